Background: an optimization exercise with open tools, aiming at small area and a short achievable clock period. Do not read the settings as production practice.
At most, simulation tests tie the RTL to the original design; equivalence was not proved.
The runs stand in the order in which they began. Some may have run side by side, so a run need not build on the results above it, and the first need not be the original design.
Not every run is shown, and edits may drop behaviour that the tests do not exercise.
No functional check of the RTL was part of runs 1 and 2.
No activity file was given, so power comes from the tool's default toggle rates.

$ cat design.v
`timescale 1ns / 1ps
module procsn32(
    input clock,
    input [31:0] inst,
    output [31:0] result
    );
    wire [4:0] rs1_num, rs2_num, rd_num;
    reg [4:0] rd_num_r, rd_num_rr;
    wire [3:0] ctrl;
    wire [11:0] imm;
    wire [31:0]  rs1, rs2;
    wire [31:0] inst_r,outP;
    inst_dec ID (inst, rs1_num, rs2_num, rd_num, inst_r, clock);
    control CTRL (inst_r, ctrl, imm, clock);
    always@(posedge clock) begin
    rd_num_r <= rd_num;
    rd_num_rr <= rd_num_r;
    end 
    ALU ALU (rs1, rs2, imm, ctrl, outP, clock);
    regBank regB(clock, rs1_num, rs2_num, rd_num_rr, outP, rs1, rs2);
    assign result = outP;
endmodule
module regBank(input clock, input [4:0] rs1_num, rs2_num, dataW_num, 
               input [31:0] dataW, output reg [31:0] data1, data2);
reg [31:0] regBank [0:31];   
always@(posedge clock) begin
data1 <= regBank[rs1_num];
data2 <= regBank[rs2_num];
regBank[dataW_num] <= dataW;
end
endmodule
module inst_dec(input [31:0] inst, 
    output [4:0] rs1_num, rs2_num, rd_num,
    output reg [31:0] inst_r, input clock);
always@(posedge clock) inst_r <= inst;
assign rs1_num = inst_r[19:15];    
assign rs2_num = inst_r[24:20];    
assign rd_num = inst_r[11:7];   
endmodule
module control(input [31:0] inst, output reg [3:0] ctrl,
               output reg [11:0] imm, input clock);
parameter   ADD = 10'b0000001, SUB = 10'b0010001, SLL = 10'b0000011,
            SRL = 10'b0010011, SRA = 10'b0100011, SLT = 10'b0000111,
            SLTU= 10'b0010111, XOR = 10'b0001111, OR  = 10'b0011111,
            AND = 10'b0101111, ADDI = 10'b0000101;        
    always@(posedge clock) begin                 
    imm <= inst[31:20];
    case({inst[14:12],inst[3:0]})  
            ADD : ctrl <= 4'h1;
            SUB : ctrl <= 4'h2;
            SLL : ctrl <= 4'h3; 
            SRL : ctrl <= 4'h4;
            SRA : ctrl <= 4'h5;
            SLT : ctrl <= 4'h6;
            SLTU: ctrl <= 4'h7;
            XOR : ctrl <= 4'h8;
            OR  : ctrl <= 4'h9;
            AND : ctrl <= 4'ha;
            ADDI: ctrl <= 4'hb;
            default : ctrl <= 4'h0;
    endcase
    end
endmodule
module ALU(input [31:0] rs1, input [31:0] rs2, input [11:0] imm,
             input [3:0] ctrl, output reg [31:0] outP, input clock);
always@(posedge clock) begin 
case(ctrl)  
4'h1 : outP <= rs1 + rs2 ;
4'h2 : outP <= rs1 - rs2 ;
4'h3 : outP <= rs1 << rs2[4:0] ; 
4'h4 : outP <= rs1 >> rs2[4:0] ;
4'h5 : outP <= $signed(rs1) >>> rs2[4:0] ;
4'h6 : outP <= ($signed(rs1) < $signed(rs2)) 
              ? 32'h00000001 : 32'h00000000 ;
4'h7 : outP <= (rs1 < rs2) 
              ? 32'h00000001 : 32'h00000000 ;
4'h8 : outP <= rs1 ^ rs2 ;
4'h9 : outP <= rs1 | rs2 ;
4'ha : outP <= rs1 & rs2 ;
4'hb : outP <= rs1 + {{20{imm[11]}}, imm} ;
default : outP <= 32'h00000000 ;
endcase
end
endmodule
$ cat run.sh
#!/bin/bash
# synth_recipe.tcl (not shown) runs the flow's synth.tcl, then flattens the netlist and writes it again
# the make line also repeats each setting of config.mk as NAME=value (left out here)
make -C /OpenROAD-flow-scripts/flow DESIGN_CONFIG=/design/flow/config.mk WORK_HOME=/design/flow/orfs CLKGATE_MAP_FILE= SYNTH_SCRIPT=/design/flow/synth_recipe.tcl finish
$ cat constraint.sdc
create_clock -name core_clock -period 4.6 [get_ports {clock}]
set_input_delay 0.9200 -clock core_clock [delete_from_list [all_inputs] [get_ports {clock}]]
set_output_delay 0.9200 -clock core_clock [all_outputs]
set_load 0.01 [all_outputs]
$ cat config.mk
export PLATFORM = sky130hd
export DESIGN_NAME = procsn32
export DESIGN_NICKNAME = procsn32
export VERILOG_FILES = /design/flow/design.v
export SDC_FILE = /design/flow/constraint.sdc
export NUM_CORES = 4
export LEC_CHECK = 0
export CAP_MARGIN = 20
export CORE_MARGIN = 2
export CORE_UTILIZATION = 40
export SLEW_MARGIN = 20
==> results of run 1 <==
## cell usage in the layout (no fill, tap or decap), drive strengths merged, types with 6 or more instances in the layout
| master | Yosys | layout |
|---|---|---|
| mux4 | 700 | 700 |
| a211oi | 32 | 32 |
| a221o | 6 | 6 |
| nand4 | 9 | 9 |
| or3 | 13 | 13 |
| nor4 | 7 | 7 |
| mux2i | 38 | 38 |
| nor2 | 207 | 207 |
| dfxtp | 151 | 151 |
| inv | 92 | 98 |
| clkbuf | 149 | 178 |
| clkdlybuf4s50 | 0 | 61 |
| a21oi | 127 | 127 |
| nor2b | 13 | 13 |
| o31ai | 8 | 8 |
| nand2 | 128 | 128 |
| nand3 | 16 | 16 |
| a221oi | 14 | 14 |
| o211ai | 14 | 14 |
| edfxtp | 1024 | 1024 |
| xnor2 | 34 | 34 |
| o21ai | 94 | 94 |
| clkinv | 1 | 45 |
| nand2b | 15 | 15 |
| xor2 | 15 | 15 |
| ha | 129 | 129 |
| o21bai | 12 | 12 |
| nor3 | 33 | 33 |
| o221ai | 20 | 20 |
| a31oi | 19 | 19 |
| a21o | 25 | 25 |
| o22ai | 11 | 11 |
| mux2 | 79 | 79 |
| nand3b | 8 | 8 |
| a211o | 11 | 11 |
| buf | 96 | 176 |
| bufinv | 0 | 7 |
| clkinvlp | 0 | 6 |
## state kept, by name, indices dropped and copies added (netlist names)
name	flops
regB.regBank	1024
ALU.outP	32
regB.data1	32
regB.data2	32
ID.inst_r	29
CTRL.imm	12
rd_num_r	5
rd_num_rr	5
CTRL.ctrl	4
## worst max-delay path: stages, from the launching register on
cell	delay [ns]
sky130_fd_sc_hd__dfxtp_1	0.40
sky130_fd_sc_hd__nor2b_1	0.29
sky130_fd_sc_hd__nand3_4	0.31
sky130_fd_sc_hd__mux2_2	0.37
sky130_fd_sc_hd__ha_1	0.34
sky130_fd_sc_hd__o21ai_0	0.14
sky130_fd_sc_hd__o21bai_2	0.35
sky130_fd_sc_hd__a2111oi_0	0.18
sky130_fd_sc_hd__buf_4	0.17
sky130_fd_sc_hd__o31a_1	0.32
sky130_fd_sc_hd__o21ai_1	0.24
sky130_fd_sc_hd__a21oi_1	0.18
sky130_fd_sc_hd__or4_1	0.54
sky130_fd_sc_hd__a21oi_1	0.19
sky130_fd_sc_hd__a211o_1	0.12
## what timing repair did
action,4_1_cts,5_1_grt
gates resized for setup,1,2
buffers inserted,0,0
setup endpoints to repair,1,3
## area by class of cell
type / count / area [um2]
timing repair buffer: 237 / 2280
tap: 1930 / 2410
fill: 12400 / 79800
clock buffer: 178 / 3660
multi-input combinational: 1904 / 24400
sequential: 1175 / 33800
inverter: 93 / 349
clock inverter: 63 / 594
## path summary, 6_finish.rpt
path	cells past startpoint	endpoint	start
worst max-delay path	14	ALU.outP[27]$_DFF_P_	CTRL.ctrl[3]$_DFF_P_
worst min-delay path	0	rd_num_rr[2]$_DFF_P_	rd_num_r[2]$_DFF_P_
worst max register to register	14	ALU.outP[27]$_DFF_P_	CTRL.ctrl[3]$_DFF_P_
worst min register to register	0	rd_num_rr[2]$_DFF_P_	rd_num_r[2]$_DFF_P_
## logic make-up (layout without fill, tap and decap cells)
kind of cell	Yosys count	in the layout
AO/OA/AOI/OAI	432	432
XOR/XNOR	49	49
adder cells (fa/ha/maj)	131	131
buffers and inverters	338	571
flip-flops	1175	1175
multiplexers	817	817
AND/OR/NAND/NOR	475	475
## per-layer routing
metal / routed length [um] / vias to the layer above / global-route usage
li1: - / 14500 / -
met1: 74300 / 18800 / 0.338
met2: 86300 / 1810 / 0.384
met3: 16300 / 298 / 0.0469
met4: 5260 / 0 / 0.0702
met5: 0 / - / 0
## power groups by stage
stage	logic (mW)	registers [mW]	clock network, mW
after floorplan	3.14	12.7	0
after global placement	4.71	12.8	0
after detailed placement	4.71	12.8	0
after CTS	4.74	12.6	10.6
after global routing	5.13	12.6	11.0
final	4.79	12.6	10.4
## stage by stage
step	area [um2]	power [mW]
finish	67500	27.8
detailed placement	63200	17.5
global placement	63100	17.5
floorplan	59200	15.8
CTS	67400	27.9
global route	67500	28.7
==> run summary, run 1 <==
- Each instance of the synthesized netlist takes up on average 17.3 um2.
- In this run, post-CTS hold repair placed 0 buffers.
- The share of the core filled with cells in the final layout is 0.458.
- For this run, the detailed router's first-pass iteration total came to 6.
- The latest clock arrival within the worst-skew pair is 0.78 ns.
- Setup slack on the worst reg-to-reg path comes out at 0.39 ns.
- The congestion estimate from routability-driven global placement came to 0.956.
- The combined global-route utilization of all metal layers is 0.241.
- At the placement stage, the worst setup path has a slack of -0.0746 ns.
- The simple-gate portion of the synthesized area is 0.0357.
- After synthesis, the share of flip-flops with an asynchronous set or reset is 0.
- The leakage power summed over all cells is 22.7 nW.
- Setup repair after global routing left no endpoint under its margin.
- The tool flagged a number of max-cap violations equal to 0.
- Subtracting the final worst setup slack from the clock period gives 4.21 ns.
- The xor and xnor area share after synthesis is 0.00725.
- The flow ran to the end and the layout has no timing, DRC or antenna violations.
- Counting the buffers created by CTS gives 131.
- CTS built an H-tree with a depth of 4.
- The number of global-route vias before repair is 35500.
- The number of antenna violations at the first check in global routing was 10.
- The first global-routing pass estimated 260000 um of wire.
- The root buffer cell is sky130_fd_sc_hd__clkbuf_16.
- Setup violations remaining at the end of the flow were counted as 0.
- The number of buffers on the longest clock path is 3.
- At the end of the flow, the number of nets in the layout was 3706.
- The post-synthesis sequential element count is 1175.
- The number of synthesized flops with an enable pin is 1024.
- The area of the mapped netlist is 59200 um2.
- Along the worst path, the maximum fanout reaches 12.
- The floorplan step defined a die boundary enclosing 151000 um2.
- Measured against the total synthesized area, the mux share comes to 0.288.
- The share of total power dissipated in sequential elements is 0.452.
- The routed length per placed instance is 32.7 um.
- The share of the synthesized area in the top cell type is 0.519.
- The share of final-layout standard cells stronger than drive strength 1 is 0.333.
- The fraction of power consumed by the clock network is 0.375.
- The critical path launch point type is a register.
- For this configuration, the core starts out at a cell density of 0.402.
- The dominant combinational cell family by area after synthesis is multiplexers.
- The synthesis-to-layout area growth is 14.0%.
- The post-synthesis share of cell area spent on full adders, half adders and majority gates is 0.0279.
- The final instance count without filler cells is 5580.
- Measured along the y axis, the die boundary spans 389 um.
- The yosys synthesis warning count is 5.
- The worst clock skew is 0.0339 ns.
- The net switching power is 7.63 mW.
- The worst setup path is captured at a register.
- Counting tap cells, the placed design contains a total of 5337 instances.
- By startpoint and endpoint, the worst setup path is classified as reg2reg.
- TritonCTS built the clock tree.
- The placeable core region is 147000 um2.
- The floorplan die width is 389 um.
- At the worst endpoint, the arrival time is 4.92 ns.
- The max-slew headroom at the worst pin is 0.213.
- The number of pins with negative max-slew slack in the final report is 0.
- At the pin with the least slew margin, the transition time is 1.18 ns.
- The post-CTS clock slew at the launch and capture registers of the worst setup and hold paths is 0.06 ns.
- Derived from the worst setup path, the maximum achievable clock frequency is 238 MHz.
- Input and output buffers added on the ports amount to 61.
- The number of hold violations in the final report came to 0.
- In this run, distinct cell masters in the synthesized netlist total 78.
- The class of the tightest hold or removal check is reg2reg.
- Across all hold checks on the routed design, the worst slack comes to 0.330 ns.
- The complex-gate fraction of the synthesized area is 0.0485.
- Clock tree synthesis found a total of 1175 sinks.
- Detailed routing inserted a total of 35400 vias.
- Cell internal power was estimated by the tool at 20.1 mW.
- The DRC violation total after the first TritonRoute iteration is 4676.
- sky130_fd_sc_hd__edfxtp_1 takes more of the synthesized area than any other cell.
- The number of rows created at floorplan is 141.
- The total global routing overflow is 0.
- Of the total power, the share spent switching nets is 0.275.
- The power density of the placed cells is 412 nW/um2.
- The smallest setup slack after layout is 0.394 ns.
- The residual antenna-violating net count after detailed routing is 0.
- The combinational share of power is 0.172.
- The routed via count divided by cell count is 6.34.
- For this run, design rule violations remaining after detail routing come to 0.
- The post-detailed-placement half-perimeter wirelength is 115000 um.
- The data required time of the critical path is 5.31 ns.
- The instance count of the mapped netlist is 3417.
- The aggregate negative setup slack is 0 ns.
- Dividing the final minimum period by the clock period gives 0.914.
- The wire length reported by the detailed router is 182000 um.
- Entering global routing, the biggest net connects 81 pins.
- The number of ports placed on the die boundary is 65.
- The worst vdd rail ir drop is 0.000409 V.
- In the synthesized netlist the dominant register cell turns out to be sky130_fd_sc_hd__edfxtp_1.
- The repair_antennas step left the layout with diodes totalling 0.
- For this run, the register share of the synthesized area comes to 0.570.
- By count the netlist is led by 1024 x sky130_fd_sc_hd__edfxtp_1, 700 x sky130_fd_sc_hd__mux4_2, 207 x sky130_fd_sc_hd__nor2_1, 151 x sky130_fd_sc_hd__dfxtp_1, 149 x sky130_fd_sc_hd__clkbuf_1.
- After synthesis, the cell types taking the most area are sky130_fd_sc_hd__edfxtp_1 52%, sky130_fd_sc_hd__mux4_2 27%, sky130_fd_sc_hd__dfxtp_1 5.1%, sky130_fd_sc_hd__ha_1 2.7%, sky130_fd_sc_hd__mux2_2 1.5%.
- The cell with the most instances after synthesis is sky130_fd_sc_hd__edfxtp_1.
- The total nets after synthesis is 3581.
==> run 2: changes to the inputs <==
==> design.v (replaced) <==
module procsn32(
    input clock,
    input [31:0] inst,
    output [31:0] result
    );
    wire [2:0] f3 = inst[14:12];
    wire [3:0] op = inst[3:0];
    wire d_add  = (f3 == 3'd0) & (op == 4'b0001);
    wire d_sub  = (f3 == 3'd1) & (op == 4'b0001);
    wire d_sll  = (f3 == 3'd0) & (op == 4'b0011);
    wire d_srl  = (f3 == 3'd1) & (op == 4'b0011);
    wire d_sra  = (f3 == 3'd2) & (op == 4'b0011);
    wire d_slt  = (f3 == 3'd0) & (op == 4'b0111);
    wire d_sltu = (f3 == 3'd1) & (op == 4'b0111);
    wire d_xor  = (f3 == 3'd0) & (op == 4'b1111);
    wire d_or   = (f3 == 3'd1) & (op == 4'b1111);
    wire d_and  = (f3 == 3'd2) & (op == 4'b1111);
    wire d_addi = (f3 == 3'd0) & (op == 4'b0101);
    reg [31:0] s1_sel1, s1_sel2;    
    reg [4:0]  s1_rd;
    reg [11:0] s1_imm;              
    reg        s1_inv, s1_rev;
    reg        s1_sum, s1_shr, s1_shl, s1_sra, s1_slt, s1_signed;
    reg        s1_xor, s1_or, s1_and;
    always @(posedge clock) begin
        s1_sel1   <= 32'd1 << inst[19:15];
        s1_sel2   <= d_addi ? 32'd0 : 32'd1 << inst[24:20];
        s1_rd     <= inst[11:7];
        s1_imm    <= d_addi ? inst[31:20] : 12'd0;
        s1_inv    <= d_sub | d_slt | d_sltu;
        s1_rev    <= d_sll;
        s1_sum    <= d_add | d_sub | d_addi;
        s1_shr    <= d_srl | d_sra;
        s1_shl    <= d_sll;
        s1_sra    <= d_sra;
        s1_slt    <= d_slt | d_sltu;
        s1_signed <= d_slt;
        s1_xor    <= d_xor;
        s1_or     <= d_or;
        s1_and    <= d_and;
    end
    reg  [31:0] outP;
    reg  [4:0]  s2_rd;
    reg  [31:0] s3_we;              
    reg  [31:0] rf [0:31];
    integer i;
    always @(posedge clock)
        for (i = 0; i < 32; i = i + 1)
            if (s3_we[i]) rf[i] <= outP;
    wire [31:0] sel1 = s1_sel1;
    wire [31:0] sel2 = s1_sel2;
    reg [31:0] rd1, rd2;
    always @(*) begin
        rd1 = 32'd0;
        rd2 = 32'd0;
        for (i = 0; i < 32; i = i + 1) begin
            rd1 = rd1 | ({32{sel1[i]}} & rf[i]);
            rd2 = rd2 | ({32{sel2[i]}} & rf[i]);
        end
    end
    reg [31:0] rd1_rev;
    always @(*)
        for (i = 0; i < 32; i = i + 1)
            rd1_rev[i] = rd1[31-i];
    wire [31:0] opa = s1_rev ? rd1_rev : rd1;
    wire [31:0] opb = (rd2 | {{20{s1_imm[11]}}, s1_imm}) ^ {32{s1_inv}};
    reg [31:0] s2_a, s2_b;
    reg        s2_cin, s2_sum, s2_shr, s2_shl, s2_fill, s2_slt, s2_signed;
    reg        s2_xor, s2_or, s2_and;
    always @(posedge clock) begin
        s2_a      <= opa;
        s2_b      <= opb;
        s2_rd     <= s1_rd;
        s2_cin    <= s1_inv;
        s2_sum    <= s1_sum;
        s2_shr    <= s1_shr;
        s2_shl    <= s1_shl;
        s2_fill   <= s1_sra & rd1[31];
        s2_slt    <= s1_slt;
        s2_signed <= s1_signed;
        s2_xor    <= s1_xor;
        s2_or     <= s1_or;
        s2_and    <= s1_and;
    end
    wire [33:0] sum_w = {1'b0, s2_a, 1'b1} + {1'b0, s2_b, s2_cin};
    wire [31:0] sum   = sum_w[32:1];
    wire        cout  = sum_w[33];
    wire        lt    = ~cout ^ (s2_signed & ~(s2_a[31] ^ s2_b[31]));
    wire [4:0]  sh  = s2_b[4:0];
    wire [63:0] shx = {{32{s2_fill}}, s2_a} >> sh;
    wire [31:0] shr = shx[31:0];
    reg  [31:0] shl;
    always @(*)
        for (i = 0; i < 32; i = i + 1)
            shl[i] = shr[31-i];
    wire [31:0] alu =
          ({32{s2_sum}} & sum)
        | ({32{s2_shr}} & shr)
        | ({32{s2_shl}} & shl)
        | ({32{s2_xor}} & (s2_a ^ s2_b))
        | ({32{s2_or}}  & (s2_a | s2_b))
        | ({32{s2_and}} & (s2_a & s2_b))
        | {31'd0, s2_slt & lt};
    always @(posedge clock) begin
        outP  <= alu;
        s3_we <= 32'd1 << s2_rd;
    end
    assign result = outP;
endmodule
--- a/config.mk
+++ b/config.mk
@@ -6,6 +6,9 @@
 export NUM_CORES = 4
 export LEC_CHECK = 0
+export ABC_CLOCK_PERIOD_IN_PS = 2400
 export CAP_MARGIN = 20
 export CORE_MARGIN = 2
-export CORE_UTILIZATION = 40
+export CORE_UTILIZATION = 45
+export SETUP_SLACK_MARGIN = 2.0
 export SLEW_MARGIN = 20
+export TNS_END_PERCENT = 20
==> run 2 against run 1 <==
  * Count of clock-buffer cells in the layout down 1
  * Hold slack got worse by 0.0061 ns
  * Worst setup slack better by 1.2 ns
  * Combinational power is 37% lower
  * Largest cell class unchanged
==> run summary, run 2 <==
- The total placed cells including tap cells is 5278 (-1.1%).
- The share of final-layout standard cells stronger than drive strength 1 is 0.179 (-0.155).
- STA classifies the critical path endpoint as a register.
- The pin count of the biggest net entering global routing is 35 (-57%).
- The slack of the worst reg-to-reg path is 1.60 ns (+1.20 ns).
- The worst-path maximum fanout came to 19 (+7).
- The combined global-route utilization of all metal layers is 0.405 (+0.164).
- The post-CTS clock slew at the launch and capture registers of the worst setup and hold paths came to 0.06 ns (about the same).
- The worst hold path terminates at s2_slt$_DFF_P_.
- The post-synthesis share of cell area spent on full adders, half adders and majority gates is 0.0155 (-0.0124).
- The final period demand of the worst path was 3.00 ns (-1.20 ns).
- The latest clock arrival within the worst-skew pair is 0.77 ns (about the same).
- The residual antenna-violating net count after detailed routing is 0 (unchanged).
- The sequential cell area fraction in the yosys report is 0.669 (+0.0986).
- The post-synthesis sequential element count is 1258 (+7.1%).
- The number of distinct library cells after synthesis was 79 (+1.3%).
- TritonCTS built the clock tree.
- The overall via count from detail_route is 43800 (+24%).
- The root buffer cell is sky130_fd_sc_hd__clkbuf_16.
- The startpoint of the lowest-slack hold path is s1_slt$_DFF_P_.
- The actual transition at the worst max-transition pin is 1.32 ns (+0.145 ns).
- The number of buffers on the longest clock path came to 3 (unchanged).
- The depth of the worst register-to-register path is 6 (-8).
- The share of async-settable or async-resettable flops after synthesis is 0 (unchanged).
- The wire length reported by the detailed router is 252000 um (+38%).
- The cell with the most instances after synthesis is sky130_fd_sc_hd__edfxtp_1.
- The final setup violation count was 0 (unchanged).
- The DRC violation total after the first TritonRoute iteration is 10000 (+110%).
- The critical path in this run is classified as reg2reg.
- The total global routing overflow was 0 (unchanged).
- The max-slew headroom at the worst pin is 0.118 (-0.0947).
- The flip-flop count of the largest register after layout was 1024 (unchanged).
- The data arrival at the endpoint of the critical path is 3.64 ns (-1.28 ns).
- The post-route clock period utilization was 0.653 (-0.261).
- The number of clock sinks came to 1258 (+7.1%).
- The final instance count without filler cells was 5578 (-0.036%).
- After synthesis, the cell types taking the most area are sky130_fd_sc_hd__edfxtp_1 58%, sky130_fd_sc_hd__dfxtp_1 8.8%, sky130_fd_sc_hd__a22oi_1 7.4%, sky130_fd_sc_hd__a221oi_1 3.8%, sky130_fd_sc_hd__a22o_1 3.7%.
- The aggregate negative setup slack is 0 ns (unchanged).
- The count of buffering cells on the critical path with inverters included is 1 (unchanged).
- The xor and xnor area share after synthesis is 0.00794 (+0.000688).
- The number of maximum-capacitance violations is 0 (unchanged).
- The y dimension of the die is 347 um (-11%).
- The placeable core region is 117000 um2 (-21%).
- The signal on the critical path passes through buf_4, a22o_1, a221oi_1, nand3_1, or4_1, mux2_2.
- The number of pins with negative max-slew slack in the final report is 0 (unchanged).
- The effective utilization at floorplan is 0.455 (+0.0527).
- The total nets after synthesis is 3893 (+8.7%).
- The achievable frequency came to 333 MHz (+40%).
- The critical path's largest stage delay is 0.81 ns (+0.27 ns).
- The share of the synthesized area in the top cell type is 0.581 (+0.0612).
- The power density of the placed cells is 437 nW/um2 (+6.2%).
- The weighted congestion at the end of routability-driven global placement was 0.956 (about the same).
- The wire length of the first global-routing pass is 334000 um (+29%).
- The instance count of the mapped netlist is 3795 (+11%).
- The data required time of the critical path came to 5.23 ns (-0.08 ns).
- The endpoint identified for the worst register-to-register timing path is s2_a[19]$_DFF_P_.
- The floorplan die width is 347 um (-11%).
- The cell class contributing the biggest share of worst-path delay is simple AND/OR/NAND/NOR gates.
- The worst vdd rail ir drop was 0.000377 V (-7.8%).
- Setup repair after global routing could not meet its margin everywhere.
- The number of rows created at floorplan is 125 (-11%).
- The run finished with no timing, DRC or antenna violations.
- The number of nets at the end of the flow is 4036 (+8.9%).
- The number of hold violations in the final report came to 0 (unchanged).
- The mean instance size in the synthesized netlist is 14.0 um2 (-19%).
- The post-detailed-placement half-perimeter wirelength is 144000 um (+25%).
- The area growth from synthesis to layout is 16.0%.
- The most common cell after layout, fill and taps aside is sky130_fd_sc_hd__edfxtp_1.
- The path class of the tightest hold or removal check is reg2reg.
- The dominant combinational cell family by area after synthesis is compound AO/OA/AOI/OAI gates.
- The number of antenna violations at the first check in global routing is 18 (+8).
- The leakage power summed over all cells is 21.1 nW (-6.8%).
- The number of CTS-inserted buffers is 132 (+0.76%).
- The remaining design rule violation count came to 0 (unchanged).
- The worst clock skew was 0.0423 ns (+0.00845 ns).
- The area of the mapped netlist is 53000 um2 (-11%).
- The yosys synthesis warning count is 2 (-3).
- The full die area is 120000 um2 (-20%).
- The routed length per placed instance is 45.2 um (+38%).
- The commonest cells after synthesis are 1024 x sky130_fd_sc_hd__edfxtp_1, 521 x sky130_fd_sc_hd__a22oi_1, 234 x sky130_fd_sc_hd__clkbuf_1, 234 x sky130_fd_sc_hd__dfxtp_1, 232 x sky130_fd_sc_hd__a221oi_1.
- The simple-gate portion of the synthesized area is 0.0647 (+0.0291).
- The complex-gate fraction of the synthesized area was 0.192 (+0.144).
- The number of cells traversed by the worst hold path is 0 (unchanged).
- The beginning of the worst register-to-register path is s1_sel1[4]$_SDFF_PP0_.
- The count of input and output buffers was 61 (unchanged).
- The routed via count divided by cell count is 7.85 (+24%).
- The cell accounting for the most synthesized area is sky130_fd_sc_hd__edfxtp_1.
- The number of ports placed on the die boundary is 65 (unchanged).
- The number of global-route vias before repair is 40200 (+13%).
- On the critical path, the stage with the largest delay is an instance of sky130_fd_sc_hd__or4_1.
- The number of synthesized flops with an enable pin is 1024 (unchanged).
- The critical path launch point type is a register.
- Ranked by flip-flop count, first place goes to rf.
- The multiplexer share of the synthesized area is 0.0249 (-0.263).
- The number of H-tree branching levels is 4 (unchanged).
- The most used flip-flop cell after synthesis is sky130_fd_sc_hd__edfxtp_1.
- The first-pass iteration count of the detailed router is 9 (+3).
- The top cell types in the final layout, fill and taps aside, are 1024 x sky130_fd_sc_hd__edfxtp_1, 520 x sky130_fd_sc_hd__a22oi_1, 232 x sky130_fd_sc_hd__a221oi_1.
==> run 2: logic make-up after synthesis <==
group                    Yosys count
buffers and inverters            355
AND/OR/NAND/NOR                  672
AO/OA/AOI/OAI                   1309
adder cells (fa/ha/maj)           65
flip-flops                      1258
XOR/XNOR                          48
multiplexers                      88
==> run 2: metrics by stage <==
step / setup slack [ns] / util / hold WS (ns) / instance area (um2) / total power [mW]
2_1_floorplan: 1.92 / - / 0.310 / 53100 / 14.7
3_3_place_gp: 1.25 / 0.480 / 0.310 / 56000 / 15.8
3_5_place_dp: 1.22 / 0.480 / 0.312 / 56000 / 15.8
4_1_cts: 1.73 / 0.524 / 0.323 / 61100 / 26.6
5_1_grt: 1.69 / 0.527 / 0.334 / 61400 / 27.4
6_report: 1.60 / 0.527 / 0.324 / 61500 / 26.9
==> run 2: what timing repair did <==
item                                   4_1_cts  5_1_grt
gates resized for setup                    164       57
endpoints found under the hold margin        0        0
cloned                                       2        0
pin swaps                                   26       15
buffers inserted                            31       16
hold buffers                                 0        0
setup endpoints to repair                   91       89
==> run 2: metal layers <==
layer	vias to the layer above	GRT usage	part of all wire
met5	-	0.00640	0.00071
met2	5254	0.551	0.39
met1	21100	0.507	0.33
met3	1370	0.206	0.19
li1	16000	-	-
met4	20	0.254	0.082
==> run 2: how the worst max path moves through the flow <==
stage,startpoint,end,slack [ns],depth (start not counted)
3_5_place_dp,s2_a[16]$_DFF_P_,outP[30]$_DFF_P_,1.22,10
3_3_place_gp,s2_a[16]$_DFF_P_,outP[30]$_DFF_P_,1.25,10
6_report,s1_sel1[4]$_SDFF_PP0_,s2_a[19]$_DFF_P_,1.60,6
5_1_grt,s2_b[0]$_DFF_P_,outP[19]$_DFF_P_,1.69,9
2_1_floorplan,s2_b[2]$_DFF_P_,outP[23]$_DFF_P_,1.92,12
4_1_cts,outP[7]$_DFF_P_,result[7],1.73,2
==> run 2: layout make-up <==
cell class	instances	area, um2
Tap cell	1524	1910
Fill cell	9551	55100
Sequential cell	1258	35700
Timing Repair Buffer	281	2600
Clock buffer	177	3710
Timing Repair inverter	2	13.8
Antenna cell	10	25.0
Multi-Input combinational cell	2182	16600
Clock inverter	63	583
Inverter	81	337
==> run 2: worst register-to-register path: cells and delay by family, from the launching register on <==
| family | cells | cell delay, ns |
|---|---|---|
| compound gates | 2 | 0.58 |
| flops | 1 | 0.52 |
| mux | 1 | 0.41 |
| buf+inv | 1 | 0.46 |
| simple gates | 2 | 0.93 |
==> run 2: power by group <==
group	switching (mW)	internal, mW	leakage [nW]	total (mW)
sequential	0.401	12.7	12.1	13.1
combinational	1.93	1.10	6.94	3.03
clock	4.66	6.11	2.12	10.8
total	6.99	19.9	21.1	26.9
==> run 3: changes to the inputs <==
--- a/design.v
+++ b/design.v
@@ -20,5 +20,5 @@
     reg [4:0]  s1_rd;
     reg [11:0] s1_imm;              
-    reg        s1_inv, s1_rev;
+    reg        s1_inv;
     reg        s1_sum, s1_shr, s1_shl, s1_sra, s1_slt, s1_signed;
     reg        s1_xor, s1_or, s1_and;
@@ -29,5 +29,4 @@
         s1_imm    <= d_addi ? inst[31:20] : 12'd0;
         s1_inv    <= d_sub | d_slt | d_sltu;
-        s1_rev    <= d_sll;
         s1_sum    <= d_add | d_sub | d_addi;
         s1_shr    <= d_srl | d_sra;
@@ -40,5 +39,6 @@
         s1_and    <= d_and;
     end
-    reg  [31:0] outP;
+    reg  [31:0] outP;               
+    reg  [31:0] wb_n;               
     reg  [4:0]  s2_rd;
     reg  [31:0] s3_we;              
@@ -47,5 +47,5 @@
     always @(posedge clock)
         for (i = 0; i < 32; i = i + 1)
-            if (s3_we[i]) rf[i] <= outP;
+            if (s3_we[i]) rf[i] <= ~wb_n;
     wire [31:0] sel1 = s1_sel1;
     wire [31:0] sel2 = s1_sel2;
@@ -59,11 +59,8 @@
         end
     end
-    reg [31:0] rd1_rev;
-    always @(*)
-        for (i = 0; i < 32; i = i + 1)
-            rd1_rev[i] = rd1[31-i];
-    wire [31:0] opa = s1_rev ? rd1_rev : rd1;
+    wire [31:0] opa = rd1;
     wire [31:0] opb = (rd2 | {{20{s1_imm[11]}}, s1_imm}) ^ {32{s1_inv}};
     reg [31:0] s2_a, s2_b;
+    reg [4:0]  s2_sh;               
     reg        s2_cin, s2_sum, s2_shr, s2_shl, s2_fill, s2_slt, s2_signed;
     reg        s2_xor, s2_or, s2_and;
@@ -71,4 +68,5 @@
         s2_a      <= opa;
         s2_b      <= opb;
+        s2_sh     <= (s1_shr | s1_shl) ? rd2[4:0] : 5'd0;
         s2_rd     <= s1_rd;
         s2_cin    <= s1_inv;
@@ -87,6 +85,10 @@
     wire        cout  = sum_w[33];
     wire        lt    = ~cout ^ (s2_signed & ~(s2_a[31] ^ s2_b[31]));
-    wire [4:0]  sh  = s2_b[4:0];
-    wire [63:0] shx = {{32{s2_fill}}, s2_a} >> sh;
+    reg  [31:0] a_rev;
+    always @(*)
+        for (i = 0; i < 32; i = i + 1)
+            a_rev[i] = s2_a[31-i];
+    wire [31:0] sha = s2_shl ? a_rev : s2_a;
+    wire [63:0] shx = {{32{s2_fill}}, sha} >> s2_sh;
     wire [31:0] shr = shx[31:0];
     reg  [31:0] shl;
@@ -104,4 +106,5 @@
     always @(posedge clock) begin
         outP  <= alu;
+        wb_n  <= ~alu;
         s3_we <= 32'd1 << s2_rd;
     end
==> flow/run.sh (new file) <==
#!/bin/bash
# Layout flow: the standard ORFS flow, with the port buffers made of
# ordinary buffers (sized by repair like any other buffer) instead of the
# delay cells buffer_ports picks by default.
set -euo pipefail
export BUFFER_PORTS_ARGS="-buffer_cell sky130_fd_sc_hd__buf_4"
bash standard.sh finish > standard.log 2>&1
==> standard.sh (new file) <==
#!/bin/bash
# synth_recipe.tcl (not shown) runs the flow's synth.tcl, then flattens the netlist and writes it again
# the make line also repeats each setting of config.mk as NAME=value (left out here)
make -C /OpenROAD-flow-scripts/flow DESIGN_CONFIG=/design/flow/config.mk WORK_HOME=/design/flow/orfs CLKGATE_MAP_FILE= SYNTH_SCRIPT=/design/flow/synth_recipe.tcl "${@:-finish}"
--- a/config.mk
+++ b/config.mk
@@ -6,8 +6,8 @@
 export NUM_CORES = 4
 export LEC_CHECK = 0
-export ABC_CLOCK_PERIOD_IN_PS = 2400
+export ABC_AREA = 1
 export CAP_MARGIN = 20
 export CORE_MARGIN = 2
-export CORE_UTILIZATION = 45
+export CORE_UTILIZATION = 40
 export SETUP_SLACK_MARGIN = 2.0
 export SLEW_MARGIN = 20
removed: run.sh
==> run 3 against run 2 <==
  * Via count grew 14%
  * Synthesized cell count rose by 48%
  * Sequential share of layout area decreased by 2.2 points
  * Die area grew 21%
  * Wire length grew 7.3%
  * Final cell count up 38%
  * Count of clock-buffer cells in the layout rose by 17
  * Clock power increased by 5%
  * Critical endpoint is now s2_b[11]$_DFF_P_
==> run summary, run 3 <==
- The flow ran to the end and the layout has no timing, DRC or antenna violations.
- The register with the most flip-flops is rf.
- The floorplan die width came to 382 um (+10%).
- The number of CTS-inserted buffers was 141 (+6.8%).
- The aggregate negative setup slack came to 0 ns (unchanged).
- The synthesis-to-layout area growth is 14.1%.
- The number of hold violations in the final report is 0 (unchanged).
- The leakage power summed over all cells is 25.4 nW (+20%).
- The share of the synthesized area in the top cell type is 0.539 (-0.0416).
- The actual transition at the worst max-transition pin is 1.33 ns (+0.00278 ns).
- The total nets after synthesis was 5715 (+47%).
- The yosys synthesis warning count is 2 (unchanged).
- The DRC violation total after the first TritonRoute iteration is 9604 (-4.4%).
- The routed via count divided by cell count was 6.44 (-18%).
- The wire length reported by the detailed router is 271000 um (+7.3%).
- The total global routing overflow was 0 (unchanged).
- The final period demand of the worst path is 2.80 ns (-0.200 ns).
- The effective utilization at floorplan is 0.403 (-0.0516).
- The number of distinct library cells after synthesis came to 47 (-41%).
- The cell with the most instances after synthesis is sky130_fd_sc_hd__nand2_1.
- The number of clock sinks came to 1295 (+2.9%).
- The number of nets at the end of the flow is 5818 (+44%).
- The mean instance size in the synthesized netlist is 10.2 um2 (-27%).
- In the layout the commonest cells are 1818 x sky130_fd_sc_hd__nand2_1, 1024 x sky130_fd_sc_hd__edfxtp_1, 494 x sky130_fd_sc_hd__nand3_1.
- The share of async-settable or async-resettable flops after synthesis is 0 (unchanged).
- Sorting the synthesized cells by how often they occur yields 1824 x sky130_fd_sc_hd__nand2_1, 1024 x sky130_fd_sc_hd__edfxtp_1, 497 x sky130_fd_sc_hd__nand3_1, 376 x sky130_fd_sc_hd__inv_1, 299 x sky130_fd_sc_hd__nand4_1.
- The critical path's largest stage delay is 0.61 ns (-0.20 ns).
- The worst vdd rail ir drop was 0.000472 V (+25%).
- The category of the most critical setup path is reg2reg.
- The number of rows created at floorplan is 138 (+10%).
- Leaving out fill and tap cells, the most frequent cell in the layout is sky130_fd_sc_hd__nand2_1.
- The number of maximum-capacitance violations is 0 (unchanged).
- The critical path launch point type is a register.
- The type of element capturing the critical path is a register.
- The cell class contributing the biggest share of worst-path delay is simple AND/OR/NAND/NOR gates.
- The sequential cell area is 36300 um2 (+1.9%).
- The number of ports placed on the die boundary is 65 (unchanged).
- The number of global-route vias before repair came to 45800 (+14%).
- The data required time of the critical path is 5.25 ns (+0.02 ns).
- The worst clock skew is 0.0355 ns (-0.00686 ns).
- The worst-path maximum fanout was 14 (-5).
- The tightest min-delay check is of the in2reg type.
- The residual antenna-violating net count after detailed routing is 0 (unchanged).
- The post-detailed-placement half-perimeter wirelength came to 169000 um (+18%).
- The post-route clock period utilization is 0.609 (-0.0435).
- The share of the core filled with cells in the final layout is 0.460 (-0.0677).
- The flip-flop count of the largest register after layout is 1024 (unchanged).
- Sorting the synthesized cells by area gives the leading types as sky130_fd_sc_hd__edfxtp_1 54%, sky130_fd_sc_hd__nand2_1 12%, sky130_fd_sc_hd__dfxtp_1 9.5%, sky130_fd_sc_hd__nand3_1 4.4%, sky130_fd_sc_hd__nand4_1 3.3%.
- The instance count of the mapped netlist is 5617 (+48%).
- The wire length of the first global-routing pass was 364000 um (+8.9%).
- The remaining design rule violation count is 0 (unchanged).
- The weighted congestion at the end of routability-driven global placement came to 1.01 (+5.4%).
- The overall via count from detail_route is 49800 (+14%).
- The final setup violation count was 0 (unchanged).
- The power density of the placed cells is 410 nW/um2 (-6.2%).
- The routed length per placed instance came to 35.0 um (-23%).
- The library cell appearing most often on the critical path is sky130_fd_sc_hd__nand4_1.
- The placeable core region is 142000 um2 (+22%).
- The final design instance area without fill was 65100 um2 (+5.9%).
- The smallest setup slack after layout is 1.80 ns (+0.200 ns).
- The combined global-route utilization of all metal layers is 0.362 (-0.0430).
- The post-synthesis sequential element count is 1295 (+2.9%).
- Setup repair after global routing could not meet its margin everywhere.
- The full die area is 146000 um2 (+21%).
- The setup slack after placement came to 1.69 ns (+0.472 ns).
- The number of synthesized flops with an enable pin is 1024 (unchanged).
- The post-route total power is 26.7 mW (-0.68%).
- The pin count of the biggest net entering global routing is 37 (+5.7%).
- The max-slew headroom at the worst pin is 0.116 (-0.00185).
- The clock tree from TritonCTS is done.
- The data arrival at the endpoint of the critical path is 3.46 ns (-0.18 ns).
- The first-pass iteration count of the detailed router was 9 (unchanged).
- The number of buffers on the longest clock path came to 3 (unchanged).
- The critical path goes through buf_4, nand2_1, nand4_1, nor4_1, nand4_1, xor2_1.
- Among all stages on the critical path, the largest delay is contributed by sky130_fd_sc_hd__dfxtp_2.
- The number of H-tree branching levels is 4 (unchanged).
- The count of buffering cells on the critical path with inverters included came to 1 (unchanged).
- The number of antenna violations at the first check in global routing is 12 (-6).
- The latest clock arrival within the worst-skew pair is 0.80 ns (+0.03 ns).
- The total placed instance area is 60300 um2 (+7.8%).
- The tree is rooted in a sky130_fd_sc_hd__clkbuf_16.
- The most used flip-flop cell after synthesis is sky130_fd_sc_hd__edfxtp_1.
- The count of input and output buffers was 61 (unchanged).
- The total of fill cells in the finished design is 13200 (+39%).
- The achievable frequency is 357 MHz (+7.1%).
- The number of pins with negative max-slew slack in the final report is 0 (unchanged).
- The area of the mapped netlist is 57100 um2 (+7.7%).
- The sequential cell area fraction in the yosys report was 0.634 (-0.0349).
- The post-CTS clock slew at the launch and capture registers of the worst setup and hold paths is 0.06 ns (about the same).
- The cell accounting for the most synthesized area is sky130_fd_sc_hd__edfxtp_1.
- The multi-input logic area is 18400 um2 (+11%).
- The y dimension of the die came to 382 um (+10%).
- The share of final-layout standard cells stronger than drive strength 1 came to 0.106 (-0.0725).
==> run 3: cell types whose count changed after synthesis, moves of 34 or more <==
| cell | before | now |
|---|---|---|
| sky130_fd_sc_hd__a22oi_1 | 521 | 0 |
| sky130_fd_sc_hd__a211oi_1 | 3 | 37 |
| sky130_fd_sc_hd__inv_1 | 78 | 376 |
| sky130_fd_sc_hd__dfxtp_1 | 234 | 271 |
| sky130_fd_sc_hd__mux2_2 | 38 | 0 |
| sky130_fd_sc_hd__a221oi_1 | 232 | 148 |
| sky130_fd_sc_hd__nor2_1 | 134 | 247 |
| sky130_fd_sc_hd__a22o_1 | 224 | 179 |
| sky130_fd_sc_hd__nand2_1 | 142 | 1824 |
| sky130_fd_sc_hd__nand3_1 | 111 | 497 |
| sky130_fd_sc_hd__xnor2_1 | 42 | 1 |
| sky130_fd_sc_hd__nand4_1 | 134 | 299 |
| sky130_fd_sc_hd__nor4_1 | 3 | 46 |
==> run 3: per-layer routing <==
layer / wire length [um] / global-route usage / vias to the layer above
li1: - / - / 20100
met1: 90200 / 0.443 / 23700
met2: 110000 / 0.523 / 4635
met3: 43600 / 0.132 / 1335
met4: 26300 / 0.266 / 12
met5: 84 / 0 / -
==> run 3: cell type report <==
class | count | share of cell area
sequential | 1295 | 0.558
multi-input combinational | 3657 | 0.283
clock buffer | 194 | 0.0614
tap | 1890 | 0.0363
timing repair buffer | 235 | 0.0299
inverter | 389 | 0.0226
clock inverter | 60 | 0.00796
antenna | 4 | 0.000154
timing repair inverter | 1 | 0.000115
==> run 3: worst register-to-register path, cell delays in order (launching register included) <==
cell                      delay, ns
sky130_fd_sc_hd__dfxtp_2       0.61
sky130_fd_sc_hd__buf_4         0.39
sky130_fd_sc_hd__nand2_1       0.10
sky130_fd_sc_hd__nand4_1       0.11
sky130_fd_sc_hd__nor4_1        0.60
sky130_fd_sc_hd__nand4_1       0.56
sky130_fd_sc_hd__xor2_1        0.30
==> run 3: cells by family after synthesis <==
group / Yosys count / synth area share
flip-flops: 1295 / 0.634
adder cells (fa/ha/maj): 65 / 0.0144
AO/OA/AOI/OAI: 576 / 0.0765
XOR/XNOR: 28 / 0.00430
AND/OR/NAND/NOR: 2988 / 0.226
buffers and inverters: 665 / 0.0449
==> run 3: worst paths after layout <==
kind / cells past startpoint / slack, ns / start / to
min reg2reg: 0 / 0.33 / s1_xor$_DFF_P_ / s2_xor$_DFF_P_
max: 6 / 1.80 / s1_sel2[20]$_SDFF_PP0_ / s2_b[11]$_DFF_P_
max reg2reg: 6 / 1.80 / s1_sel2[20]$_SDFF_PP0_ / s2_b[11]$_DFF_P_
min: 1 / 0.24 / inst[8] / s1_rd[1]$_DFF_P_
==> run 3: stage by stage <==
step / std cells / hold WS (ns)
after floorplan: 5617 / 0.310
after global placement: 7458 / 0.313
after detailed placement: 7459 / 0.312
after CTS: 7714 / 0.203
after global routing: 7721 / 0.207
final: 7725 / 0.239
==> run 3: repair_timing <==
item,in CTS,in global routing
buffers inserted,0,6
gates resized for setup,31,36
setup endpoints to repair,51,58
hold buffers,0,0
cloned,1,0
pin swaps,0,1
==> run 3: power by group <==
part	internal, mW	switching [mW]	total, mW	leakage (nW)
Sequential	12.9	0.410	13.3	12.4
Clock	6.47	4.84	11.3	2.20
Combinational	0.569	1.53	2.10	10.8
Total	19.9	6.78	26.7	25.4
==> run 4: changes to the inputs <==
--- a/design.v
+++ b/design.v
@@ -39,6 +39,5 @@
         s1_and    <= d_and;
     end
-    reg  [31:0] outP;               
-    reg  [31:0] wb_n;               
+    reg  [31:0] outP;
     reg  [4:0]  s2_rd;
     reg  [31:0] s3_we;              
@@ -47,5 +46,5 @@
     always @(posedge clock)
         for (i = 0; i < 32; i = i + 1)
-            if (s3_we[i]) rf[i] <= ~wb_n;
+            if (s3_we[i]) rf[i] <= outP;
     wire [31:0] sel1 = s1_sel1;
     wire [31:0] sel2 = s1_sel2;
@@ -106,5 +105,4 @@
     always @(posedge clock) begin
         outP  <= alu;
-        wb_n  <= ~alu;
         s3_we <= 32'd1 << s2_rd;
     end
--- a/config.mk
+++ b/config.mk
@@ -9,5 +9,5 @@
 export CAP_MARGIN = 20
 export CORE_MARGIN = 2
-export CORE_UTILIZATION = 40
+export CORE_UTILIZATION = 45
 export SETUP_SLACK_MARGIN = 2.0
 export SLEW_MARGIN = 20
==> run 4 against run 3 <==
  * Final cell count decreased by 5.0%
  * First-iteration DRC count decreased by 2.8%
  * Largest power group unchanged
  * Largest cell class unchanged
  * Die area decreased by 13%
==> run summary, run 4 <==
- The max-slew headroom at the worst pin came to 0.101 (-0.0148).
- The post-route total power came to 25.9 mW (-2.8%).
- The worst clock skew is 0.0248 ns (-0.0107 ns).
- The worst vdd rail ir drop came to 0.000365 V (-23%).
- The number of nets at the end of the flow is 5684 (-2.3%).
- The multi-input logic area is 18300 um2 (-0.94%).
- The area of the mapped netlist came to 55900 um2 (-2.0%).
- The total global routing overflow is 0 (unchanged).
- The portion of total power attributed to sequential cells is 0.500 (+0.003).
- The actual transition at the worst max-transition pin is 1.35 ns (+0.0222 ns).
- By instance count, the leading cell after synthesis is sky130_fd_sc_hd__nand2_1.
- The DRC violation total after the first TritonRoute iteration is 9338 (-2.8%).
- The yosys synthesis warning count was 2 (unchanged).
- The post-detailed-placement half-perimeter wirelength came to 157000 um (-7.0%).
- The power density of the placed cells came to 410 nW/um2 (+0.16%).
- The cell-internal power is 19.2 mW (-3.3%).
- The overall via count from detail_route came to 49000 (-1.5%).
- The effective utilization at floorplan is 0.453 (+0.0498).
- The total of fill cells in the finished design is 11100 (-16%).
- The flip-flop count of the largest register after layout is 1024 (unchanged).
- The aggregate negative setup slack came to 0 ns (unchanged).
- The category of the most critical setup path is reg2reg.
- The critical path's largest stage delay was 1.21 ns (+0.60 ns).
- The routed length per placed instance is 35.2 um (+0.35%).
- The mean instance size in the synthesized netlist is 10.2 um2 (about the same).
- The number of global-route vias before repair came to 45400 (-0.83%).
- The net switching share of the total power is 0.259 (+0.00448).
- The largest total area in the synthesized netlist belongs to sky130_fd_sc_hd__edfxtp_1.
- The number of antenna violations at the first check in global routing is 5 (-7).
- The instance count of the mapped netlist is 5504 (-2.0%).
- The achievable frequency is 364 MHz (+2.1%).
- The placeable core region is 123000 um2 (-13%).
- The wire length reported by the detailed router is 258000 um (-4.6%).
- The post-synthesis sequential element count was 1263 (-2.5%).
- The critical path launch point type is a register.
- The share of the core filled with cells in the final layout is 0.512 (+0.0521).
- The pin count of the biggest net entering global routing was 65 (+76%).
- The wire length of the first global-routing pass is 350000 um (-3.8%).
- The register with the most flip-flops is rf.
- The number of distinct library cells after synthesis is 41 (-13%).
- The synthesis-to-layout area growth is 13.1%.
- The latest clock arrival within the worst-skew pair is 0.77 ns (-0.03 ns).
- The number of hold violations in the final report was 0 (unchanged).
- The number of maximum-capacitance violations is 0 (unchanged).
- The number of pins with negative max-slew slack in the final report came to 0 (unchanged).
- The count of input and output buffers came to 61 (unchanged).
- The library cells used most frequently in the layout, excluding fill and tap cells, are 1919 x sky130_fd_sc_hd__nand2_1, 1024 x sky130_fd_sc_hd__edfxtp_1, 527 x sky130_fd_sc_hd__nand3_1.
- The depth of the worst register-to-register path is 6 (unchanged).
- The worst setup path is captured at a register.
- The share of async-settable or async-resettable flops after synthesis is 0 (unchanged).
- TritonCTS built the clock tree.
- The most common cell after layout, fill and taps aside is sky130_fd_sc_hd__nand2_1.
- Setup repair after global routing could not meet its margin everywhere.
- The first-pass iteration count of the detailed router came to 8 (-1).
- The number of synthesized flops with an enable pin was 1024 (unchanged).
- The worst-path maximum fanout is 21 (+7).
- In this run the critical register-to-register path is launched from s1_sel2[7]$_SDFF_PP0_.
- The post-route clock period utilization is 0.597 (-0.0125).
- The y dimension of the die is 356 um (-6.6%).
- The final setup violation count is 0 (unchanged).
- Among the stages of the critical path, the cell type that occurs most often is sky130_fd_sc_hd__nand3_1.
- The final period demand of the worst path was 2.75 ns (-0.0576 ns).
- The min-delay analysis places its worst path in the category in2reg.
- The data arrival at the endpoint of the critical path was 3.34 ns (-0.12 ns).
- The signal on the critical path passes through buf_4, nand2_1, nand3_1, nor4_1, nand3_1, xor2_1.
- The endpoint identified for the worst register-to-register timing path is s2_b[20]$_DFF_P_.
- The post-CTS setup buffer count is 0 (unchanged).
- The fraction of power consumed by the clock network is 0.421 (-0.003).
- The full die area came to 127000 um2 (-13%).
- The startpoint of the lowest-slack hold path is inst[9].
- The number of buffers on the longest clock path is 3 (unchanged).
- The most instantiated flip-flop cell in the synthesis netlist is sky130_fd_sc_hd__edfxtp_1.
- The sequential cell area came to 35700 um2 (-1.8%).
- On the critical path, the stage with the largest delay is an instance of sky130_fd_sc_hd__dfxtp_2.
- The number of clock sinks came to 1263 (-2.5%).
- The sequential cell area fraction in the yosys report is 0.636 (+0.00157).
- The residual antenna-violating net count after detailed routing is 0 (unchanged).
- The number of CTS-inserted buffers is 132 (-6.4%).
- The number of H-tree branching levels is 4 (unchanged).
- The floorplan die width is 356 um (-6.6%).
- The weighted congestion at the end of routability-driven global placement was 1.00 (-0.48%).
- The root buffer cell is sky130_fd_sc_hd__clkbuf_16.
- The combined global-route utilization of all metal layers is 0.399 (+0.0368).
- The number of ports placed on the die boundary is 65 (unchanged).
- The routed via count divided by cell count came to 6.68 (+3.7%).
- The share of the synthesized area in the top cell type was 0.550 (+0.0111).
- The flow ran to the end and the layout has no timing, DRC or antenna violations.
- The number of cells traversed by the worst hold path came to 1 (unchanged).
- The number of rows created at floorplan was 129 (-6.5%).
- The data required time of the critical path was 5.19 ns (-0.06 ns).
- The slack of the worst reg-to-reg path came to 1.85 ns (+0.06 ns).
- The total nets after synthesis is 5602 (-2.0%).
- Counting instances in the post-synthesis netlist gives the leading cell types as 1922 x sky130_fd_sc_hd__nand2_1, 1024 x sky130_fd_sc_hd__edfxtp_1, 527 x sky130_fd_sc_hd__nand3_1, 330 x sky130_fd_sc_hd__nand4_1, 274 x sky130_fd_sc_hd__inv_1.
- The post-CTS clock slew at the launch and capture registers of the worst setup and hold paths is 0.06 ns (about the same).
- The remaining design rule violation count is 0 (unchanged).
- After synthesis, the cell types taking the most area are sky130_fd_sc_hd__edfxtp_1 55%, sky130_fd_sc_hd__nand2_1 13%, sky130_fd_sc_hd__dfxtp_1 8.6%, sky130_fd_sc_hd__nand3_1 4.7%, sky130_fd_sc_hd__nand4_1 3.7%.
- The total of hold buffers inserted after clock tree synthesis was 0 (unchanged).
- The worst hold path terminates at s1_rd[2]$_DFF_P_.
- The share of final-layout standard cells stronger than drive strength 1 is 0.0999 (-0.00643).
- The combinational share of power came to 0.079 (about the same).
- The net switching power is 6.71 mW (-1.0%).
- The leakage power summed over all cells came to 24.2 nW (-4.6%).
run 4: changes by cell type after synthesis, moves of 23 or more:
cell and change:
sky130_fd_sc_hd__inv_1 -102, sky130_fd_sc_hd__nand4_1 +31, sky130_fd_sc_hd__nand3_1 +30, sky130_fd_sc_hd__nor2_1 -23, sky130_fd_sc_hd__a21oi_1 -34, sky130_fd_sc_hd__nand2_1 +98, sky130_fd_sc_hd__a22o_1 -23, sky130_fd_sc_hd__dfxtp_1 -32
run 4: area by class of cell:
cell class | count | area share
timing repair buffer | 222 | 0.0276
clock inverter | 66 | 0.0112
tap | 1637 | 0.0324
timing repair inverter | 1 | 0.000119
multi-input combinational | 3687 | 0.289
inverter | 279 | 0.0167
antenna | 8 | 0.000317
sequential | 1263 | 0.565
clock buffer | 178 | 0.0579
run 4: repair_timing:
| item | in CTS | in global routing |
|---|---|---|
| gates resized for setup | 12 | 34 |
| setup endpoints to repair | 22 | 53 |
| cloned | 0 | 1 |
run 4: stage by stage:
stage / worst slack, ns / hold WS [ns] / area [um2] / std cells
2_1_floorplan: 2.58 / 0.310 / 55900 / 5504
3_3_place_gp: 1.94 / 0.314 / 58700 / 7088
3_5_place_dp: 1.93 / 0.314 / 58700 / 7088
4_1_cts: 1.86 / 0.229 / 63100 / 7332
5_1_grt: 1.88 / 0.246 / 63200 / 7333
6_report: 1.85 / 0.268 / 63200 / 7341
run 4: worst max-delay path by stage:
stage | startpoint | end | slack [ns] | cells after the start
6_report | s1_sel2[7]$_SDFF_PP0_ | s2_b[20]$_DFF_P_ | 1.85 | 6
5_1_grt | s2_a[4]$_DFF_P_ | outP[10]$_DFF_P_ | 1.88 | 11
4_1_cts | outP[22]$_DFF_P_ | result[22] | 1.86 | 2
3_5_place_dp | inst[14] | s1_sel2[24]$_SDFF_PP0_ | 1.93 | 8
3_3_place_gp | inst[14] | s1_sel2[11]$_SDFF_PP0_ | 1.94 | 8
2_1_floorplan | inst[14] | s1_sel2[10]$_SDFF_PP0_ | 2.58 | 7
run 4: power by group through the flow:
stage          clock (mW)  sequential (mW)  combinational, mW
2_1_floorplan           0             13.0               1.09
3_3_place_gp            0             13.2               1.92
3_5_place_dp            0             13.2               1.93
4_1_cts              10.9             12.9               1.94
5_1_grt              11.3             13.0               2.17
6_report             10.9             13.0               2.04
run 4: kinds of logic (layout without fill, tap and decap cells):
family          after synthesis  in the layout  synth area share
compound gates              478            478            0.0665
other cells                   0              8                 0
xor+xnor                     27             27           0.00423
buf+inv                     554            746            0.0384
fa+ha+maj                    65             65            0.0147
simple gates               3117           3117             0.241
flops                      1263           1263             0.636
run 4: worst max-delay path: cells and delay by family, from the launching register on:
kind / cells / cell delay (ns)
buf+inv: 1 / 0.37
xor+xnor: 1 / 0.55
flops: 1 / 1.21
simple gates: 4 / 0.40
run 4: layer usage:
layer	up-vias	routed length, um	track usage
li1	19700	-	-
met1	23600	88000	0.501
met2	4490	108000	0.582
met3	1212	40400	0.135
met4	2	22000	0.271
met5	-	20	0.00222
==> run 5: changes to the inputs <==
==> design.v (replaced) <==
module procsn32(
    input clock,
    input [31:0] inst,
    output [31:0] result
    );
    integer i, l;
    wire [2:0] f3 = inst[14:12];
    wire [3:0] op = inst[3:0];
    wire d_add  = (f3 == 3'd0) & (op == 4'b0001);
    wire d_sub  = (f3 == 3'd1) & (op == 4'b0001);
    wire d_sll  = (f3 == 3'd0) & (op == 4'b0011);
    wire d_srl  = (f3 == 3'd1) & (op == 4'b0011);
    wire d_sra  = (f3 == 3'd2) & (op == 4'b0011);
    wire d_slt  = (f3 == 3'd0) & (op == 4'b0111);
    wire d_sltu = (f3 == 3'd1) & (op == 4'b0111);
    wire d_xor  = (f3 == 3'd0) & (op == 4'b1111);
    wire d_or   = (f3 == 3'd1) & (op == 4'b1111);
    wire d_and  = (f3 == 3'd2) & (op == 4'b1111);
    wire d_addi = (f3 == 3'd0) & (op == 4'b0101);
    wire [31:0] dec1 = 32'd1 << inst[19:15];
    wire [31:0] dec2 = d_addi ? 32'd0 : 32'd1 << inst[24:20];
    reg [31:0] s1_sel1, s1_sel2;        
    reg [4:0]  s1_rd;
    reg [11:0] s1_imm;                  
    reg        s1_inv, s1_shift;
    reg        s1_sum, s1_shr, s1_shl, s1_sra, s1_slt, s1_signed;
    reg        s1_xor, s1_or, s1_and;
    always @(posedge clock) begin
        s1_sel1   <= dec1;
        s1_sel2   <= dec2;
        s1_rd     <= inst[11:7];
        s1_imm    <= d_addi ? inst[31:20] : 12'd0;
        s1_inv    <= d_sub | d_slt | d_sltu;
        s1_shift  <= d_sll | d_srl | d_sra;
        s1_sum    <= d_add | d_sub | d_addi;
        s1_shr    <= d_srl | d_sra;
        s1_shl    <= d_sll;
        s1_sra    <= d_sra;
        s1_slt    <= d_slt | d_sltu;
        s1_signed <= d_slt;
        s1_xor    <= d_xor;
        s1_or     <= d_or;
        s1_and    <= d_and;
    end
    reg  [31:0] outP;               
    reg  [31:0] wb_n;               
    reg  [4:0]  s2_rd;
    reg  [31:0] s3_we;              
    reg  [31:0] rf [0:31];
    always @(posedge clock)
        for (i = 0; i < 32; i = i + 1)
            if (s3_we[i]) rf[i] <= ~wb_n;
    reg [31:0] rd1, rd2;
    always @(*) begin
        rd1 = 32'd0;
        rd2 = 32'd0;
        for (i = 0; i < 32; i = i + 1) begin
            rd1 = rd1 | ({32{s1_sel1[i]}} & rf[i]);
            rd2 = rd2 | ({32{s1_sel2[i]}} & rf[i]);
        end
    end
    wire [31:0] opa = rd1;
    wire [31:0] opb = (rd2 | {{20{s1_imm[11]}}, s1_imm}) ^ {32{s1_inv}};
    reg [31:0] s2_a, s2_p, s2_g;    
    reg [4:0]  s2_sh;               
    reg        s2_cin, s2_sum, s2_shr, s2_shl, s2_fill, s2_slt, s2_signed;
    reg        s2_norev;            
    reg        s2_xor, s2_or, s2_and;
    always @(posedge clock) begin
        s2_a      <= opa;
        s2_p      <= opa | opb;
        s2_g      <= opa & opb;
        s2_sh     <= s1_shift ? rd2[4:0] : 5'd0;
        s2_rd     <= s1_rd;
        s2_cin    <= s1_inv;
        s2_sum    <= s1_sum;
        s2_shr    <= s1_shr;
        s2_shl    <= s1_shl;
        s2_norev  <= ~s1_shl;
        s2_fill   <= s1_sra & rd1[31];
        s2_slt    <= s1_slt;
        s2_signed <= s1_signed;
        s2_xor    <= s1_xor;
        s2_or     <= s1_or;
        s2_and    <= s1_and;
    end
    reg [31:0] gk [0:5];
    reg [31:0] pk [0:5];
    always @(*) begin
        gk[0] = {s2_g[31:1], s2_g[0] | (s2_p[0] & s2_cin)};
        pk[0] = {s2_p[31:1], 1'b0};
        for (l = 0; l < 5; l = l + 1)
            for (i = 0; i < 32; i = i + 1)
                if (i >= (1 << l)) begin
                    gk[l+1][i] = gk[l][i] | (pk[l][i] & gk[l][i - (1 << l)]);
                    pk[l+1][i] = pk[l][i] & pk[l][i - (1 << l)];
                end else begin
                    gk[l+1][i] = gk[l][i];
                    pk[l+1][i] = pk[l][i];
                end
    end
    wire [31:0] carry = {gk[5][30:0], s2_cin};    
    wire        cout  = gk[5][31];
    wire [31:0] x     = s2_p & ~s2_g;               
    wire [31:0] sum   = x ^ carry;
    wire        lt    = ~cout ^ (s2_signed & ~x[31]);
    reg  [31:0] a_rev;
    always @(*)
        for (i = 0; i < 32; i = i + 1)
            a_rev[i] = s2_a[31-i];
    wire [31:0] sha = s2_norev ? s2_a : a_rev;
    wire [63:0] shx = {{32{s2_fill}}, sha} >> s2_sh;
    wire [31:0] shr = shx[31:0];
    reg  [31:0] shl;
    always @(*)
        for (i = 0; i < 32; i = i + 1)
            shl[i] = shr[31-i];
    wire [31:0] other =
          ({32{s2_shr}} & shr)
        | ({32{s2_shl}} & shl)
        | ({32{s2_xor}} & x)
        | ({32{s2_or}}  & s2_p)
        | ({32{s2_and}} & s2_g);
    wire [31:0] alu = other
        | ({32{s2_sum}} & sum)
        | {31'd0, s2_slt & lt};
    always @(posedge clock) begin
        outP  <= alu;
        wb_n  <= ~alu;
        s3_we <= 32'd1 << s2_rd;
    end
    assign result = outP;
endmodule
--- a/config.mk
+++ b/config.mk
@@ -9,6 +9,9 @@
 export CAP_MARGIN = 20
 export CORE_MARGIN = 2
-export CORE_UTILIZATION = 45
-export SETUP_SLACK_MARGIN = 2.0
+export CORE_UTILIZATION = 55
+export CTS_CLUSTER_DIAMETER = 60
+export CTS_CLUSTER_SIZE = 24
+export PLACE_DENSITY = 0.7
+export SETUP_SLACK_MARGIN = 2.5
 export SLEW_MARGIN = 20
-export TNS_END_PERCENT = 20
+export TNS_END_PERCENT = 100
==> run 5 against run 4 <==
  * Worst setup slack gained 0.55 ns
  * Design area increased by 3.5%
  * Combinational power increased by 4%
  * Fmax rose by 25%
  * Die area is 16% lower
  * Sequential cell count increased by 66
  * Clock power decreased by 11%
  * Hold slack better by 0.020 ns
  * Clock skew is 0.0036 ns higher
  * Largest power group unchanged
  * Critical path type unchanged
  * Still clean on timing, DRC and antenna
  * Via count is 6.3% higher
  * Largest cell class unchanged
==> run summary, run 5 <==
- The smallest setup slack after layout is 2.40 ns (+0.551 ns).
- The total length of routed met2 wires is 103000 um (-4.2%).
- The placeable core region is 103000 um2 (-16%).
- The net switching share of the total power is 0.277 (+0.0183).
- The share of final-layout standard cells stronger than drive strength 1 is 0.140 (+0.0402).
- The number of rows created at floorplan was 118 (-8.5%).
- The number of cells traversed by the worst hold path is 1 (unchanged).
- The instance count of the mapped netlist is 5589 (+1.5%).
- The fraction of power consumed by the clock network came to 0.382 (-0.039).
- In this run the most critical hold path is launched from inst[8].
- CTS placed an instance of sky130_fd_sc_hd__clkbuf_16 at the clock tree root.
- The floorplan die width is 327 um (-8.4%).
- The y dimension of the die is 327 um (-8.4%).
- The total placed instance area was 59500 um2 (+1.3%).
- The end of the worst register-to-register path is s2_g[6]$_DFF_P_.
- The sequential cell area fraction in the yosys report is 0.644 (+0.00789).
- The DRC violation total after the first TritonRoute iteration was 11000 (+17%).
- The routed via count divided by cell count is 7.27 (+8.8%).
- Setup repair after global routing could not meet its margin everywhere.
- The min-delay analysis places its worst path in the category in2reg.
- The latest clock arrival within the worst-skew pair is 0.75 ns (-0.02 ns).
- The number of H-tree branching levels is 3 (-1).
- The final instance count without filler cells came to 7172 (-2.3%).
- The cell accounting for the most synthesized area is sky130_fd_sc_hd__edfxtp_1.
- In this run the critical register-to-register path is launched from s1_sel2[15]$_SDFF_PP0_.
- The number of synthesized flops with an enable pin is 1024 (unchanged).
- The number of CTS-inserted buffers is 98 (-26%).
- The number of pins with negative max-slew slack in the final report is 0 (unchanged).
- The data arrival at the endpoint of the critical path is 2.86 ns (-0.48 ns).
- The register with the most flip-flops is rf.
- The share of the synthesized area in the top cell type is 0.537 (-0.0131).
- The number of maximum-capacitance violations is 0 (unchanged).
- The final-layout worst hold slack was 0.288 ns (+0.0202 ns).
- In the post-synthesis netlist, the biggest area contributors are sky130_fd_sc_hd__edfxtp_1 54%, sky130_fd_sc_hd__nand2_1 12%, sky130_fd_sc_hd__dfxtp_1 11%, sky130_fd_sc_hd__nand4_1 4.2%, sky130_fd_sc_hd__a22o_1 3.8%.
- The worst vdd rail ir drop is 0.000316 V (-13%).
- For this run, the leading register cell type out of synthesis is sky130_fd_sc_hd__edfxtp_1.
- The depth of the worst register-to-register path is 8 (+2).
- The leakage power summed over all cells is 25.2 nW (+4.3%).
- The routed length per placed instance was 36.9 um (+5.0%).
- The yosys synthesis warning count is 4 (+2).
- The achievable frequency is 456 MHz (+25%).
- The full die area is 107000 um2 (-16%).
- The top routing layer in use is met5.
- The actual transition at the worst max-transition pin is 1.26 ns (-0.0906 ns).
- The critical path launch point type is a register.
- The final period demand of the worst path is 2.20 ns (-0.551 ns).
- The mean instance size in the synthesized netlist is 10.2 um2 (+0.89%).
- The flow ran to the end and the layout has no timing, DRC or antenna violations.
- The number of distinct library cells after synthesis is 49 (+20%).
- The number of buffers on the longest clock path came to 3 (unchanged).
- The number of global-route vias before repair is 46800 (+3.1%).
- The final setup violation count is 0 (unchanged).
- TritonCTS built the clock tree.
- The count of input and output buffers came to 61 (unchanged).
- The post-route total power was 25.4 mW (-2.2%).
- The critical path is of the reg2reg type.
- The worst clock skew is 0.0284 ns (+0.00360 ns).
- Leaving out fill and tap cells, the most frequent cell in the layout is sky130_fd_sc_hd__nand2_1.
- The met3 routed wirelength came to 52900 um (+31%).
- The wire length reported by the detailed router is 265000 um (+2.6%).
- The post-synthesis sequential element count came to 1329 (+5.2%).
- The post-CTS clock slew at the launch and capture registers of the worst setup and hold paths is 0.08 ns (+0.02 ns).
- The share of async-settable or async-resettable flops after synthesis is 0 (unchanged).
- The pin count of the biggest net entering global routing is 34 (-48%).
- The effective utilization at floorplan was 0.554 (+0.101).
- The residual antenna-violating net count after detailed routing is 0 (unchanged).
- By count the netlist is led by 1794 x sky130_fd_sc_hd__nand2_1, 1024 x sky130_fd_sc_hd__edfxtp_1, 425 x sky130_fd_sc_hd__nand3_1, 386 x sky130_fd_sc_hd__nand4_1, 324 x sky130_fd_sc_hd__inv_1.
- The setup slack after placement is 1.81 ns (-0.119 ns).
- The number of ports placed on the die boundary is 65 (unchanged).
- In the layout the commonest cells are 1745 x sky130_fd_sc_hd__nand2_1, 1024 x sky130_fd_sc_hd__edfxtp_1, 396 x sky130_fd_sc_hd__nand3_1.
- The number of antenna violations at the first check in global routing is 11 (+6).
- The total of fill cells in the finished design was 8147 (-27%).
- Yosys instantiated no cell more often than sky130_fd_sc_hd__nand2_1.
- The combinational share of power is 0.084 (+0.005).
- The number of hold violations in the final report came to 0 (unchanged).
- The max-slew headroom at the worst pin came to 0.162 (+0.0604).
- The combined global-route utilization of all metal layers is 0.479 (+0.0805).
- The area of the mapped netlist is 57300 um2 (+2.4%).
- The total global routing overflow is 0 (unchanged).
- The share of the core filled with cells in the final layout is 0.633 (+0.121).
- The worst hold path terminates at s1_rd[1]$_DFF_P_.
- The synthesis-to-layout area growth is 14.3%.
- STA classifies the critical path endpoint as a register.
- The routed length on met1 is 78400 um (-11%).
- The worst-path maximum fanout is 20 (-4.8%).
- The total nets after synthesis is 5622 (+0.36%).
- The weighted congestion at the end of routability-driven global placement was 1.08 (+7.6%).
- The net switching power is 7.03 mW (+4.7%).
- The wire length of the first global-routing pass came to 353000 um (+0.82%).
- The aggregate negative setup slack is 0 ns (unchanged).
- The data required time of the critical path is 5.27 ns (+0.08 ns).
- The flip-flop count of the largest register after layout was 1024 (unchanged).
- The first-pass iteration count of the detailed router is 8 (unchanged).
- The overall via count from detail_route is 52100 (+6.3%).
- The cell-internal power is 18.4 mW (-4.6%).
- The post-detailed-placement half-perimeter wirelength was 155000 um (-1.7%).
- The final design instance area without fill is 65400 um2 (+3.5%).
- The slack of the worst reg-to-reg path came to 2.40 ns (+0.55 ns).
- The portion of total power attributed to sequential cells was 0.535 (+0.035).
- The remaining design rule violation count was 0 (unchanged).
- The power density of the placed cells is 388 nW/um2 (-5.5%).
- The number of nets at the end of the flow was 5730 (+0.81%).
- The total placed cells including tap cells is 6885 (-2.9%).
- The post-route clock period utilization is 0.477 (-0.120).
- The number of clock sinks is 1329 (+5.2%).
==> run 5: how the worst max path moves through the flow <==
stage	from	slack [ns]	end	depth (start not counted)
after global routing	s2_norev$_DFF_P_	2.46	wb_n[24]$_DFF_P_	13
after CTS	s2_p[7]$_DFF_P_	2.46	outP[28]$_DFF_P_	8
final	s1_sel2[15]$_SDFF_PP0_	2.40	s2_g[6]$_DFF_P_	8
after detailed placement	inst[14]	1.81	s1_sel2[30]$_SDFF_PP0_	8
after floorplan	inst[14]	2.65	s1_sel2[10]$_SDFF_PP0_	7
after global placement	s2_sh[1]$_SDFF_PN0_	1.87	wb_n[17]$_DFF_P_	11
==> run 5: what timing repair did <==
| action | 4_1_cts | 5_1_grt |
|---|---|---|
| resized for setup | 163 | 204 |
| hold buffers | 0 | 0 |
| cloned | 5 | 2 |
| setup buffers | 35 | 50 |
| pin swaps | 17 | 29 |
| endpoints found under the setup margin | 167 | 180 |
==> run 5: worst max-delay path, cell delays in order (launching register included) <==
cell,delay [ns]
sky130_fd_sc_hd__dfxtp_4,0.51
sky130_fd_sc_hd__buf_8,0.30
sky130_fd_sc_hd__nand2_1,0.12
sky130_fd_sc_hd__nand3_1,0.12
sky130_fd_sc_hd__nor4_2,0.40
sky130_fd_sc_hd__nand3_1,0.12
sky130_fd_sc_hd__nand2_1,0.07
sky130_fd_sc_hd__nand2_1,0.28
sky130_fd_sc_hd__nor2_1,0.17
==> run 5: final cells by class <==
| type | count | area (um2) | area share |
|---|---|---|---|
| diodes | 12 | 30.0 | 0.000459 |
| repair buffers | 280 | 2750 | 0.0420 |
| inverters | 339 | 1320 | 0.0202 |
| flip-flops and latches | 1329 | 37200 | 0.568 |
| clock inverters | 78 | 1030 | 0.0157 |
| clock buffers | 105 | 2560 | 0.0392 |
| multi-input cells | 3646 | 18800 | 0.288 |
| well taps | 1380 | 1730 | 0.0264 |
| repair inverters | 3 | 22.5 | 0.000344 |
==> run 5: kinds of logic (layout without fill, tap and decap cells) <==
kind of cell              count (synthesis)  count (layout)  share of synthesized area
xor gates and xnor gates                  1               1                   0.000153
AOI/OAI and AO/OA                       589             589                     0.0799
buffers and inverters                   614             805                     0.0419
other                                     0              12                          0
DFF                                    1329            1329                      0.644
and+or+nand+nor                        3056            3056                      0.234
==> run 5: per-layer routing <==
layer | global-route usage | vias to the layer above
met5 | 0 | -
met4 | 0.388 | 14
met3 | 0.249 | 1961
met2 | 0.660 | 5829
met1 | 0.556 | 24100
li1 | - | 20200
==> run 5: power groups by stage <==
stage	clock (mW)	combinational [mW]	sequential [mW]
after floorplan	0	1.08	13.6
after global placement	0	1.76	13.8
after detailed placement	0	1.78	13.8
after CTS	9.59	1.86	13.5
after global routing	10.0	2.21	13.6
final	9.69	2.12	13.6
==> run 6: changes to the inputs <==
--- a/config.mk
+++ b/config.mk
@@ -9,8 +9,8 @@
 export CAP_MARGIN = 20
 export CORE_MARGIN = 2
-export CORE_UTILIZATION = 55
-export CTS_CLUSTER_DIAMETER = 60
-export CTS_CLUSTER_SIZE = 24
-export PLACE_DENSITY = 0.7
+export CORE_UTILIZATION = 65
+export CTS_CLUSTER_DIAMETER = 70
+export CTS_CLUSTER_SIZE = 27
+export PLACE_DENSITY = 0.8
 export SETUP_SLACK_MARGIN = 2.5
 export SLEW_MARGIN = 20
==> run 6 against run 5 <==
  * Sequential power barely moved
  * Die area decreased by 15%
  * Hold slack improved by 0.043 ns
  * Count of clock-buffer cells in the layout decreased by 11
  * Clock skew up 0.016 ns
  * Combinational power barely moved
  * Final cell count down 3.4%
  * Sequential cell count unchanged
  * Utilization up 10 points
==> run summary, run 6 <==
- The weighted congestion at the end of routability-driven global placement came to 1.05 (-2.6%).
- The setup slack after placement is 1.87 ns (+0.0534 ns).
- The number of global-route vias before repair is 48200 (+2.9%).
- The mean instance size in the synthesized netlist is 10.2 um2 (unchanged).
- The depth of the worst register-to-register path is 7 (-1).
- The number of clock sinks is 1329 (unchanged).
- The data required time of the critical path is 5.20 ns (-0.07 ns).
- The portion of total power attributed to sequential cells came to 0.594 (+0.059).
- The wire length of the first global-routing pass is 345000 um (-2.3%).
- The worst hold path begins at s1_and$_DFF_P_.
- The total of hold buffers inserted after clock tree synthesis is 0 (unchanged).
- The first-pass iteration count of the detailed router is 30 (+22).
- The achievable frequency came to 440 MHz (-3.5%).
- The pin count of the biggest net entering global routing was 34 (unchanged).
- The final period demand of the worst path is 2.27 ns (+0.0793 ns).
- The cell accounting for the most synthesized area is sky130_fd_sc_hd__edfxtp_1.
- The residual antenna-violating net count after detailed routing is 0 (unchanged).
- The share of final-layout standard cells stronger than drive strength 1 came to 0.129 (-0.0115).
- The remaining design rule violation count is 0 (unchanged).
- The combined global-route utilization of all metal layers is 0.553 (+0.0735).
- The final instance count without filler cells was 6931 (-3.4%).
- The number of rows created at floorplan was 108 (-8.5%).
- In this run the critical register-to-register path is captured at s2_g[5]$_DFF_P_.
- The number of pins with negative max-slew slack in the final report is 0 (unchanged).
- The routed length per placed instance is 37.3 um (+1.1%).
- The cell-internal power is 16.8 mW (-8.7%).
- The max-slew headroom at the worst pin is 0.0918 (-0.0699).
- The number of buffers on the longest clock path is 3 (unchanged).
- The overall via count from detail_route is 53500 (+2.6%).
- The category of the most critical setup path is reg2reg.
- The net switching power was 6.10 mW (-13%).
- The class of the tightest hold or removal check is reg2reg.
- The number of H-tree branching levels is 3 (unchanged).
- The final setup violation count is 0 (unchanged).
- The number of distinct library cells after synthesis is 49 (unchanged).
- The data arrival at the endpoint of the critical path is 2.87 ns (about the same).
- The yosys synthesis warning count was 4 (unchanged).
- The number of cells traversed by the worst hold path is 0 (-1).
- The count of input and output buffers is 61 (unchanged).
- The cell with the most instances after synthesis is sky130_fd_sc_hd__nand2_1.
- The worst clock skew came to 0.0442 ns (+0.0158 ns).
- The number of hold violations in the final report is 0 (unchanged).
- The aggregate negative setup slack is 0 ns (unchanged).
- After synthesis, the cell types taking the most area are sky130_fd_sc_hd__edfxtp_1 54%, sky130_fd_sc_hd__nand2_1 12%, sky130_fd_sc_hd__dfxtp_1 11%, sky130_fd_sc_hd__nand4_1 4.2%, sky130_fd_sc_hd__a22o_1 3.8%.
- The root buffer cell is sky130_fd_sc_hd__clkbuf_16.
- The smallest setup slack after layout was 2.33 ns (-0.0793 ns).
- The end of the worst hold path is s2_and$_DFF_P_.
- The power density of the placed cells came to 357 nW/um2 (-7.9%).
- The effective utilization at floorplan is 0.658 (+0.104).
- The share of the synthesized area in the top cell type came to 0.537 (unchanged).
- The flow ran to the end and the layout has no timing, DRC or antenna violations.
- The worst-path maximum fanout is 19 (-5.0%).
- The wire length reported by the detailed router was 259000 um (-2.3%).
- The y dimension of the die is 301 um (-7.9%).
- The total placed instance area is 59200 um2 (-0.39%).
- The flip-flop count of the largest register after layout is 1024 (unchanged).
- The number of maximum-capacitance violations was 0 (unchanged).
- The total of fill cells in the finished design came to 5887 (-28%).
- The number of CTS-inserted buffers is 66 (-33%).
- The fraction of power consumed by the clock network is 0.313 (-0.069).
- The full die area is 90500 um2 (-15%).
- The area of the mapped netlist is 57300 um2 (unchanged).
- The number of synthesized flops with an enable pin is 1024 (unchanged).
- rf holds more flip-flops than any other register.
- The number of ports placed on the die boundary is 65 (unchanged).
- The worst setup path is captured at a register.
- The post-CTS clock slew at the launch and capture registers of the worst setup and hold paths came to 0.10 ns (+0.02 ns).
- The slack of the worst reg-to-reg path came to 2.33 ns (-0.08 ns).
- The number of nets at the end of the flow is 5730 (unchanged).
- The DRC violation total after the first TritonRoute iteration is 13300 (+22%).
- By count the netlist is led by 1794 x sky130_fd_sc_hd__nand2_1, 1024 x sky130_fd_sc_hd__edfxtp_1, 425 x sky130_fd_sc_hd__nand3_1, 386 x sky130_fd_sc_hd__nand4_1, 324 x sky130_fd_sc_hd__inv_1.
- The actual transition at the worst max-transition pin came to 1.36 ns (+0.105 ns).
- STA classifies the critical path startpoint as a register.
- The leakage power summed over all cells is 24.7 nW (-2.1%).
- The sequential cell area fraction in the yosys report is 0.644 (unchanged).
- The latest clock arrival within the worst-skew pair is 0.71 ns (-0.04 ns).
- In the layout the commonest cells are 1743 x sky130_fd_sc_hd__nand2_1, 1024 x sky130_fd_sc_hd__edfxtp_1, 386 x sky130_fd_sc_hd__nand4_1.
- The routed via count divided by cell count came to 7.72 (+6.2%).
- The combinational share of power is 0.094 (+0.010).
- The final design instance area without fill is 64000 um2 (-2.3%).
- TritonCTS built the clock tree.
- The area growth from synthesis to layout is 11.7%.
- The total nets after synthesis came to 5622 (unchanged).
- The post-route clock period utilization is 0.494 (+0.0172).
- The worst register-to-register path begins at s1_sel1[30]$_SDFF_PN0_.
- The net switching share of the total power was 0.267 (-0.0100).
- The placeable core region is 87000 um2 (-16%).
- Setup repair after global routing could not meet its margin everywhere.
- Among all flip-flop cells after synthesis, the most frequent one is sky130_fd_sc_hd__edfxtp_1.
- The post-synthesis sequential element count was 1329 (unchanged).
- The share of async-settable or async-resettable flops after synthesis came to 0 (unchanged).
- The instance count of the mapped netlist is 5589 (unchanged).
- The total placed cells including tap cells is 6669 (-3.1%).
- The post-detailed-placement half-perimeter wirelength is 152000 um (-1.7%).
- The library cell used most frequently in the layout, excluding fill and tap cells, is sky130_fd_sc_hd__nand2_1.
- The total global routing overflow is 0 (unchanged).
- The number of antenna violations at the first check in global routing came to 17 (+6).
- The worst vdd rail ir drop came to 0.000414 V (+31%).
- The floorplan die width came to 301 um (-7.9%).
run 6: cell counts after synthesis:
Identical to the previous run, type by type.
run 6: how the worst max path moves through the flow:
stage / start / cells past startpoint / slack [ns] / endpoint
final: s1_sel1[30]$_SDFF_PN0_ / 7 / 2.33 / s2_g[5]$_DFF_P_
after CTS: s2_norev$_DFF_P_ / 13 / 2.50 / wb_n[17]$_DFF_P_
after floorplan: inst[14] / 7 / 2.65 / s1_sel2[10]$_SDFF_PP0_
after global placement: s2_sh[2]$_SDFF_PN0_ / 9 / 1.86 / outP[9]$_DFF_P_
after global routing: s1_sel2[22]$_SDFF_PP0_ / 10 / 2.45 / s2_g[1]$_DFF_P_
after detailed placement: s2_sh[2]$_SDFF_PN0_ / 9 / 1.87 / outP[9]$_DFF_P_
run 6: power by group through the flow:
stage | combinational, mW | clock [mW] | sequential [mW]
global placement | 1.74 | 0 | 13.8
floorplan | 1.08 | 0 | 13.6
detailed placement | 1.76 | 0 | 13.8
finish | 2.14 | 7.15 | 13.6
global route | 2.21 | 7.38 | 13.6
CTS | 1.84 | 6.99 | 13.5
run 6: routing by layer:
layer,track usage,share of wire
met5,0.0254,0.0028
met1,0.620,0.28
met2,0.734,0.38
met4,0.468,0.13
met3,0.341,0.21
run 6: cell families after synthesis:
kind of cell    Yosys count  synth area share
buf+inv                 614            0.0419
simple gates           3056             0.234
compound gates          589            0.0799
xor+xnor                  1          0.000153
flops                  1329             0.644
run 6: worst max-delay path, cell delays in order (launching register included):
cell and delay (ns):
sky130_fd_sc_hd__dfxtp_2 0.80, sky130_fd_sc_hd__buf_6 0.47, sky130_fd_sc_hd__a22o_1 0.20, sky130_fd_sc_hd__a221oi_1 0.06, sky130_fd_sc_hd__nand4_1 0.17, sky130_fd_sc_hd__buf_4 0.19
sky130_fd_sc_hd__inv_1 0.08, sky130_fd_sc_hd__nor2_2 0.19
run 6: final cells by class:
class / instances / area (um2) / area share
clock inverters: 21 / 313 / 0.00489
well taps: 1155 / 1450 / 0.0226
diodes: 32 / 80.1 / 0.00125
multi-input cells: 3646 / 18800 / 0.294
repair inverters: 2 / 15.0 / 0.000235
flip-flops and latches: 1329 / 37200 / 0.581
inverters: 339 / 1310 / 0.0205
repair buffers: 313 / 2960 / 0.0463
clock buffers: 94 / 1860 / 0.0290
run 6: per-stage QoR:
| step | util | power (mW) | hold slack, ns |
|---|---|---|---|
| 4_1_cts | 0.716 | 22.4 | 0.330 |
| 2_1_floorplan | - | 14.7 | 0.310 |
| 5_1_grt | 0.734 | 23.1 | 0.322 |
| 3_5_place_dp | 0.681 | 15.6 | 0.312 |
| 6_report | 0.735 | 22.9 | 0.331 |
| 3_3_place_gp | 0.681 | 15.6 | 0.311 |
run 6: repair_timing:
item	in CTS	in global routing
setup buffers	36	73
endpoints found under the hold margin	0	0
resized for setup	160	171
setup endpoints to repair	160	164
pin swaps	12	25
gates cloned	4	2
==> run 7: changes to the inputs <==
--- a/config.mk
+++ b/config.mk
@@ -9,8 +9,8 @@
 export CAP_MARGIN = 20
 export CORE_MARGIN = 2
-export CORE_UTILIZATION = 65
-export CTS_CLUSTER_DIAMETER = 70
-export CTS_CLUSTER_SIZE = 27
-export PLACE_DENSITY = 0.8
+export CORE_UTILIZATION = 60
+export CTS_CLUSTER_DIAMETER = 60
+export CTS_CLUSTER_SIZE = 24
+export PLACE_DENSITY = 0.75
 export SETUP_SLACK_MARGIN = 2.5
 export SLEW_MARGIN = 20
==> run 7 against run 6 <==
  * Largest cell class unchanged
  * Synthesized cell count is the same
  * Fmax grew 2.8%
  * Sequential cell count is the same
  * Critical path type unchanged
  * Register-to-register slack gained 0.06 ns
  * Area after synthesis is the same
  * Non-clock buffer count shrank 38
  * Count of clock-buffer cells in the layout grew 13
  * Final cell count grew 1.9%
==> run summary, run 7 <==
- The flow ran to the end and the layout has no timing, DRC or antenna violations.
- The type of element capturing the critical path is a register.
- The fraction of power consumed by the clock network is 0.380 (+0.067).
- The startpoint identified for the worst hold timing path is inst[11].
- The post-detailed-placement half-perimeter wirelength is 153000 um (+0.86%).
- The portion of total power attributed to sequential cells was 0.535 (-0.059).
- The sequential cell area fraction in the yosys report was 0.644 (unchanged).
- The number of ports placed on the die boundary is 65 (unchanged).
- The standard cell with the maximum stage delay on the critical path is sky130_fd_sc_hd__dfxtp_4.
- The post-CTS clock slew at the launch and capture registers of the worst setup and hold paths is 0.08 ns (-0.02 ns).
- The critical path's largest stage delay is 0.51 ns (-0.29 ns).
- The mean instance size in the synthesized netlist is 10.2 um2 (unchanged).
- The first-pass iteration count of the detailed router is 12 (-60%).
- The final setup violation count was 0 (unchanged).
- The yosys synthesis warning count came to 4 (unchanged).
- The number of rows created at floorplan is 113 (+4.6%).
- The data arrival at the endpoint of the critical path is 2.84 ns (-0.03 ns).
- The post-route clock period utilization is 0.481 (-0.0136).
- The clock tree from TritonCTS is done.
- The slack of the worst reg-to-reg path is 2.39 ns (+0.06 ns).
- The commonest cells after synthesis are 1794 x sky130_fd_sc_hd__nand2_1, 1024 x sky130_fd_sc_hd__edfxtp_1, 425 x sky130_fd_sc_hd__nand3_1, 386 x sky130_fd_sc_hd__nand4_1, 324 x sky130_fd_sc_hd__inv_1.
- The total global routing overflow came to 0 (unchanged).
- The wire length of the first global-routing pass is 346000 um (+0.36%).
- The remaining design rule violation count is 0 (unchanged).
- The number of maximum-capacitance violations is 0 (unchanged).
- The register with the most flip-flops is rf.
- The routed length per placed instance came to 36.2 um (-3.0%).
- For hold timing, the worst endpoint is s1_rd[4]$_DFF_P_.
- The data required time of the critical path is 5.23 ns (+0.03 ns).
- Setup repair after global routing could not meet its margin everywhere.
- The number of cells traversed by the worst hold path is 1 (+1).
- The DRC violation total after the first TritonRoute iteration is 11400 (-14%).
- The cell accounting for the most synthesized area is sky130_fd_sc_hd__edfxtp_1.
- The final period demand of the worst path is 2.21 ns (-0.0628 ns).
- The total of fill cells in the finished design came to 7006 (+19%).
- The floorplan die width is 313 um (+4.0%).
- The net switching power is 7.03 mW (+15%).
- The number of hold violations in the final report came to 0 (unchanged).
- The post-synthesis sequential element count is 1329 (unchanged).
- The number of clock sinks is 1329 (unchanged).
- The sequential cell area is 37200 um2 (about the same).
- The flip-flop count of the largest register after layout is 1024 (unchanged).
- The effective utilization at floorplan is 0.605 (-0.0535).
- The max-slew headroom at the worst pin came to 0.0730 (-0.0188).
- The overall via count from detail_route came to 52000 (-2.7%).
- The depth of the worst register-to-register path came to 7 (unchanged).
- The setup slack after placement is 1.84 ns (-0.0278 ns).
- Among the stages of the critical path, the cell type that occurs most often is sky130_fd_sc_hd__nand2_1.
- The combined global-route utilization of all metal layers is 0.511 (-0.0419).
- The number of synthesized flops with an enable pin is 1024 (unchanged).
- The most common cell in the synthesized netlist is sky130_fd_sc_hd__nand2_1.
- The wire length reported by the detailed router is 256000 um (-1.2%).
- The instance count of the mapped netlist is 5589 (unchanged).
- The complex-gate fraction of the synthesized area is 0.0799 (unchanged).
- The number of antenna violations at the first check in global routing came to 10 (-7).
- The share of async-settable or async-resettable flops after synthesis is 0 (unchanged).
- The worst vdd rail ir drop is 0.000390 V (-5.9%).
- The smallest setup slack after layout came to 2.39 ns (+0.0628 ns).
- The placeable core region was 94700 um2 (+8.9%).
- The leakage power summed over all cells came to 25.1 nW (+1.8%).
- The full die area was 97900 um2 (+8.2%).
- The total nets after synthesis is 5622 (unchanged).
- The cell-internal power came to 18.3 mW (+9.3%).
- In this run the critical register-to-register path is launched from s1_sel1[19]$_SDFF_PN0_.
- The end of the worst register-to-register path is s2_p[6]$_DFF_P_.
- The xor and xnor area share after synthesis is 0.000153 (unchanged).
- The number of CTS-inserted buffers is 101 (+53%).
- The weighted congestion at the end of routability-driven global placement is 1.05 (about the same).
- The power density of the placed cells is 389 nW/um2 (+8.8%).
- The share of the synthesized area in the top cell type came to 0.537 (unchanged).
- The routed via count divided by cell count came to 7.37 (-4.5%).
- The simple-gate portion of the synthesized area is 0.234 (unchanged).
- The most common cell after layout, fill and taps aside is sky130_fd_sc_hd__nand2_1.
- The root buffer cell is sky130_fd_sc_hd__clkbuf_16.
- The latest clock arrival within the worst-skew pair was 0.76 ns (+0.05 ns).
- The aggregate negative setup slack was 0 ns (unchanged).
- The y dimension of the die is 313 um (+4.0%).
- The achievable frequency is 452 MHz (+2.8%).
- The number of pins with negative max-slew slack in the final report is 0 (unchanged).
- The multi-input logic area is 18800 um2 (about the same).
- From synthesis to final layout, the design area changed by 13.8%.
- The count of input and output buffers was 61 (unchanged).
- The multiplexer share of the synthesized area is 0 (unchanged).
- The residual antenna-violating net count after detailed routing is 0 (unchanged).
- Ranked by total cell area, the synthesized netlist is headed by sky130_fd_sc_hd__edfxtp_1 54%, sky130_fd_sc_hd__nand2_1 12%, sky130_fd_sc_hd__dfxtp_1 11%, sky130_fd_sc_hd__nand4_1 4.2%, sky130_fd_sc_hd__a22o_1 3.8%.
- The worst-path maximum fanout is 14 (-5).
- The area of the mapped netlist is 57300 um2 (unchanged).
- The pin count of the biggest net entering global routing is 34 (unchanged).
- The actual transition at the worst max-transition pin came to 1.39 ns (+0.0282 ns).
- The share of final-layout standard cells stronger than drive strength 1 is 0.142 (+0.0132).
- The number of global-route vias before repair is 47200 (-2.0%).
- The number of H-tree branching levels is 3 (unchanged).
- In the layout the commonest cells are 1742 x sky130_fd_sc_hd__nand2_1, 1024 x sky130_fd_sc_hd__edfxtp_1, 393 x sky130_fd_sc_hd__nand3_1.
- The category of the most critical setup path is reg2reg.
- After synthesis, the largest family of logic cells by area is simple AND/OR/NAND/NOR gates.
- In the synthesized netlist the dominant register cell turns out to be sky130_fd_sc_hd__edfxtp_1.
- The combinational share of power is 0.084 (-0.010).
- Walking the worst path, the cells encountered are buf_4, a22o_1, a221oi_2, nand2_1, nor3_4, buf_12, nand2_1.
- The critical path launch point type is a register.
- The number of buffers on the longest clock path is 3 (unchanged).
- The worst clock skew came to 0.0349 ns (-0.00926 ns).
- The number of nets at the end of the flow is 5728 (-0.035%).
- The number of distinct library cells after synthesis came to 49 (unchanged).
- The worst hold path belongs to the class in2reg.
- The net switching share of the total power came to 0.277 (+0.0103).
- The post-synthesis share of cell area spent on full adders, half adders and majority gates is 0 (unchanged).
## run 7: cell types whose count changed in the layout (fill, tap and decap cells not counted), moves of 9 or more
cell                         change
sky130_fd_sc_hd__nand3_2        -11
sky130_fd_sc_hd__clkbuf_1       -18
sky130_fd_sc_hd__dfxtp_1        -25
sky130_fd_sc_hd__clkbuf_16      +34
sky130_fd_sc_hd__buf_6          +33
sky130_fd_sc_hd__inv_8          +14
sky130_fd_sc_hd__inv_6          +16
sky130_fd_sc_hd__dfxtp_2        +30
sky130_fd_sc_hd__buf_12         -19
sky130_fd_sc_hd__clkinvlp_4      +9
sky130_fd_sc_hd__clkinv_8       +15
sky130_fd_sc_hd__buf_4          -54
sky130_fd_sc_hd__diode_2        -16
## run 7: metrics by stage
stage	instance area, um2	util	instances	hold slack, ns	total power [mW]
after global placement	59300	0.626	6773	0.313	15.6
after detailed placement	59300	0.626	6773	0.313	15.6
after floorplan	57300	-	5589	0.310	14.7
after CTS	63900	0.674	6997	0.264	24.9
final	65200	0.688	7060	0.269	25.3
after global routing	65100	0.688	7045	0.262	25.8
## run 7: worst max path at each step
stage / start / to / slack [ns] / depth (start not counted)
detailed placement: s2_sh[1]$_SDFF_PN0_ / wb_n[18]$_DFF_P_ / 1.84 / 11
CTS: s2_p[8]$_DFF_P_ / outP[9]$_DFF_P_ / 2.43 / 9
global placement: s2_sh[1]$_SDFF_PN0_ / wb_n[18]$_DFF_P_ / 1.79 / 11
floorplan: inst[14] / s1_sel2[10]$_SDFF_PP0_ / 2.65 / 7
finish: s1_sel1[19]$_SDFF_PN0_ / s2_p[6]$_DFF_P_ / 2.39 / 7
global route: s2_p[14]$_DFF_P_ / wb_n[31]$_DFF_P_ / 2.39 / 12
## run 7: layout make-up
cell class / instances / share of cell area
timing repair inverter: 3 / 0.000346
timing repair buffer: 275 / 0.0397
clock inverter: 80 / 0.0153
sequential: 1329 / 0.570
multi-input combinational: 3646 / 0.289
clock buffer: 107 / 0.0401
antenna: 16 / 0.000614
inverter: 339 / 0.0204
tap: 1265 / 0.0243
## run 7: worst max-delay path: cells and delay by family (launching register included)
family	cells	cell delay (ns)
AO/OA/AOI/OAI	2	0.57
flip-flops	1	0.51
buffers and inverters	2	0.47
AND/OR/NAND/NOR	3	0.50
## run 7: per-layer routing
metal / vias to the layer above / GRT usage / part of all wire
met5: - / 0.00145 / 0.0024
met4: 27 / 0.420 / 0.12
met3: 2008 / 0.265 / 0.20
met2: 6083 / 0.703 / 0.39
met1: 23700 / 0.593 / 0.29
li1: 20200 / - / -
## run 7: cells by family after synthesis
logic type / Yosys count
buffers and inverters: 614
XOR/XNOR: 1
AO/OA/AOI/OAI: 589
flip-flops: 1329
AND/OR/NAND/NOR: 3056
## run 7: repair_timing
action | 4_1_cts | 5_1_grt
setup endpoints to repair | 162 | 157
resized for setup | 182 | 206
pin swaps | 13 | 28
hold buffers | 0 | 0
cloned | 5 | 2
setup buffers | 32 | 45
## run 7: power groups by stage
stage / sequential [mW] / clock, mW / combinational (mW)
5_1_grt: 13.6 / 10.0 / 2.24
4_1_cts: 13.5 / 9.53 / 1.89
3_5_place_dp: 13.8 / 0 / 1.81
6_report: 13.6 / 9.64 / 2.14
2_1_floorplan: 13.6 / 0 / 1.08
3_3_place_gp: 13.8 / 0 / 1.79

## re-timing with driven ports
In the flow no input, the clock included, has a driving cell. The finished layouts below were timed again as built, in two steps. Step 1 sets driving cells, clkbuf_16 on the clock port and buf_2 on the other inputs (assumed; they add their load-dependent delay and slew). Step 2 also shifts input and output timing later by t, the mid clock arrival at the registers, as if the neighbouring blocks saw the same clock. Slacks: ideal ports / drivers / drivers and shift; pairs: ideal ports / drivers.
| run | t (ns) | slack for setup (ns) | worst setup path at the end | latest minus earliest clock arrival (ns) |
|---|---|---|---|---|
| run 1 | 0.844 | 0.394 / 0.394 / 0.394 | register to register | 0.038 / 0.038 |
| run 2 | 0.827 | 1.597 / 1.597 / 1.597 | register to register | 0.042 / 0.042 |
| run 3 | 0.869 | 1.797 / 1.797 / 1.797 | register to register | 0.041 / 0.042 |
| run 4 | 0.832 | 1.854 / 1.813 / 1.854 | register to register | 0.025 / 0.026 |
| run 5 | 0.810 | 2.405 / 2.392 / 2.003 | input to register | 0.035 / 0.035 |
| run 6 | 0.764 | 2.325 / 2.325 / 2.083 | input to register | 0.047 / 0.047 |
| run 7 | 0.808 | 2.388 / 2.388 / 2.066 | input to register | 0.038 / 0.037 |
After both steps every run listed still meets setup and hold. The setup slack of run 5, which loses most, moves by -0.013 ns with the drivers and by -0.402 ns with both steps.
